Background: an optimization exercise with open tools, aiming at small area. Do not read the settings as production practice.
The RTL was checked by simulation tests, not by an equivalence proof against the original design.
Runs are listed by start time; runs that overlapped did not see each other's results, and the first one shown may already differ from the original design.
Some runs may be left out. An edit can pass the tests and still lose a function that they never use.
No driver is modelled on the clock port, so clocking that relies on it looks cheaper here than on a real chip.
Power figures rest on the tool's default switching activity, not on a simulated workload.

[flow/design.v]
`timescale 1ns / 1ps
module master #
(
	parameter	READ_ADDR		= 123,
	parameter	READ_ADDR_FAST	= 456,
	parameter	WRITE_ADDR		= 789,
	parameter	READ_ADDR_MPU	= 114
)
(
	input	CLK,				 
	input	RESET,				 
	input	MISO,				 
	output	reg MOSI,			 
	output	reg FLASH_CS,		 
	output	reg SENSOR_CS		 
);
localparam	READ_DATA_INSTR		= 8'h3;		 
localparam	WRITE_ENABLE_INSTR	= 8'h6;		 
localparam	WRITE_DATA_INSTR	= 8'h2;		 
localparam	WRITE_DISABLE_INSTR	= 8'h4;		 
localparam	FAST_READ_INSTR		= 8'h0;		 
localparam	IDLE				= 8'h00;		
localparam	FLASH_ISNTR_READ	= 8'h01;
localparam	FLASH_ADDR_READ		= 8'h02;
localparam	FLASH_READ_STATE	= 8'h03;
localparam	LED_GLOW_1			= 8'h04;
localparam	FLASH_WRITE_ENABLE	= 8'h05;
localparam	FLASH_INSTR_WRITE	= 8'h06;
localparam	FLASH_ADDR_WRITE	= 8'h07;
localparam	FLASH_WRITE_STATE	= 8'h08;
localparam	FLASH_WRITE_DISABLE	= 8'h09;
localparam	FLASH_INSTR_FAST	= 8'h0a;
localparam	FLASH_ADDR_FAST		= 8'h0b;
localparam	FLASH_FAST_DUMMY	= 8'h0c;
localparam	FLASH_FAST_READ		= 8'h0d;
localparam	LED_GLOW_2			= 8'h0e;
localparam	SENSOR_ISNTR_READ	= 8'h0f;
localparam	SENSOR_ADDR_READ	= 8'h10;
localparam	SENSOR_READ_STATE	= 8'h11;
localparam	LED_GLOW_3			= 8'h12;
localparam	TERMINATE			= 8'h13;
reg		[23:0]	flash_addr;			 
reg		[7:0]	flash_instr;		 
reg		[63:0]	flash_data;			 
reg		[31:0]	iter;				 
reg		[7:0]	STATE;				 
reg		[7:0]	NEXT_STATE;			 
reg		ERROR;						 
reg		[7:0]	sclc_cnt;
reg		SCLK;
always @(posedge CLK) begin
	if (RESET) begin
		sclc_cnt <= 0;
		SCLK <= 0;
	end else if (sclc_cnt == 49) begin
		SCLK <= ~SCLK;
		sclc_cnt <= 0;
	end else begin
		sclc_cnt <= sclc_cnt + 1;
	end
end
wire	sclk_rise = (sclc_cnt == 49) && !SCLK;
always @(posedge CLK)
	if (RESET) begin
		STATE		<= IDLE;
		NEXT_STATE	<= FLASH_ISNTR_READ;
		flash_instr	<= READ_DATA_INSTR;
		FLASH_CS	<= 1'd1;
		SENSOR_CS	<= 1'd1;
		MOSI		<= 1'd0;
		ERROR		<= 1'd0;
	end
	else if (sclk_rise) begin
	case (STATE)
		IDLE: begin
			STATE			<= NEXT_STATE;
			iter			<= 31'd0;
			FLASH_CS		<= 1'd0;
		end
		FLASH_ISNTR_READ: begin
			MOSI			<= flash_instr[iter];
			iter			<= iter + 31'd1;
			if (iter == 31'd7) begin
				STATE		<= FLASH_ADDR_READ;
				flash_addr	<= READ_ADDR;
				iter		<= 31'd0;
			end
		end
		FLASH_ADDR_READ: begin
			MOSI			<= flash_addr[23 - iter];
			iter			<= iter + 31'd1;
			if (iter == 31'd23) begin
				STATE		<= FLASH_READ_STATE;
				iter		<= 31'd0;
			end
		end
		FLASH_READ_STATE: begin
			MOSI			<= 1'd0;
			flash_data[iter]<= MISO;
			iter			<= iter + 31'd1;
			if (iter == 31'd63) begin
				STATE		<= LED_GLOW_1;
				FLASH_CS	<= 1'd1;
				iter		<= 31'd0;
			end
		end
		LED_GLOW_1: begin
			MOSI			<= flash_data[31'd63 - iter];
			iter			<= iter + 31'd1;
			if (iter == 31'd63) begin
				NEXT_STATE	<= FLASH_WRITE_ENABLE;
				STATE		<= IDLE;
				FLASH_CS	<= 1'd1;
				flash_instr	<= WRITE_ENABLE_INSTR;
			end
		end
		FLASH_WRITE_ENABLE: begin
			MOSI			<= flash_instr[iter];
			iter			<= iter + 31'd1;
			if (iter == 31'd7) begin
				NEXT_STATE	<= FLASH_INSTR_WRITE;
				STATE		<= IDLE;
				FLASH_CS	<= 1'd1;
				flash_instr	<= WRITE_ENABLE_INSTR;
			end
		end
		FLASH_INSTR_WRITE: begin
			MOSI			<= flash_instr[iter];
			iter			<= iter + 31'd1;
			if (iter == 31'd7) begin
				STATE		<= FLASH_ADDR_WRITE;
				flash_addr	<= WRITE_ADDR;
				iter		<= 31'd0;
			end
		end
		FLASH_ADDR_WRITE: begin
			MOSI			<= flash_addr[23 - iter];
			iter			<= iter + 31'd1;
			if (iter == 31'd23) begin
				STATE		<= FLASH_WRITE_STATE;
				FLASH_CS	<= 1'd1;
				iter		<= 31'd0;
			end
		end
		FLASH_WRITE_STATE: begin
			MOSI			<= flash_data[iter];
			iter			<= iter + 31'd1;
			if (iter == 31'd63) begin
				NEXT_STATE	<= FLASH_WRITE_DISABLE;
				STATE		<= IDLE;
				FLASH_CS	<= 1'd1;
				flash_instr	<= WRITE_DISABLE_INSTR;
			end
		end
		FLASH_WRITE_DISABLE: begin
			MOSI			<= flash_instr[iter];
			iter			<= iter + 31'd1;
			if (iter == 31'd7) begin
				NEXT_STATE	<= FLASH_INSTR_FAST;
				STATE		<= IDLE;
				FLASH_CS	<= 1'd1;
				flash_instr	<= FAST_READ_INSTR;
			end
		end
		FLASH_INSTR_FAST: begin
			MOSI			<= flash_instr[iter];
			iter			<= iter + 31'd1;
			if (iter == 31'd7) begin
				STATE		<= FLASH_ADDR_FAST;
				flash_addr	<= READ_ADDR_FAST;
				iter		<= 31'd0;
			end
		end
		FLASH_ADDR_FAST: begin
			MOSI			<= flash_addr[23 - iter];
			iter			<= iter + 31'd1;
			if (iter == 31'd23) begin
				STATE		<= FLASH_FAST_DUMMY;
				FLASH_CS	<= 1'd1;
				iter		<= 31'd0;
			end
		end
		FLASH_FAST_DUMMY: begin
			iter			<= iter + 31'd1;
			if (iter == 31'd7) begin
				STATE		<= FLASH_FAST_READ;
				iter		<= 31'd0;
			end
		end
		FLASH_FAST_READ: begin
			MOSI			<= 1'd0;
			flash_data[iter]<= MISO;
			iter			<= iter + 31'd1;
			if (iter == 31'd63) begin
				STATE		<= LED_GLOW_2;
				FLASH_CS	<= 1'd1;
				iter		<= 31'd0;
			end
		end
		LED_GLOW_2: begin
			MOSI			<= flash_data[31'd63 - iter];
			iter			<= iter + 31'd1;
			if (iter == 31'd63) begin
				STATE		<= SENSOR_ISNTR_READ;
				SENSOR_CS	<= 1'd0;
				iter		<= 31'd0;
			end
		end
		SENSOR_ISNTR_READ: begin
			MOSI			<= flash_instr[iter];
			iter			<= iter + 31'd1;
			if (iter == 31'd7) begin
				STATE		<= SENSOR_ADDR_READ;
				flash_addr	<= READ_ADDR;
				iter		<= 31'd0;
			end
		end
		SENSOR_ADDR_READ: begin
			MOSI			<= flash_addr[23 - iter];
			iter			<= iter + 31'd1;
			if (iter == 31'd23) begin
				STATE		<= SENSOR_READ_STATE;
				iter		<= 31'd0;
			end
		end
		SENSOR_READ_STATE: begin
			MOSI			<= 1'd0;
			flash_data[iter]<= MISO;
			iter			<= iter + 31'd1;
			if (iter == 31'd63) begin
				STATE		<= LED_GLOW_3;
				SENSOR_CS	<= 1'd1;
				iter		<= 31'd0;
			end
		end
		LED_GLOW_3: begin
			MOSI			<= flash_data[31'd63 - iter];
			iter			<= iter + 31'd1;
			if (iter == 31'd63) begin
				STATE		<= TERMINATE;
			end
		end
		TERMINATE: begin
			STATE		<= TERMINATE;
		end
		default: begin
			ERROR		<= 1'd1;
			STATE		<= TERMINATE;
		end
	endcase
end
endmodule
[flow/run.sh]
#!/bin/bash
# synth_recipe.tcl (not shown) runs the flow's synth.tcl, then flattens the netlist and writes it again
# the make line also repeats each setting of config.mk as NAME=value (left out here)
make -C /OpenROAD-flow-scripts/flow DESIGN_CONFIG=/design/flow/config.mk WORK_HOME=/design/flow/orfs CLKGATE_MAP_FILE= SYNTH_SCRIPT=/design/flow/synth_recipe.tcl finish
[flow/config.mk]
export PLATFORM = sky130hd
export DESIGN_NAME = master
export DESIGN_NICKNAME = master
export VERILOG_FILES = /design/flow/design.v
export SDC_FILE = /design/flow/constraint.sdc
export NUM_CORES = 4
export LEC_CHECK = 0
export CAP_MARGIN = 20
export CORE_MARGIN = 2
export CORE_UTILIZATION = 40
export PLACE_DENSITY = 0.6
export SLEW_MARGIN = 20
[flow/constraint.sdc]
create_clock -name core_clock -period 5.0 [get_ports {CLK}]
set_input_delay 1.0000 -clock core_clock [delete_from_list [all_inputs] [get_ports {CLK}]]
set_output_delay 1.0000 -clock core_clock [all_outputs]
set_load 0.01 [all_outputs]
==> results.cfg, run 1 <==
[route]
drtIter0Drc = 903
drt_wl_total_mm = 25.6
drc_errors = 0
vias_per_cell = 6.41
drt.antenna.violating_nets = 0
drt_pass1_iterations = 5
wl_per_cell_um = 20.9
dr_total_vias = 7857

[clock_network]
cts_buffer_depth = 2
cts_max_level = 4
cts.clk_slew.worst_paths_ps = 60
cts_resized = 0
cts_tree = done
numCtsBuffers = 17
worst_skew_pair.late_latency_ps = 420
cts-root-buf = clkbuf_16
cts_sinks = 126
postCtsHoldBufs = 0
post-cts-setup-buffers = 0

[synthesis]
yosysWarningCount = 1
ys_seq_area_frac = 0.384
synth_cells = 966
synth-edff-count = 102
synthArstFlopShare = 0
avgSynthCellArea_sq_um = 9.56
synth_cell_types = 78
synth_fp_nets = 979
synthFlopType = edfxtp_1
synth_area_sq_um = 9240
ys_ff_latch = 126

[min_path]
worst_hold_path_type = reg -> reg
holdPathEnd = flash_instr[0]$_SDFFE_PP1P_
hold_path.startpoint = flash_instr[0]$_SDFFE_PP1P_
whs_path_depth = 2

[worst_setup_path]
arrival_ps = 4650
worstReg2RegStart = iter[6]$_DFFE_PP_
cp-end-kind = flop
path_max_fanout = 63
rr_worst_depth = 12
critPathKind = reg -> reg
startpoint_type = flop
r2r-end = flash_data[4]$_DFFE_PP_
cp_data_required_time_ps = 5170
timing.reg2reg.setup_slack_ps = 520

[floorplan]
die_area_sq_um = 24300
die_w_um = 156
initial_utilization = 0.408
rows = 55
io_pins = 6
core_region_area_sq_um = 22600
die_h_um = 156

[placement]
io_buffers = 5
gp_congestion = 0.921
dpl.hpwl_mm = 16.8

[cells_and_area]
final_common_cell = edfxtp_1
syn_to_final_growth_pct = 9.39
layout.nets = 940
drive_above_1_share = 0.133
n_fill_cell = 2168
final_cell_mix = edfxtp_1, nor2_1, nand2_1, nor4_1, mux2_1
diodes = 0

[sta]
period_share = 0.897
tns_ps = 0
period_needed_ps = 4480
tightest_slew_ps = 1090
rsz0062_at_grt = false
setup_viol = 0
slew_headroom = 0.272
skew_ps = 9.58
slew_violations = 0
fmax_mhz = 223
hold_viol_final = 0

[global_route]
grt_pass1_wl_mm = 41.6
grt_usage = 0.215
grt_overflow_total = 0
grt_max_degree = 65
antenna_found_initial = 0
first_global_vias = 7616

[status]
status = finished clean

[flow_run]
maxCapViolCount = 0
synthesized netlist by cell type, drive strengths merged, types with 28 or more instances:
master,number,area [sq um]
edfxtp,102,3060
nor2,84,315
nand2,77,289
nor4,77,513
clkbuf,66,248
mux2,64,721
nand3,34,170
nor3,33,175
xor2,32,280
o32ai,31,272
a21oi,28,140
metal layers:
metal | up-vias | part of all wire | track usage
met5 | - | 0 | 0
met4 | 0 | 0.028 | 0.0821
met3 | 64 | 0.068 | 0.0425
met2 | 341 | 0.45 | 0.335
met1 | 3796 | 0.45 | 0.297
li1 | 3656 | - | -
how the worst max path moves through the flow:
stage,cells past startpoint,from,slack (ps),end
after floorplan,6,sclc_cnt[0]$_SDFF_PP0_,520,iter[0]$_DFFE_PP_
after global placement,11,iter[1]$_DFFE_PP_,520,flash_data[5]$_DFFE_PP_
after detailed placement,12,iter[1]$_DFFE_PP_,360,flash_data[4]$_DFFE_PP_
after CTS,12,iter[1]$_DFFE_PP_,300,flash_data[4]$_DFFE_PP_
after global routing,12,iter[6]$_DFFE_PP_,70,flash_data[18]$_DFFE_PP_
final,12,iter[6]$_DFFE_PP_,520,flash_data[4]$_DFFE_PP_
stage by stage:
stage	utilization	instance area [sq um]	std cells	hold WS, ps	setup WS, ps
after floorplan	-	9250	966	422	515
after global placement	0.420	9510	1193	437	525
after detailed placement	0.420	9510	1193	447	363
after CTS	0.446	10100	1225	456	299
after global routing	0.446	10100	1225	475	70.8
final	0.446	10100	1225	448	517
flip-flops by register name, summed over array words and instances (netlist names):
signal and cells:
STATE 5, SENSOR_CS 1, flash_data 64, flash_addr 6
iter 32, FLASH_CS 1, sclc_cnt 8, NEXT_STATE 4
MOSI 1, flash_instr 3, SCLK 1
critical path: stages, from the launching register on:
cell and delay [ps]:
edfxtp_1 530, inv_1 280, ha_1 250, nor4b_1 460
nand2_1 290, nor4b_1 310, o211ai_1 110, a2111oi_0 520
buf_4 200, o221ai_4 80, buf_4 350, nor4_1 420
mux2_2 380
cells by family after synthesis:
family | share of synthesized area
fa+ha+maj | 0.0146
flops | 0.384
compound gates | 0.130
buf+inv | 0.0527
mux | 0.127
xor+xnor | 0.0550
simple gates | 0.237
final cells by class:
type	instances	area [sq um]	share of cell area
sequential	126	3540	0.351
clock buffer	28	538	0.0533
inverter	20	75.1	0.00743
clock inverter	4	50.0	0.00495
timing repair buffer	34	275	0.0272
tap	285	357	0.0353
multi-input combinational	728	5260	0.521
Power of run 1 is not shown: the default activity estimate is doubtful for this run.
==> run 2: changes to the inputs <==
==> flow/design.v (replaced) <==
`timescale 1ns / 1ps
module master #
(
	parameter	READ_ADDR		= 123,
	parameter	READ_ADDR_FAST	= 456,
	parameter	WRITE_ADDR		= 789,
	parameter	READ_ADDR_MPU	= 114
)
(
	input	CLK,
	input	RESET,
	input	MISO,
	output	reg MOSI,
	output	FLASH_CS,
	output	SENSOR_CS
);
localparam	READ_DATA_INSTR		= 8'h3;
localparam	WRITE_ENABLE_INSTR	= 8'h6;
localparam	WRITE_DISABLE_INSTR	= 8'h4;
localparam	FAST_READ_INSTR		= 8'h0;
function [23:0] rev24(input [23:0] x);
	integer k;
	for (k = 0; k < 24; k = k + 1) rev24[k] = x[23 - k];
endfunction
localparam [63:0] V1 = {31'd0, rev24(READ_ADDR), READ_DATA_INSTR, 1'b0};
localparam [63:0] V2 = {22'd0, rev24(WRITE_ADDR), WRITE_ENABLE_INSTR, 1'b0,
						WRITE_ENABLE_INSTR, 1'b0};
localparam [63:0] V3 = {14'd0, 8'd0, rev24(READ_ADDR_FAST), FAST_READ_INSTR, 1'b0,
						WRITE_DISABLE_INSTR, 1'b0};
localparam [63:0] V4 = {32'd0, rev24(READ_ADDR), FAST_READ_INSTR};
localparam [3:0] C1 = 4'd0, R = 4'd1, L1 = 4'd2, C2 = 4'd3, W = 4'd4, C3 = 4'd5,
				 FR = 4'd6, L2 = 4'd7, C4 = 4'd8, SR = 4'd9, L3 = 4'd10, TERM = 4'd11;
reg		[6:0]	c;			 
reg		[3:0]	st;
reg		[5:0]	it;
reg		[66:0]	r;			 
reg				stage;
wire	rise = (c == 7'd99);
always @(posedge CLK)
	if (RESET)		c <= 7'd50;
	else if (rise)	c <= 7'd0;
	else			c <= c + 7'd1;
reg last;
always @* begin
	case (st)
		C1:			last = (it == 6'd32);
		C2:			last = (it == 6'd41);
		C3:			last = (it == 6'd49);
		C4:			last = (it == 6'd31);
		default:	last = (it == 6'd63);
	endcase
end
always @(posedge CLK)
	if (RESET) begin
		st <= C1;
		it <= 6'd0;
	end else if (rise && st != TERM) begin
		it <= last ? 6'd0 : it + 6'd1;
		if (last) st <= st + 4'd1;
	end
wire	sampling = (st == R) || (st == FR) || (st == SR);
wire	led = (st == L1) || (st == L2) || (st == L3);
always @(posedge CLK)
	r <= {r[65:0], (rise && sampling) ? MISO : r[66]};
always @(posedge CLK)
	if (led && c == {1'b0, it}) stage <= r[0];
always @(posedge CLK)
	if (RESET) MOSI <= 1'b0;
	else if (rise) case (st)
		C1:			MOSI <= V1[it];
		C2:			if (it != 6'd0) MOSI <= V2[it];
		C3:			if (it != 6'd0) MOSI <= V3[it];
		C4:			MOSI <= V4[it];
		W:			MOSI <= r[48];
		L1, L2, L3:	MOSI <= stage;
		TERM:		;
		default:	MOSI <= 1'b0;
	endcase
assign FLASH_CS = !((st == C1 && it != 6'd0) || st == R ||
				((st == C2 || st == C3) && it != 6'd0 && it != 6'd9 && it < 6'd42));
assign SENSOR_CS = !(st == C4 || st == SR);
endmodule
--- a/flow/config.mk
+++ b/flow/config.mk
@@ -5,6 +5,7 @@
 export SDC_FILE = /design/flow/constraint.sdc
 export NUM_CORES = 4
 export LEC_CHECK = 0
+export ABC_AREA = 1
 export CAP_MARGIN = 20
 export CORE_MARGIN = 2
 export CORE_UTILIZATION = 40
==> results.cfg, run 2 <==
[global_route]
grt_pass1_wl_mm = 8.41
antenna_found_initial = 0
grt_max_degree = 15
grt_overflow_total = 0
grt_usage = 0.146
first_global_vias = 1813

[worst_setup_path]
crit_path_top_delay_cell = clkdlybuf4s50_1
path_max_fanout = 6
critPathKind = reg -> out
cp_cell_sequence = inv_1, ha_1, nand3_4, nand2_4, nand2_1, o21ai_0, a22oi_1, clkdlybuf4s50_1
arrival_ps = 2190
cp.buffers_inverters = 2
slowest_delay_ps = 570
cp_data_required_time_ps = 4000
crit_family = buffers and inverters
startpoint_type = flop
cp-end-kind = output port

[power_and_ir_drop]
p_leak_nw = 1.27
ir_drop_mv = 0.207
pwr_density_cell_nw_per_um2 = 360
p_total_mw = 1.13

[clock_network]
cts_max_level = 3
cts-root-buf = clkbuf_8
cts_sinks = 86
cts.clk_slew.worst_paths_ps = 80
cts_resized = 0
worst_skew_pair.late_latency_ps = 340
cts_buffer_depth = 2
post-cts-setup-buffers = 0
numCtsBuffers = 9
cts_tree = done
postCtsHoldBufs = 0

[cells_and_area]
layout.nets = 311
final_cell_mix = dfxtp_1, nand2_1, nor2_1, inv_1
final_common_cell = dfxtp_1
largestRegisters = r: 67 flops, c: 7 flops, it: 6 flops
regMostFlops = r
drive_above_1_share = 0.128
n_fill_cell = 677
syn_to_final_growth_pct = 11.1
diodes = 0
largest_reg_flops = 67

[status]
status = finished clean

[sta]
skew_ps = 8.77
tightest_slew_ps = 413
slew_headroom = 0.724
setup_viol = 0
slew_violations = 0
period_needed_ps = 3190
period_share = 0.639
rsz0062_at_grt = false
tns_ps = 0
hold_viol_final = 0
fmax_mhz = 313

[placement]
io_buffers = 5
gp_congestion = 0.948
dpl.hpwl_mm = 3.33

[synthesis]
synthFlopType = dfxtp_1
synth_cell_types = 39
synth-edff-count = 1
synth_cells = 289
yosysWarningCount = 1
ys_ff_latch = 86
synth_commonest_cells = dfxtp_1, nand2_1, nor2_1
synth_fp_nets = 300
avgSynthCellArea_sq_um = 9.73
synth_top_area_share = 0.605
netlist_top_cells_area = dfxtp_1, nand2_1, ha_1, nor2_1, inv_1
yosysTopAreaCell = dfxtp_1
yosysMostFrequentCell = dfxtp_1
ys_seq_area_frac = 0.616
synth_area_sq_um = 2810
synthArstFlopShare = 0

[route]
dr_total_vias = 1866
wl_per_cell_um = 11.8
drt.antenna.violating_nets = 0
vias_per_cell = 4.67
drt_pass1_iterations = 4
drt_wl_total_mm = 4.72
drtIter0Drc = 88
drc_errors = 0

[floorplan]
die_h_um = 87.8
io_pins = 6
core_region_area_sq_um = 6790
die_w_um = 87.8
initial_utilization = 0.414
rows = 30
die_area_sq_um = 7710

[min_path]
worst_hold_path_type = reg -> reg

[flow_run]
maxCapViolCount = 0
run 2: metal layers:
metal  part of all wire  vias to the layer above  global-route usage
met4              0.022                        0              0.0671
met1               0.50                      856               0.194
met3              0.043                       12              0.0490
met5                  0                        -                   0
li1                   -                      952                   -
met2               0.44                       46               0.215
run 2: cells by family after synthesis:
kind of cell	share of synthesized area
AOI/OAI and AO/OA	0.0850
DFF	0.616
buffers and inverters	0.0552
xor gates and xnor gates	0.0218
and+or+nand+nor	0.186
adders and majority gates	0.0356
run 2: power by group:
group	switching, mW	internal (mW)
clock	0.228	0.194
combinational	0.00712	0.00586
sequential	0.00333	0.688
run 2: per-stage QoR:
stage                     setup slack (ps)  instances  utilization  hold slack [ps]  instance area [sq um]
after global placement                2230        385        0.434              311                   2950
after floorplan                       2780        289            -              310                   2810
after detailed placement              2180        385        0.434              312                   2950
after CTS                             1790        400        0.460              325                   3120
final                                 1810        400        0.460              323                   3120
after global routing                  1630        400        0.460              328                   3120
run 2: area by class of cell:
| class | count | area [sq um] | area share |
|---|---|---|---|
| Sequential cell | 86 | 1730 | 0.554 |
| Multi-Input combinational cell | 165 | 925 | 0.296 |
| Clock buffer | 11 | 141 | 0.0453 |
| Inverter | 33 | 124 | 0.0396 |
| Tap cell | 96 | 120 | 0.0384 |
| Timing Repair Buffer | 5 | 50.0 | 0.0160 |
| Clock inverter | 4 | 32.5 | 0.0104 |
run 2: path summary, 6_finish.rpt:
check / start / end / slack (ps) / depth (start not counted)
setup / recovery: st[1]$_SDFFE_PP0P_ / FLASH_CS / 1810 / 8
hold / removal: r[38]$_DFF_P_ / r[39]$_DFF_P_ / 320 / 0
setup reg to reg: st[0]$_SDFFE_PP0P_ / st[2]$_SDFFE_PP0P_ / 3120 / 13
hold reg to reg: r[38]$_DFF_P_ / r[39]$_DFF_P_ / 320 / 0
run 2: worst reg2reg max path: cells and delay by family (launching register included):
kind	cells	cell delay, ps
xor gates and xnor gates	1	170
AOI/OAI and AO/OA	1	80
buffers and inverters	3	250
DFF	1	390
and+or+nand+nor	7	640
adders and majority gates	1	240
==> run 3: changes to the inputs <==
==> flow/design.v (replaced) <==
`timescale 1ns / 1ps
module master #
(
	parameter	READ_ADDR		= 123,
	parameter	READ_ADDR_FAST	= 456,
	parameter	WRITE_ADDR		= 789,
	parameter	READ_ADDR_MPU	= 114
)
(
	input	CLK,
	input	RESET,
	input	MISO,
	output	reg MOSI,
	output	FLASH_CS,
	output	SENSOR_CS
);
localparam	READ_DATA_INSTR		= 8'h3;
localparam	WRITE_ENABLE_INSTR	= 8'h6;
localparam	WRITE_DISABLE_INSTR	= 8'h4;
localparam	FAST_READ_INSTR		= 8'h0;
function [23:0] rev24(input [23:0] x);
	integer k;
	for (k = 0; k < 24; k = k + 1) rev24[k] = x[23 - k];
endfunction
localparam [63:0] V1 = {rev24(READ_ADDR), READ_DATA_INSTR, 1'b0, 31'd0};
localparam [63:0] V2 = {rev24(WRITE_ADDR), WRITE_ENABLE_INSTR, 1'b0,
						WRITE_ENABLE_INSTR, 1'b0, 22'd0};
localparam [63:0] V3 = {8'd0, rev24(READ_ADDR_FAST), FAST_READ_INSTR, 1'b0,
						WRITE_DISABLE_INSTR, 1'b0, 14'd0};
localparam [63:0] V4 = {rev24(READ_ADDR), FAST_READ_INSTR, 32'd0};
localparam [3:0] C1 = 4'd0, R = 4'd1, L1 = 4'd2, C2 = 4'd3, W = 4'd4, C3 = 4'd5,
				 FR = 4'd6, L2 = 4'd7, C4 = 4'd8, SR = 4'd9, L3 = 4'd10, TERM = 4'd11;
reg		[6:0]	c;			 
reg		[3:0]	st;
reg		[5:0]	it;
reg		[66:0]	r;			 
reg				stage;
wire	rise = c[6] & c[5] & c[1] & c[0];		 
always @(posedge CLK)
	if (RESET)		c <= 7'd50;
	else if (rise)	c <= 7'd0;
	else			c <= c + 7'd1;
wire	carry = &it;
wire	term = st[3] & st[1] & st[0];			 
always @(posedge CLK)
	if (RESET) begin
		st <= C1;
		it <= 6'd31;
	end else if (rise && !term) begin
		st <= st + {3'd0, carry};
		it <= (it + 6'd1) | ({6{carry && st == L1}} & 6'd22)
						  | ({6{carry && st == W}}  & 6'd14)
						  | ({6{carry && st == L2}} & 6'd32);
	end
wire	sampling = (st == R) || (st == FR) || (st == SR);
wire	led = (st == L1) || (st == L2) || (st == L3);
always @(posedge CLK)
	r <= {r[65:0], (rise && sampling) ? MISO : r[66]};
always @(posedge CLK)
	if (led && c == {1'b0, it}) stage <= r[0];
always @(posedge CLK)
	if (RESET) MOSI <= 1'b0;
	else if (rise) case (st)
		C1:			MOSI <= V1[it];
		C2:			if (it != 6'd22) MOSI <= V2[it];
		C3:			if (it != 6'd14) MOSI <= V3[it];
		C4:			MOSI <= V4[it];
		W:			MOSI <= r[48];
		L1, L2, L3:	MOSI <= stage;
		TERM:		;
		default:	MOSI <= 1'b0;
	endcase
assign FLASH_CS = !((st == C1 && it[5]) || st == R ||
				(st == C2 && it != 6'd22 && it != 6'd31) ||
				(st == C3 && ((it >= 6'd15 && it <= 6'd22) || (it >= 6'd24 && it <= 6'd55))));
assign SENSOR_CS = !(st == C4 || st == SR);
endmodule
==> flow/flow/run.sh (new file) <==
#!/bin/bash
# Own layout flow: the standard ORFS flow with
#  - synthesis: the standard flow's script, but the final ABC mapping uses an area-oriented
#    script (flow/area.abc) and the adders are left to ABC (no extract_fa);
#    the front-end (synth -nofsm -noshare, flatten, renames) is unchanged,
#    so the registers are those of the standard synthesis;
#  - CTS without dummy loads and with small clock buffers;
#  - port buffers of the smallest buffer cell.
set -euo pipefail
W=$PWD
F=$W/flow
# synthesis script = synth_recipe.tcl with hooks inserted after its first line
{ head -n 1 synth_recipe.tcl; cat "$F/synth_hooks.tcl"; tail -n +2 synth_recipe.tcl; } > my_synth.tcl
sed "s#SYNTH_SCRIPT=[^ ]*synth_recipe.tcl#SYNTH_SCRIPT=$W/my_synth.tcl#" standard.sh > my_standard.sh
grep -q "SYNTH_SCRIPT=$W/my_synth.tcl" my_standard.sh
export MY_ABC_SCRIPT=$F/area.abc
export CTS_ARGS="-sink_clustering_enable -repair_clock_nets -dont_use_dummy_load -buf_list sky130_fd_sc_hd__clkbuf_8"
export BUFFER_PORTS_ARGS="-buffer_cell sky130_fd_sc_hd__buf_1"
bash my_standard.sh > flow_make.log 2>&1
==> flow/flow/area.abc (new file) <==
strash
&get -n
&deepsyn -T 60
&put
dch -f
map -a
topo
==> flow/flow/synth_hooks.tcl (new file) <==
# area-oriented ABC mapping script in place of ORFS's
proc abc {args} {
  set i [lsearch -exact $args -script]
  if {$i >= 0} { lset args [expr {$i + 1}] $::env(MY_ABC_SCRIPT) }
  set j [lsearch -exact $args -D]
  if {$j >= 0} { set args [lreplace $args $j [expr {$j + 1}]] }
  yosys abc {*}$args
}
# leave adders to ABC instead of mapping them to half/full adder cells
proc extract_fa {args} {}
==> flow/standard.sh (new file) <==
#!/bin/bash
# synth_recipe.tcl (not shown) runs the flow's synth.tcl, then flattens the netlist and writes it again
# the make line also repeats each setting of config.mk as NAME=value (left out here)
make -C /OpenROAD-flow-scripts/flow DESIGN_CONFIG=/design/flow/config.mk WORK_HOME=/design/flow/orfs CLKGATE_MAP_FILE= SYNTH_SCRIPT=/design/flow/synth_recipe.tcl "${@:-finish}"
removed: flow/run.sh
==> results.cfg, run 3 <==
[worst_setup_path]
cp-end-kind = flop
cp.buffers_inverters = 7
cp_data_required_time_ps = 5250
critPathKind = reg -> reg
startpoint_type = flop
crit_family = simple AND/OR/NAND/NOR gates
path_max_fanout = 4
crit_path_top_delay_cell = nor3_1
cp_cell_sequence = clkinv_1, nor2_1, clkinv_1, nor3_1, clkinv_1, a31oi_1, clkinv_1, nor2_1, clkinv_1, nor2_1, clkinv_1, nor2_1, nand2_1, nor2_1, clkinv_1, a21oi_1
slowest_delay_ps = 440
cpMostUsedCell = clkinv_1
arrival_ps = 3400

[placement]
io_buffers = 5
dpl.hpwl_mm = 2.77
gp_congestion = 0.906

[synthesis]
synth_commonest_cells = dfxtp_1, nor2_1, clkinv_1
yosysTopAreaCell = dfxtp_1
synth_fp_nets = 235
synthFlopType = dfxtp_1
synth-edff-count = 1
synth_cell_types = 25
yosysWarningCount = 1
synth_top_area_share = 0.702
ys_seq_area_frac = 0.714
avgSynthCellArea_sq_um = 10.5
synthArstFlopShare = 0
synth_area_sq_um = 2420
yosysMostFrequentCell = dfxtp_1
netlist_top_cells_area = dfxtp_1, nor2_1, clkinv_1, o21ai_0, nand2_1
synth_cells = 232
ys_ff_latch = 86

[cells_and_area]
n_fill_cell = 577
final_cell_mix = dfxtp_1, nor2_1, clkinv_1, o21ai_0, nand2_1
multi_input_area_sq_um = 573
final_common_cell = dfxtp_1
layout.nets = 251
syn_to_final_growth_pct = 9.75
drive_above_1_share = 0.0528
regMostFlops = r
final_util = 0.452
largestRegisters = r: 67 flops, c: 7 flops, it: 6 flops
diodes = 0
largest_reg_flops = 67
seqCellArea_sq_um = 1730

[sta]
tightest_slew_ps = 541
hold_viol_final = 0
slew_violations = 0
fmax_mhz = 318
period_needed_ps = 3150
slew_headroom = 0.636
period_share = 0.630
skew_ps = 19.1
rsz0062_at_grt = false
tns_ps = 0
setup_viol = 0

[power_and_ir_drop]
p_leak_nw = 1.03
p_seq_frac = 0.650
p_sw_frac = 0.196
p_sw_mw = 0.209
ir_drop_mv = 0.354
pwr_density_cell_nw_per_um2 = 399
p_comb_frac = 0.011
clockPowerShare = 0.338
internal-power_mw = 0.854

[clock_network]
cts_tree = done
cts_resized = 0
cts_sinks = 86
cts_buffer_depth = 2
cts.clk_slew.worst_paths_ps = 90
cts_max_level = 3
numCtsBuffers = 9
cts-root-buf = clkbuf_8
worst_skew_pair.late_latency_ps = 330
postCtsHoldBufs = 0
post-cts-setup-buffers = 0

[global_route]
grt_overflow_total = 0
grt_pass1_wl_mm = 6.66
grt_max_degree = 17
first_global_vias = 1379
grt_usage = 0.139
antenna_found_initial = 0

[route]
drc_errors = 0
drt.antenna.violating_nets = 0
vias_per_cell = 4.76
drtIter0Drc = 128
wl_per_cell_um = 12.5
dr_total_vias = 1528
drt_wl_total_mm = 4.02
drt_pass1_iterations = 4

[status]
status = finished clean

[floorplan]
rows = 28
initial_utilization = 0.412
die_h_um = 81.9
die_w_um = 81.9
core_region_area_sq_um = 5890
die_area_sq_um = 6700
io_pins = 6

[min_path]
worst_hold_path_type = reg -> reg

[flow_run]
maxCapViolCount = 0
[run 3: cells by family (layout without fill, tap and decap cells)]
family	after synthesis	after routing	synth area share
compound gates	45	45	0.113
simple gates	68	68	0.119
mux	1	1	0.00464
flops	86	86	0.714
buf+inv	32	46	0.0495
[run 3: area by class of cell]
cell class,count,area share
inverter,32,0.0451
timing repair buffer,5,0.00705
tap,75,0.0353
sequential,86,0.651
clock buffer,9,0.0465
multi-input combinational,114,0.215
[run 3: power by group through the flow]
stage	clock network [mW]	logic [mW]	registers, mW
6_report	0.360	0.0119	0.691
5_1_grt	0.400	0.0138	0.691
4_1_cts	0.370	0.0120	0.691
3_5_place_dp	0	0.0120	0.707
3_3_place_gp	0	0.0121	0.707
2_1_floorplan	0	0.00858	0.706
[run 3: layer usage]
metal  up-vias  part of all wire  track usage
met4         0             0.018       0.0683
met3         9             0.063       0.0527
li1        801                 -            -
met2        42              0.41        0.182
met5         -                 0            0
met1       676              0.51        0.197
[run 3: final timing paths]
path,to,cells after the start,slack (ps),startpoint
hold reg to reg,r[26]$_DFF_P_,0,310,r[25]$_DFF_P_
setup / recovery,it[5]$_SDFFE_PP0P_,16,1850,c[0]$_SDFF_PP0_
setup reg to reg,it[5]$_SDFFE_PP0P_,16,1850,c[0]$_SDFF_PP0_
hold / removal,r[26]$_DFF_P_,0,310,r[25]$_DFF_P_
[run 3: per-stage QoR]
stage | power, mW | area, sq um | setup WS [ps] | cells | hold slack, ps
global placement | 0.719 | 2540 | 1740 | 312 | 312
detailed placement | 0.719 | 2540 | 1820 | 312 | 312
global route | 1.10 | 2660 | 1410 | 321 | 318
floorplan | 0.714 | 2420 | 2550 | 232 | 310
finish | 1.06 | 2660 | 1850 | 321 | 305
CTS | 1.07 | 2660 | 1780 | 321 | 309
==> run 4: changes to the inputs <==
==> flow/design.v (replaced) <==
`timescale 1ns / 1ps
module master #
(
	parameter	READ_ADDR		= 123,
	parameter	READ_ADDR_FAST	= 456,
	parameter	WRITE_ADDR		= 789,
	parameter	READ_ADDR_MPU	= 114
)
(
	input	CLK,
	input	RESET,
	input	MISO,
	output	reg MOSI,
	output	FLASH_CS,
	output	SENSOR_CS
);
localparam	READ_DATA_INSTR		= 8'h3;
localparam	WRITE_ENABLE_INSTR	= 8'h6;
localparam	WRITE_DISABLE_INSTR	= 8'h4;
localparam	FAST_READ_INSTR		= 8'h0;
function [23:0] rev24(input [23:0] x);
	integer k;
	for (k = 0; k < 24; k = k + 1) rev24[k] = x[23 - k];
endfunction
localparam [63:0] V1 = {31'd0, rev24(READ_ADDR), READ_DATA_INSTR, 1'b0};
localparam [63:0] V2 = {22'd0, rev24(WRITE_ADDR), WRITE_ENABLE_INSTR, 1'b0,
						WRITE_ENABLE_INSTR, 1'b0};
localparam [63:0] V3 = {14'd0, 8'd0, rev24(READ_ADDR_FAST), FAST_READ_INSTR, 1'b0,
						WRITE_DISABLE_INSTR, 1'b0};
localparam [63:0] V4 = {32'd0, rev24(READ_ADDR), FAST_READ_INSTR};
localparam [3:0] C1 = 4'd0, R = 4'd1, L1 = 4'd2, C2 = 4'd3, W = 4'd4, C3 = 4'd5,
				 FR = 4'd6, L2 = 4'd7, C4 = 4'd8, SR = 4'd9, L3 = 4'd10, TERM = 4'd11;
reg		[6:0]	c;			 
reg		[3:0]	st;
reg		[5:0]	it;
reg		[66:0]	r;			 
reg				stage;
wire	rise = c[6] & c[5] & c[1] & c[0];		 
always @(posedge CLK)
	if (RESET)		c <= 7'd50;
	else if (rise)	c <= 7'd0;
	else			c <= c + 7'd1;
reg last;
always @* begin
	case (st)
		C1:			last = it[5];						 
		C2:			last = it[5] & it[3] & it[0];		 
		C3:			last = it[5] & it[4] & it[0];		 
		C4:			last = &it[4:0];					 
		default:	last = &it;							 
	endcase
end
wire	term = st[3] & st[1] & st[0];			 
always @(posedge CLK)
	if (RESET) begin
		st <= C1;
		it <= 6'd0;
	end else if (rise && !term) begin
		it <= last ? 6'd0 : it + 6'd1;
		if (last) st <= st + 4'd1;
	end
wire	sampling = (st == R) || (st == FR) || (st == SR);
wire	led = (st == L1) || (st == L2) || (st == L3);
always @(posedge CLK)
	r <= {r[65:0], (rise && sampling) ? MISO : r[66]};
always @(posedge CLK)
	if ((led && c == {1'b0, it}) || (st == W && c == 7'd51)) stage <= r[0];
always @(posedge CLK)
	if (RESET) MOSI <= 1'b0;
	else if (rise) case (st)
		C1:			MOSI <= V1[it];
		C2:			MOSI <= (it == 6'd0) ? stage : V2[it];
		C3:			MOSI <= (it == 6'd0) ? stage : V3[it];
		C4:			MOSI <= V4[it];
		W, L1, L2, L3, TERM:	MOSI <= stage;
		default:	MOSI <= 1'b0;
	endcase
assign FLASH_CS = !((st == C1 && it != 6'd0) || st == R ||
				((st == C2 || st == C3) && it != 6'd0 && it != 6'd9 && it < 6'd42));
assign SENSOR_CS = !(st == C4 || st == SR);
endmodule
--- a/flow/flow/run.sh
+++ b/flow/flow/run.sh
@@ -4,7 +4,9 @@
 #    script (flow/area.abc) and the adders are left to ABC (no extract_fa);
 #    the front-end (synth -nofsm -noshare, flatten, renames) is unchanged,
 #    so the registers are those of the standard synthesis;
-#  - CTS without dummy loads and with small clock buffers;
+#  - CTS without dummy loads; afterwards each clock buffer is downsized to the
+#    smallest clkbuf that keeps every flip-flop clock pin's slew under 110 ps
+#    (flow/post_cts.tcl);
 #  - port buffers of the smallest buffer cell.
 set -euo pipefail
 W=$PWD
@@ -15,5 +17,7 @@
 grep -q "SYNTH_SCRIPT=$W/my_synth.tcl" my_standard.sh
 export MY_ABC_SCRIPT=$F/area.abc
 export CTS_ARGS="-sink_clustering_enable -repair_clock_nets -dont_use_dummy_load -buf_list sky130_fd_sc_hd__clkbuf_8"
+export POST_CTS_TCL=$F/post_cts.tcl
+export MY_CLK_SLEW_PS=110
 export BUFFER_PORTS_ARGS="-buffer_cell sky130_fd_sc_hd__buf_1"
 bash my_standard.sh > flow_make.log 2>&1
==> flow/flow/post_cts.tcl (new file) <==
# Downsize each clock-tree buffer to the smallest clkbuf whose flip-flop clock
# pins keep a slew under the limit below (placement parasitics, with margin
# for the extracted ones). Smaller cells keep their origin, so placement stays
# legal.
set my_clk_slew_limit [expr {$::env(MY_CLK_SLEW_PS) / 1000.0}]  ;# in ns, as STA reports slews
proc my_sink_slew {inst} {
  set w 0
  foreach opin [get_pins -of_objects $inst -filter "direction == output"] {
    foreach pin [get_pins -of_objects [get_nets -of_objects $opin] -filter "direction == input"] {
      foreach a {max min} { foreach e {rise fall} {
        set s [get_property $pin slew_${a}_$e]
        if {[string is double -strict $s] && $s > $w} { set w $s }
      }}
    }
  }
  return $w
}
proc my_all_sink_slew {} {
  set w 0
  foreach pin [get_pins -hierarchical */CLK] {
    foreach a {max min} { foreach e {rise fall} {
      set s [get_property $pin slew_${a}_$e]
      if {[string is double -strict $s] && $s > $w} { set w $s }
    }}
  }
  return $w
}
estimate_parasitics -placement
puts "my_post_cts: worst clock pin slew before [my_all_sink_slew]"
# leaves first (those driving flip-flops), then the buffers above them
set leaves {}
set others {}
foreach inst [get_cells -filter "ref_name =~ sky130_fd_sc_hd__clkbuf_*"] {
  set drives_ff 0
  foreach opin [get_pins -of_objects $inst -filter "direction == output"] {
    foreach pin [get_pins -of_objects [get_nets -of_objects $opin] -filter "direction == input"] {
      if {[get_property $pin name] == "CLK"} { set drives_ff 1 }
    }
  }
  if {$drives_ff} { lappend leaves $inst } else { lappend others $inst }
}
foreach inst [concat $leaves $others] {
  set name [get_full_name $inst]
  set orig [get_property $inst ref_name]
  foreach cand {sky130_fd_sc_hd__clkbuf_1 sky130_fd_sc_hd__clkbuf_2 sky130_fd_sc_hd__clkbuf_4} {
    if {$cand == $orig} { break }
    replace_cell $inst $cand
    estimate_parasitics -placement
    if {[my_all_sink_slew] <= $my_clk_slew_limit} {
      puts "my_post_cts: $name $orig -> $cand"
      break
    }
    replace_cell $inst $orig
    estimate_parasitics -placement
  }
}
puts "my_post_cts: worst clock pin slew after [my_all_sink_slew]"
==> results.cfg, run 4 <==
[route]
vias_per_cell = 4.83
drt_pass1_iterations = 4
drt_wl_total_mm = 3.83
dr_total_vias = 1513
drc_errors = 0
drtIter0Drc = 87
wl_per_cell_um = 12.2
drt.antenna.violating_nets = 0

[sta]
tns_ps = 0
skew_ps = 26.5
hold_viol_final = 0
fmax_mhz = 297
period_needed_ps = 3370
slew_violations = 0
hold_slack_ps = 306
setup_viol = 0
period_share = 0.673
tightest_slew_ps = 554
rsz0062_at_grt = false
slew_headroom = 0.630

[cells_and_area]
fin_cells = 313
drive_above_1_share = 0.0420
n_fill_cell = 578
multi_input_area_sq_um = 546
largestRegisters = r: 67 flops, c: 7 flops, it: 6 flops
diodes = 0
final_cell_mix = dfxtp_1, nor2_1, clkinv_1, nand2_1, nor3_1
seqCellArea_sq_um = 1730
final_common_cell = dfxtp_1
syn_to_final_growth_pct = 8.47
final_cell_area_sq_um = 2580
largest_reg_flops = 67
regMostFlops = r
layout.nets = 243

[worst_setup_path]
slowest_delay_ps = 510
startpoint_type = flop
arrival_ps = 2370
critPathKind = reg -> out
cp-end-kind = output port
cp_data_required_time_ps = 4000
path_max_fanout = 7
crit_path_top_delay_cell = dfxtp_1
cp_cell_sequence = clkinv_1, a21oi_1, nand3_1, a31oi_1, a22oi_1, buf_1

[floorplan]
core_region_area_sq_um = 5820
initial_utilization = 0.409
die_area_sq_um = 6580
io_pins = 6
rows = 28
die_h_um = 81.1
die_w_um = 81.1

[placement]
dp.cells = 304
io_buffers = 5
place_area_sq_um = 2490
gp_congestion = 0.939
dpl.hpwl_mm = 2.54

[global_route]
grt_max_degree = 16
grt_usage = 0.140
first_global_vias = 1415
antenna_found_initial = 0
grt_overflow_total = 0
grt_pass1_wl_mm = 6.63

[clock_network]
worst_skew_pair.late_latency_ps = 730
cts_sinks = 86
cts.clk_slew.worst_paths_ps = 100
cts_tree = done

[min_path]
worst_hold_path_type = reg -> reg

[synthesis]
avgSynthCellArea_sq_um = 10.6
synth_top_area_share = 0.715
synth_fp_nets = 227
synth-edff-count = 1
ys_ff_latch = 86
ys_seq_area_frac = 0.728
synthArstFlopShare = 0
synth_cells = 224
synthFlopType = dfxtp_1
yosysWarningCount = 1
yosysTopAreaCell = dfxtp_1
synth_area_sq_um = 2380
yosysMostFrequentCell = dfxtp_1
netlist_top_cells_area = dfxtp_1, nor2_1, clkinv_1, nand2_1, nor3_1
synth_commonest_cells = dfxtp_1, nor2_1, clkinv_1
synth_cell_types = 23

[status]
status = finished clean

[flow_run]
maxCapViolCount = 0

[power_and_ir_drop]
ir_drop_mv = 0.239
p_total_mw = 0.998
pwr_density_cell_nw_per_um2 = 387
p_leak_nw = 0.953
-- run 4: cell type report --
type,instances,area share
clock buffers,9,0.0344
well taps,75,0.0364
repair buffers,5,0.00727
flip-flops and latches,86,0.671
inverters,27,0.0393
multi-input cells,111,0.211
-- run 4: final timing paths --
check | start | to | slack [ps] | cells past startpoint
setup / recovery | st[0]$_SDFFE_PP0P_ | FLASH_CS | 1630 | 6
hold / removal | r[19]$_DFF_P_ | r[20]$_DFF_P_ | 310 | 0
setup reg to reg | c[0]$_SDFF_PP0_ | st[3]$_SDFFE_PP0P_ | 1950 | 20
hold reg to reg | r[19]$_DFF_P_ | r[20]$_DFF_P_ | 310 | 0
-- run 4: metal layers --
metal	track usage	routed length (um)
met1	0.188	1880
met3	0.0700	317
met2	0.190	1600
met5	0	0
met4	0.0576	37
-- run 4: report_power, final --
group          total [mW]  internal [mW]  switching (mW)
Sequential          0.690          0.688         0.00191
Clock               0.297          0.110           0.187
Combinational      0.0116        0.00388         0.00772
-- run 4: cells by family (layout without fill, tap and decap cells) --
group / count (synthesis) / after routing / share of synthesized area
flip-flops: 86 / 86 / 0.728
buffers and inverters: 27 / 41 / 0.0426
AND/OR/NAND/NOR: 75 / 75 / 0.131
AO/OA/AOI/OAI: 35 / 35 / 0.0936
multiplexers: 1 / 1 / 0.00473
-- run 4: through the flow --
stage	util	setup WS, ps
6_report	0.444	1630
5_1_grt	0.444	1390
3_5_place_dp	0.428	2010
3_3_place_gp	0.428	2170
2_1_floorplan	-	2420
-- run 4: critical path, delay by kind of cell, from the launching register on --
| kind | cells | cell delay [ps] |
|---|---|---|
| compound gates | 3 | 580 |
| flops | 1 | 510 |
| buf+inv | 2 | 380 |
| simple gates | 1 | 170 |
==> run 5: changes to the inputs <==
--- a/flow/design.v
+++ b/flow/design.v
@@ -55,9 +55,9 @@
 	if (RESET) begin
 		st <= C1;
 		it <= 6'd0;
-	end else if (rise && !term) begin
+	end else if (rise) begin
 		it <= last ? 6'd0 : it + 6'd1;
-		if (last) st <= st + 4'd1;
+		if (last && !term) st <= st + 4'd1;
 	end
 wire	sampling = (st == R) || (st == FR) || (st == SR);
 wire	led = (st == L1) || (st == L2) || (st == L3);
--- a/flow/flow/run.sh
+++ b/flow/flow/run.sh
@@ -1,7 +1,8 @@
 #!/bin/bash
 # Own layout flow: the standard ORFS flow with
 #  - synthesis: the standard flow's script, but the final ABC mapping uses an area-oriented
-#    script (flow/area.abc) and the adders are left to ABC (no extract_fa);
+#    script (flow/area.abc, run with several seeds, smallest result kept) and
+#    the adders are left to ABC (no extract_fa);
 #    the front-end (synth -nofsm -noshare, flatten, renames) is unchanged,
 #    so the registers are those of the standard synthesis;
 #  - CTS without dummy loads; afterwards each clock buffer is downsized to the
@@ -15,7 +16,11 @@
 { head -n 1 synth_recipe.tcl; cat "$F/synth_hooks.tcl"; tail -n +2 synth_recipe.tcl; } > my_synth.tcl
 sed "s#SYNTH_SCRIPT=[^ ]*synth_recipe.tcl#SYNTH_SCRIPT=$W/my_synth.tcl#" standard.sh > my_standard.sh
 grep -q "SYNTH_SCRIPT=$W/my_synth.tcl" my_standard.sh
-export MY_ABC_SCRIPT=$F/area.abc
+export MY_ABC_DIR=$W/abc_scripts
+mkdir -p "$MY_ABC_DIR"
+for S in ${MY_ABC_SEEDS:-1 2 3 4 5 6 7 8}; do
+  sed "s/SEED/$S/" "$F/area.abc" > "$MY_ABC_DIR/seed_$S.abc"
+done
 export CTS_ARGS="-sink_clustering_enable -repair_clock_nets -dont_use_dummy_load -buf_list sky130_fd_sc_hd__clkbuf_8"
 export POST_CTS_TCL=$F/post_cts.tcl
 export MY_CLK_SLEW_PS=110
==> flow/flow/area.abc (replaced) <==
strash
&get -n
&deepsyn -T 30 -S SEED
&put
dch -f
map -a
topo
==> flow/flow/synth_hooks.tcl (replaced) <==
# Final ABC mapping: instead of ORFS's script, run an area-oriented script
# (&deepsyn, then area mapping) with several random seeds and keep the
# smallest mapped netlist. Flip-flops are mapped before ABC and untouched.
proc abc {args} {
  set li [lsearch -exact $args -liberty]
  set lib [lindex $args [expr {$li + 1}]]
  foreach opt {-script -D} {
    set i [lsearch -exact $args $opt]
    if {$i >= 0} { set args [lreplace $args $i [expr {$i + 1}]] }
  }
  yosys design -save my_pre_abc
  set best_area 1e18
  set n 0
  foreach script [lsort [glob $::env(MY_ABC_DIR)/*.abc]] {
    yosys design -load my_pre_abc
    yosys abc -script $script {*}$args
    set tmp $::env(MY_ABC_DIR)/stat_$n.txt
    yosys tee -q -o $tmp stat -liberty $lib
    set fh [open $tmp r]
    set txt [read $fh]
    close $fh
    if {[regexp {Chip area for module [^:]*: ([0-9.]+)} $txt -> area]} {
      puts "my_abc: $script area $area"
      if {$area < $best_area} {
        set best_area $area
        yosys design -save my_best_abc
      }
    }
    incr n
  }
  puts "my_abc: best area $best_area"
  yosys design -load my_best_abc
}
# leave adders to ABC instead of mapping them to half/full adder cells
proc extract_fa {args} {}
==> results.cfg, run 5 <==
[worst_setup_path]
cp-end-kind = output port
startpoint_type = flop
path_max_fanout = 6
cp_data_required_time_ps = 4000
arrival_ps = 2020
critPathKind = reg -> out

[route]
dr_total_vias = 1466
drt_pass1_iterations = 5
drt_wl_total_mm = 3.65
drtIter0Drc = 175
drc_errors = 0
wl_per_cell_um = 12.2
vias_per_cell = 4.92
drt.antenna.violating_nets = 0

[clock_network]
worst_skew_pair.late_latency_ps = 470
cts_sinks = 86
cts.clk_slew.worst_paths_ps = 100
cts_tree = done

[cells_and_area]
final_cell_mix = dfxtp_1, nor2_1, clkinv_1, nand2_1, o21ai_0
syn_to_final_growth_pct = 8.17
largestRegisters = r: 67 flops, c: 7 flops, it: 6 flops
layout.nets = 231
regMostFlops = r
drive_above_1_share = 0.0442
final_common_cell = dfxtp_1
n_fill_cell = 548
final_cell_area_sq_um = 2550
largest_reg_flops = 67
fin_cells = 298
diodes = 0
final_util = 0.455

[sta]
period_share = 0.605
period_needed_ps = 3020
setup_viol = 0
slew_headroom = 0.707
tns_ps = 0
hold_viol_final = 0
fmax_mhz = 331
skew_ps = 30.8
rsz0062_at_grt = false
fin_ws_ps = 1980
tightest_slew_ps = 438
slew_violations = 0
hold_slack_ps = 322

[synthesis]
netlist_top_cells_area = dfxtp_1, nor2_1, clkinv_1, o21ai_0, nand2_1
ys_ff_latch = 86
synthFlopType = dfxtp_1
synth_area_sq_um = 2360
synth_commonest_cells = dfxtp_1, nor2_1, clkinv_1
synth-edff-count = 1
yosysMostFrequentCell = dfxtp_1
synthArstFlopShare = 0
yosysWarningCount = 1
synth_fp_nets = 215
synth_cells = 212
avgSynthCellArea_sq_um = 11.1
synth_cell_types = 26
yosysTopAreaCell = dfxtp_1
ys_seq_area_frac = 0.735
synth_top_area_share = 0.722

[global_route]
antenna_found_initial = 0
first_global_vias = 1337
grt_pass1_wl_mm = 6.30
grt_usage = 0.129
grt_max_degree = 16
grt_overflow_total = 0

[floorplan]
die_area_sq_um = 6520
initial_utilization = 0.420
die_h_um = 80.8
core_region_area_sq_um = 5610
rows = 27
die_w_um = 80.8
io_pins = 6

[power_and_ir_drop]
p_total_mw = 0.994
p_leak_nw = 0.937
ir_drop_mv = 0.294
pwr_density_cell_nw_per_um2 = 390

[flow_run]
maxCapViolCount = 0

[placement]
dp.cells = 289
io_buffers = 5
gp_congestion = 0.927
pre_cts_slack_ps = 2020
place_area_sq_um = 2470
dpl.hpwl_mm = 2.37

[min_path]
worst_hold_path_type = reg -> reg

[status]
status = finished clean
[run 5: per-layer routing]
layer | GRT usage | share of wire | wire (um)
met4 | 0.0390 | 0.015 | 54
met2 | 0.184 | 0.41 | 1510
met3 | 0.0544 | 0.080 | 291
met5 | 0 | 0 | 0
met1 | 0.177 | 0.49 | 1800
[run 5: worst paths after layout]
path | startpoint | end | slack (ps) | cells past startpoint
hold reg to reg | r[10]$_DFF_P_ | r[11]$_DFF_P_ | 320 | 0
setup reg to reg | c[0]$_SDFF_PP0_ | st[2]$_SDFFE_PP0P_ | 2010 | 16
setup / recovery | st[1]$_SDFFE_PP0P_ | FLASH_CS | 1980 | 6
hold / removal | r[10]$_DFF_P_ | r[11]$_DFF_P_ | 320 | 0
[run 5: cells by family (layout without fill, tap and decap cells)]
group	after synthesis	after routing	share of synthesized area
flip-flops	86	86	0.735
AND/OR/NAND/NOR	60	60	0.107
AO/OA/AOI/OAI	40	40	0.115
buffers and inverters	25	39	0.0398
XOR/XNOR	1	1	0.00372
[run 5: report_power, final]
group	internal, mW	total (mW)	switching (mW)
combinational	0.00417	0.0122	0.00802
clock	0.104	0.291	0.187
sequential	0.688	0.690	0.00212
total	0.796	0.994	0.198
[run 5: cell type report]
cell class | instances | area [sq um] | share of cell area
Timing Repair Buffer | 5 | 18.8 | 0.00736
Sequential cell | 86 | 1730 | 0.679
Inverter | 25 | 93.8 | 0.0368
Tap cell | 72 | 90.1 | 0.0353
Multi-Input combinational cell | 101 | 532 | 0.209
Clock buffer | 9 | 83.8 | 0.0329
[run 5: worst max-delay path, cell delays in order (launching register included)]
cell and delay, ps:
dfxtp_1 460, clkinv_1 250, nor2_1 180, clkinv_1 110
o211ai_1 140, a2bb2oi_1 240, buf_1 180
==> run 6: changes to the inputs <==
--- a/flow/design.v
+++ b/flow/design.v
@@ -22,7 +22,7 @@
 	integer k;
 	for (k = 0; k < 24; k = k + 1) rev24[k] = x[23 - k];
 endfunction
-localparam [63:0] V1 = {31'd0, rev24(READ_ADDR), READ_DATA_INSTR, 1'b0};
+localparam [63:0] V1 = {22'd0, rev24(READ_ADDR), READ_DATA_INSTR, 1'b0, 9'd0};
 localparam [63:0] V2 = {22'd0, rev24(WRITE_ADDR), WRITE_ENABLE_INSTR, 1'b0,
 						WRITE_ENABLE_INSTR, 1'b0};
 localparam [63:0] V3 = {14'd0, 8'd0, rev24(READ_ADDR_FAST), FAST_READ_INSTR, 1'b0,
@@ -43,8 +43,7 @@
 reg last;
 always @* begin
 	case (st)
-		C1:			last = it[5];						 
-		C2:			last = it[5] & it[3] & it[0];		 
+		C1, C2:		last = it[5] & it[3] & it[0];		 
 		C3:			last = it[5] & it[4] & it[0];		 
 		C4:			last = &it[4:0];					 
 		default:	last = &it;							 
@@ -54,7 +53,7 @@
 always @(posedge CLK)
 	if (RESET) begin
 		st <= C1;
-		it <= 6'd0;
+		it <= 6'd9;
 	end else if (rise) begin
 		it <= last ? 6'd0 : it + 6'd1;
 		if (last && !term) st <= st + 4'd1;
@@ -75,7 +74,7 @@
 		W, L1, L2, L3, TERM:	MOSI <= stage;
 		default:	MOSI <= 1'b0;
 	endcase
-assign FLASH_CS = !((st == C1 && it != 6'd0) || st == R ||
-				((st == C2 || st == C3) && it != 6'd0 && it != 6'd9 && it < 6'd42));
+assign FLASH_CS = !(st == R ||
+				((st == C1 || st == C2 || st == C3) && it != 6'd0 && it != 6'd9 && it < 6'd42));
 assign SENSOR_CS = !(st == C4 || st == SR);
 endmodule
--- a/flow/flow/run.sh
+++ b/flow/flow/run.sh
@@ -6,7 +6,7 @@
 #    the front-end (synth -nofsm -noshare, flatten, renames) is unchanged,
 #    so the registers are those of the standard synthesis;
 #  - CTS without dummy loads; afterwards each clock buffer is downsized to the
-#    smallest clkbuf that keeps every flip-flop clock pin's slew under 110 ps
+#    smallest clkbuf that keeps every flip-flop clock pin's slew under 120 ps
 #    (flow/post_cts.tcl);
 #  - port buffers of the smallest buffer cell.
 set -euo pipefail
@@ -23,6 +23,6 @@
 done
 export CTS_ARGS="-sink_clustering_enable -repair_clock_nets -dont_use_dummy_load -buf_list sky130_fd_sc_hd__clkbuf_8"
 export POST_CTS_TCL=$F/post_cts.tcl
-export MY_CLK_SLEW_PS=110
+export MY_CLK_SLEW_PS=120
 export BUFFER_PORTS_ARGS="-buffer_cell sky130_fd_sc_hd__buf_1"
 bash my_standard.sh > flow_make.log 2>&1
==> results.cfg, run 6 <==
[worst_setup_path]
critPathKind = reg -> out
arrival_ps = 2220
slowest_delay_ps = 420
crit_family = compound AO/OA/AOI/OAI gates
cp_cell_sequence = clkinv_1, o21ai_0, a41oi_1, a32oi_1, buf_1
cp_data_required_time_ps = 4000
cp.buffers_inverters = 2
startpoint_type = flop
crit_path_top_delay_cell = dfxtp_1
path_max_fanout = 7
cp-end-kind = output port

[sta]
fin_ws_ps = 1780
period_share = 0.644
tightest_slew_ps = 510
slew_violations = 0
period_needed_ps = 3220
hold_slack_ps = 286
rsz0062_at_grt = false
setup_viol = 0
skew_ps = 65.7
slew_headroom = 0.651
tns_ps = 0
hold_viol_final = 0
fmax_mhz = 311

[synthesis]
yosysMostFrequentCell = dfxtp_1
synthFlopType = dfxtp_1
avgSynthCellArea_sq_um = 11.0
ys_seq_area_frac = 0.739
synth_area_sq_um = 2340
yosysTopAreaCell = dfxtp_1
synth-edff-count = 1
netlist_top_cells_area = dfxtp_1, nor2_1, o21ai_0, clkinv_1, nand2_1
synth_cell_types = 24
synth_cells = 214
yosysWarningCount = 1
synth_fp_nets = 217
ys_ff_latch = 86
synthArstFlopShare = 0
synth_commonest_cells = dfxtp_1, nor2_1, clkinv_1
synth_top_area_share = 0.726

[floorplan]
rows = 27
die_h_um = 80.5
io_pins = 6
core_region_area_sq_um = 5570
die_w_um = 80.5
initial_utilization = 0.420
die_area_sq_um = 6490

[power_and_ir_drop]
clockPowerShare = 0.287
p_sw_frac = 0.198
p_total_mw = 0.984
ir_drop_mv = 0.293
p_seq_frac = 0.703
internal-power_mw = 0.789
p_sw_mw = 0.195
p_leak_nw = 0.957
p_comb_frac = 0.010
pwr_density_cell_nw_per_um2 = 389

[cells_and_area]
multi_input_area_sq_um = 533
drive_above_1_share = 0.0395
diodes = 0
largestRegisters = r: 67 flops, c: 7 flops, it: 6 flops
regMostFlops = r
layout.nets = 233
fin_cells = 300
largest_reg_flops = 67
final_common_cell = dfxtp_1
n_fill_cell = 529
final_cell_mix = dfxtp_1, nor2_1, clkinv_1, o21ai_0, nand2_1
syn_to_final_growth_pct = 8.06
seqCellArea_sq_um = 1730

[route]
drtIter0Drc = 75
drt.antenna.violating_nets = 0
vias_per_cell = 4.73
wl_per_cell_um = 11.9
drt_wl_total_mm = 3.58
dr_total_vias = 1418
drc_errors = 0
drt_pass1_iterations = 4

[min_path]
worst_hold_path_type = reg -> reg

[placement]
io_buffers = 5
pre_cts_slack_ps = 2580
dp.cells = 291
gp_congestion = 0.845
dpl.hpwl_mm = 2.44

[global_route]
first_global_vias = 1332
grt_overflow_total = 0
grt_usage = 0.135
antenna_found_initial = 0
grt_max_degree = 15
grt_pass1_wl_mm = 6.35

[flow_run]
maxCapViolCount = 0

[clock_network]
cts.clk_slew.worst_paths_ps = 110
worst_skew_pair.late_latency_ps = 710
cts_sinks = 86
cts_tree = done

[status]
status = finished clean
[run 6: metal layers]
layer  GRT usage  share of wire  vias up
met5           0              0        -
met3      0.0607          0.062        7
met4      0.0763          0.020        0
met1       0.172           0.48      634
met2       0.189           0.43       33
li1            -              -      744
[run 6: per-stage QoR]
stage	area, sq um	utilization
2_1_floorplan	2340	-
3_3_place_gp	2450	0.440
3_5_place_dp	2450	0.440
5_1_grt	2530	0.454
6_report	2530	0.454
[run 6: path summary, 6_finish.rpt]
check                          start            endpoint  slack, ps  cells after the start
hold reg to reg        r[18]$_DFF_P_       r[19]$_DFF_P_        290                      0
hold / removal         r[18]$_DFF_P_       r[19]$_DFF_P_        290                      0
setup reg to reg     c[1]$_SDFF_PP1_  st[3]$_SDFFE_PP0P_       2560                     14
setup / recovery  st[2]$_SDFFE_PP0P_            FLASH_CS       1780                      5
[run 6: final cells by class]
cell class	count	share of cell area
Tap cell	72	0.0356
Multi-Input combinational cell	107	0.210
Sequential cell	86	0.684
Clock buffer	9	0.0316
Inverter	21	0.0311
Timing Repair Buffer	5	0.00741
[run 6: power groups by stage]
stage | combinational (mW) | clock, mW | sequential (mW)
floorplan | 0.00692 | 0 | 0.707
global placement | 0.00988 | 0 | 0.707
detailed placement | 0.00990 | 0 | 0.707
global route | 0.0118 | 0.325 | 0.692
finish | 0.00989 | 0.283 | 0.691
[run 6: cell families (layout without fill, tap and decap cells)]
family,Yosys count,after routing,share of synthesized area
AO/OA/AOI/OAI,41,41,0.108
buffers and inverters,21,35,0.0336
flip-flops,86,86,0.739
multiplexers,1,1,0.00480
AND/OR/NAND/NOR,65,65,0.115
==> run 7: changes to the inputs <==
--- a/flow/design.v
+++ b/flow/design.v
@@ -27,7 +27,7 @@
 						WRITE_ENABLE_INSTR, 1'b0};
 localparam [63:0] V3 = {14'd0, 8'd0, rev24(READ_ADDR_FAST), FAST_READ_INSTR, 1'b0,
 						WRITE_DISABLE_INSTR, 1'b0};
-localparam [63:0] V4 = {32'd0, rev24(READ_ADDR), FAST_READ_INSTR};
+localparam [63:0] V4 = {22'd0, rev24(READ_ADDR), FAST_READ_INSTR, 10'd0};
 localparam [3:0] C1 = 4'd0, R = 4'd1, L1 = 4'd2, C2 = 4'd3, W = 4'd4, C3 = 4'd5,
 				 FR = 4'd6, L2 = 4'd7, C4 = 4'd8, SR = 4'd9, L3 = 4'd10, TERM = 4'd11;
 reg		[6:0]	c;			 
@@ -43,9 +43,8 @@
 reg last;
 always @* begin
 	case (st)
-		C1, C2:		last = it[5] & it[3] & it[0];		 
+		C1, C2, C4:	last = it[5] & it[3] & it[0];		 
 		C3:			last = it[5] & it[4] & it[0];		 
-		C4:			last = &it[4:0];					 
 		default:	last = &it;							 
 	endcase
 end
@@ -55,7 +54,7 @@
 		st <= C1;
 		it <= 6'd9;
 	end else if (rise) begin
-		it <= last ? 6'd0 : it + 6'd1;
+		it <= last ? ((st == L2) ? 6'd10 : 6'd0) : it + 6'd1;
 		if (last && !term) st <= st + 4'd1;
 	end
 wire	sampling = (st == R) || (st == FR) || (st == SR);
--- a/flow/flow/run.sh
+++ b/flow/flow/run.sh
@@ -1,8 +1,8 @@
 #!/bin/bash
 # Own layout flow: the standard ORFS flow with
-#  - synthesis: the standard flow's script, but the final ABC mapping uses an area-oriented
-#    script (flow/area.abc, run with several seeds, smallest result kept) and
-#    the adders are left to ABC (no extract_fa);
+#  - synthesis: the standard flow's script, but the final ABC mapping uses area-oriented
+#    scripts (flow/area.abc, flow/area_nf.abc, each run with several seeds,
+#    smallest result kept) and the adders are left to ABC (no extract_fa);
 #    the front-end (synth -nofsm -noshare, flatten, renames) is unchanged,
 #    so the registers are those of the standard synthesis;
 #  - CTS without dummy loads; afterwards each clock buffer is downsized to the
@@ -19,7 +19,8 @@
 export MY_ABC_DIR=$W/abc_scripts
 mkdir -p "$MY_ABC_DIR"
 for S in ${MY_ABC_SEEDS:-1 2 3 4 5 6 7 8}; do
-  sed "s/SEED/$S/" "$F/area.abc" > "$MY_ABC_DIR/seed_$S.abc"
+  sed "s/SEED/$S/" "$F/area.abc" > "$MY_ABC_DIR/map_seed_$S.abc"
+  sed "s/SEED/$S/" "$F/area_nf.abc" > "$MY_ABC_DIR/nf_seed_$S.abc"
 done
 export CTS_ARGS="-sink_clustering_enable -repair_clock_nets -dont_use_dummy_load -buf_list sky130_fd_sc_hd__clkbuf_8"
 export POST_CTS_TCL=$F/post_cts.tcl
==> flow/flow/area_nf.abc (new file) <==
strash
&get -n
&deepsyn -T 30 -S SEED
&dch -f
&nf -a -R 1000
&put
topo
==> results.cfg, run 7 <==
[status]
status = finished clean

[cells_and_area]
fin_cells = 283
largest_reg_flops = 67
diodes = 0
regMostFlops = r
largestRegisters = r: 67 flops, c: 7 flops, it: 6 flops
final_cell_mix = dfxtp_1, nor2_1, a21oi_1, nand2_1, o21ai_0
layout.nets = 216
syn_to_final_growth_pct = 7.99
final_common_cell = dfxtp_1
drive_above_1_share = 0.0427

[global_route]
first_global_vias = 1250
antenna_found_initial = 0
grt_overflow_total = 0
grt_usage = 0.127
grt_max_degree = 15
grt_pass1_wl_mm = 5.88

[sta]
period_needed_ps = 2980
rsz0062_at_grt = false
skew_ps = 38.9
hold_slack_ps = 289
hold_viol_final = 0
fmax_mhz = 336
slew_headroom = 0.693
slew_violations = 0
tightest_slew_ps = 460
fin_ws_ps = 2020
tns_ps = 0
setup_viol = 0
period_share = 0.595

[worst_setup_path]
arrival_ps = 1980
worstReg2RegStart = st[2]$_SDFFE_PP0P_
crit_family = compound AO/OA/AOI/OAI gates
timing.reg2reg.setup_slack_ps = 2590
r2r-end = st[2]$_SDFFE_PP0P_
slowest_delay_ps = 430
rr_worst_depth = 9
cp.depth = 6
startpoint_type = flop
crit_path_top_delay_cell = dfxtp_1
path_max_fanout = 7
cp_cell_sequence = clkinv_1, a21oi_1, nand2_1, o22a_1, o21ai_0, buf_1
cp.buffers_inverters = 2
cp_data_required_time_ps = 4000
cp-end-kind = output port
critPathKind = reg -> out

[placement]
gp_congestion = 0.921
io_buffers = 5
dpl.hpwl_mm = 2.18
dp.cells = 274
pre_cts_slack_ps = 2560

[route]
drtIter0Drc = 71
drt_pass1_iterations = 4
dr_total_vias = 1360
vias_per_cell = 4.81
drt.antenna.violating_nets = 0
drc_errors = 0
wl_per_cell_um = 12.2
drt_wl_total_mm = 3.44

[clock_network]
cts.clk_slew.worst_paths_ps = 110
cts_tree = done
cts_sinks = 86
worst_skew_pair.late_latency_ps = 490

[power_and_ir_drop]
p_leak_nw = 0.951
pwr_density_cell_nw_per_um2 = 392
ir_drop_mv = 0.249

[synthesis]
synth_area_sq_um = 2330
yosysTopAreaCell = dfxtp_1
synthArstFlopShare = 0
yosysWarningCount = 1
synth_commonest_cells = dfxtp_1, nor2_1, a21oi_1
avgSynthCellArea_sq_um = 11.8
ys_ff_latch = 86
synth-edff-count = 1
synthFlopType = dfxtp_1
yosysMostFrequentCell = dfxtp_1
synth_top_area_share = 0.730
synth_cells = 197
netlist_top_cells_area = dfxtp_1, a21oi_1, nor2_1, o21ai_0, nand2_1
ys_seq_area_frac = 0.742
synth_fp_nets = 200
synth_cell_types = 32

[min_path]
holdPathEnd = r[10]$_DFF_P_
worst_hold_path_type = reg -> reg
whs_path_depth = 0
hold_path.startpoint = r[9]$_DFF_P_

[floorplan]
io_pins = 6
rows = 27
die_area_sq_um = 6460
die_h_um = 80.4
core_region_area_sq_um = 5570
initial_utilization = 0.418
die_w_um = 80.4

[flow_run]
maxCapViolCount = 0
[run 7: cell count changes after synthesis, moves of 2 or more]
cell,before,now
nor2b_1,0,3
xnor2_1,0,2
and2_0,0,4
o21ai_0,16,12
nor2_1,35,18
or2_0,0,2
o31ai_1,3,1
a21oi_1,9,14
a211oi_1,3,1
nand2_1,16,13
and3_1,0,7
clkinv_1,21,6
[run 7: how the worst max path moves through the flow]
stage                             startpoint        to
after global placement    it[0]$_SDFFE_PP1P_  FLASH_CS
after floorplan           it[0]$_SDFFE_PP1P_  FLASH_CS
after detailed placement  it[0]$_SDFFE_PP1P_  FLASH_CS
final                     it[0]$_SDFFE_PP1P_  FLASH_CS
after global routing      it[0]$_SDFFE_PP1P_  FLASH_CS
[run 7: power breakdown]
part           switching (mW)  internal (mW)
registers             0.00380          0.689
logic                 0.00634        0.00481
clock network           0.187         0.0953
total                   0.197          0.789
[run 7: metal layers]
layer  vias up  routed length [um]  track usage
met5         -                   0            0
met4         0                  45       0.0593
met3         6                 247       0.0798
met2        34                1380        0.162
met1       614                1770        0.166
li1        706                   -            -
[run 7: worst reg2reg max path, delay by kind of cell (launching register included)]
| kind | cells | cell delay (ps) |
|---|---|---|
| simple gates | 4 | 850 |
| compound gates | 5 | 1060 |
| flops | 1 | 410 |
[run 7: layout make-up]
type,count,area (sq um)
sequential,86,1730
timing repair buffer,5,18.8
tap,72,90.1
fill,537,3060
inverter,6,22.5
multi-input combinational,105,578
clock buffer,9,77.6
[run 7: stage by stage]
stage / cell area (sq um) / utilization / power [mW]
after floorplan: 2330 / - / 0.716
after global placement: 2440 / 0.438 / 0.720
after detailed placement: 2440 / 0.438 / 0.720
after global routing: 2520 / 0.452 / 1.04
final: 2520 / 0.452 / 0.986
[run 7: kinds of logic after synthesis]
kind of cell / synth area share
DFF: 0.742
AOI/OAI and AO/OA: 0.112
muxes: 0.00483
and+or+nand+nor: 0.120
buffers and inverters: 0.00966
xor gates and xnor gates: 0.0113
==> run 8: changes to the inputs <==
--- a/flow/flow/post_cts.tcl
+++ b/flow/flow/post_cts.tcl
@@ -1,4 +1,7 @@
-# Downsize each clock-tree buffer to the smallest clkbuf whose flip-flop clock
+# Clock tree trimming after CTS (ORFS POST_CTS_TCL hook):
+# 1. re-cluster the flip-flops evenly under the H-tree's leaf buffers (each
+#    leaf moved to the centre of its cluster), then
+# 2. downsize each clock-tree buffer to the smallest clkbuf whose flip-flop clock
 # pins keep a slew under the limit below (placement parasitics, with margin
 # for the extracted ones). Smaller cells keep their origin, so placement stays
 # legal.
@@ -25,8 +28,85 @@
   }
   return $w
 }
+proc my_drives_ff {inst} {
+  set net [[$inst findITerm X] getNet]
+  foreach it [$net getITerms] { if {[[$it getMTerm] getName] == "CLK"} { return 1 } }
+  return 0
+}
+# Balanced re-clustering of the flip-flop clock pins under the existing leaf
+# buffers: capacity-limited k-means on pin positions, each leaf buffer moved
+# to its cluster's centre.
+proc my_recluster {} {
+  set block [ord::get_db_block]
+  set leaves {}
+  foreach inst [$block getInsts] {
+    if {[string match sky130_fd_sc_hd__clkbuf_* [[$inst getMaster] getName]] && [my_drives_ff $inst]} {
+      lappend leaves $inst
+    }
+  }
+  set k [llength $leaves]
+  set sinks {}
+  foreach inst $leaves {
+    foreach it [[[$inst findITerm X] getNet] getITerms] {
+      if {[$it getInst] != $inst} { lappend sinks $it }
+    }
+  }
+  set pts {}
+  foreach it $sinks {
+    set b [[$it getInst] getBBox]
+    lappend pts [list [expr {([$b xMin] + [$b xMax]) / 2}] [expr {([$b yMin] + [$b yMax]) / 2}]]
+  }
+  set n [llength $pts]
+  set cap [expr {($n + $k - 1) / $k}]
+  set cen {}
+  foreach inst $leaves { lappend cen [$inst getLocation] }
+  for {set iter 0} {$iter < 40} {incr iter} {
+    set pairs {}
+    for {set p 0} {$p < $n} {incr p} {
+      lassign [lindex $pts $p] x y
+      for {set g 0} {$g < $k} {incr g} {
+        lassign [lindex $cen $g] cx cy
+        lappend pairs [list [expr {abs($x - $cx) + abs($y - $cy)}] $p $g]
+      }
+    }
+    set pairs [lsort -real -index 0 $pairs]
+    set asg [lrepeat $n -1]
+    set cnt [lrepeat $k 0]
+    foreach pr $pairs {
+      lassign $pr d p g
+      if {[lindex $asg $p] >= 0 || [lindex $cnt $g] >= $cap} { continue }
+      lset asg $p $g
+      lset cnt $g [expr {[lindex $cnt $g] + 1}]
+    }
+    set newcen {}
+    for {set g 0} {$g < $k} {incr g} {
+      set sx 0; set sy 0; set m 0
+      foreach pt $pts a $asg {
+        if {$a == $g} { lassign $pt x y; set sx [expr {$sx + $x}]; set sy [expr {$sy + $y}]; incr m }
+      }
+      if {$m > 0} { lappend newcen [list [expr {$sx / $m}] [expr {$sy / $m}]] } else { lappend newcen [lindex $cen $g] }
+    }
+    set cen $newcen
+  }
+  foreach it $sinks a $asg {
+    set net [[[lindex $leaves $a] findITerm X] getNet]
+    if {[$it getNet] != $net} { $it disconnect; $it connect $net }
+  }
+  for {set g 0} {$g < $k} {incr g} {
+    set inst [lindex $leaves $g]
+    lassign [lindex $cen $g] cx cy
+    set w [[$inst getMaster] getWidth]
+    $inst setLocation [expr {int($cx - $w / 2)}] [expr {int($cy)}]
+    replace_cell [get_cells [$inst getName]] sky130_fd_sc_hd__clkbuf_8
+  }
+  detailed_placement
+  estimate_parasitics -placement
+}
+
 estimate_parasitics -placement
 puts "my_post_cts: worst clock pin slew before [my_all_sink_slew]"
+my_recluster
+puts "my_post_cts: worst clock pin slew after re-clustering [my_all_sink_slew]"
 # leaves first (those driving flip-flops), then the buffers above them
 set leaves {}
 set others {}
@@ -54,4 +134,6 @@
     estimate_parasitics -placement
   }
 }
+detailed_placement
+estimate_parasitics -placement
 puts "my_post_cts: worst clock pin slew after [my_all_sink_slew]"
==> results.cfg, run 8 <==
[global_route]
antenna_found_initial = 0
grt_usage = 0.129
grt_overflow_total = 0
grt_max_degree = 13
first_global_vias = 1243
grt_pass1_wl_mm = 5.96

[floorplan]
die_w_um = 80.4
core_region_area_sq_um = 5570
die_h_um = 80.4
die_area_sq_um = 6460
initial_utilization = 0.418
rows = 27
io_pins = 6

[cells_and_area]
layout.nets = 216
largest_reg_flops = 67
seqCellArea_sq_um = 1730
n_fill_cell = 538
syn_to_final_growth_pct = 7.67
regMostFlops = r
final_cell_mix = dfxtp_1, nor2_1, a21oi_1, nand2_1, o21ai_0
largestRegisters = r: 67 flops, c: 7 flops, it: 6 flops
drive_above_1_share = 0.0379
final_common_cell = dfxtp_1
final_util = 0.451
diodes = 0
multi_input_area_sq_um = 578
fin_cells = 283

[sta]
fmax_mhz = 316
slew_violations = 0
setup_viol = 0
rsz0062_at_grt = false
period_needed_ps = 3170
skew_ps = 32.3
period_share = 0.633
tns_ps = 0
tightest_slew_ps = 497
hold_viol_final = 0
slew_headroom = 0.669

[worst_setup_path]
crit_path_top_delay_cell = dfxtp_1
worstReg2RegStart = st[2]$_SDFFE_PP0P_
cp_cell_sequence = clkinv_1, a21oi_1, nand2_1, o22a_1, o21ai_0, buf_1
timing.reg2reg.setup_slack_ps = 2590
rr_worst_depth = 9
arrival_ps = 2170
cp_data_required_time_ps = 4000
startpoint_type = flop
path_max_fanout = 7
critPathKind = reg -> out
cp-end-kind = output port
slowest_delay_ps = 440
crit_path_start = it[0]$_SDFFE_PP1P_

[synthesis]
synthArstFlopShare = 0
synth-simple-area-share = 0.120
synth-xor-area-share = 0.0113
yosysWarningCount = 1
synth-edff-count = 1
ys_ff_latch = 86
synth_area_sq_um = 2330
synthAdderAreaFrac = 0
synth_commonest_cells = dfxtp_1, nor2_1, a21oi_1
synth_top_family_by_area = simple AND/OR/NAND/NOR gates
yosysTopAreaCell = dfxtp_1
synth_fp_nets = 200
avgSynthCellArea_sq_um = 11.8
synthFlopType = dfxtp_1
synth_compound_area_frac = 0.112
synth_top_area_share = 0.730
synth_cell_types = 32
yosysMostFrequentCell = dfxtp_1
netlist_top_cells_area = dfxtp_1, a21oi_1, nor2_1, o21ai_0, nand2_1
synth_mux_area_frac = 0.00483
ys_seq_area_frac = 0.742
synth_cells = 197

[clock_network]
cts.clk_slew.worst_paths_ps = 110
cts_tree = done
cts_sinks = 86
worst_skew_pair.late_latency_ps = 690

[route]
drt_wl_total_mm = 3.46
drc_errors = 0
drtIter0Drc = 51
wl_per_cell_um = 12.2
dr_total_vias = 1351
vias_per_cell = 4.77
drt.antenna.violating_nets = 0
drt_pass1_iterations = 4

[flow_run]
maxCapViolCount = 0

[placement]
dp.cells = 274
dpl.hpwl_mm = 2.18
gp_congestion = 0.921
io_buffers = 5

[power_and_ir_drop]
p_total_mw = 0.978
p_leak_nw = 0.946
pwr_density_cell_nw_per_um2 = 389
ir_drop_mv = 0.236

[min_path]
whs_path_depth = 0
hold_path.startpoint = r[37]$_DFF_P_
worst_hold_path_type = reg -> reg

[status]
status = finished clean
==> run 8: path summary, 6_finish.rpt <==
kind / end
worst min-delay path: r[38]$_DFF_P_
worst max-delay path: FLASH_CS
worst min register to register: r[38]$_DFF_P_
worst max register to register: st[2]$_SDFFE_PP0P_
==> run 8: power breakdown <==
group	total [mW]	internal, mW	leakage (nW)	switching [mW]
combinational	0.0111	0.00481	0.210	0.00627
sequential	0.693	0.689	0.695	0.00373
clock	0.274	0.0846	0.0406	0.189
total	0.978	0.778	0.946	0.199
==> run 8: cell families after synthesis <==
family / count (synthesis)
mux: 1
simple gates: 59
flops: 86
buf+inv: 6
xor+xnor: 3
compound gates: 42
==> run 8: per-stage QoR <==
step | worst slack (ps) | cell area (sq um) | hold slack [ps]
after global routing | 1560 | 2510 | 302
after global placement | 2490 | 2440 | 312
after floorplan | 2790 | 2330 | 310
after detailed placement | 2560 | 2440 | 312
final | 1830 | 2510 | 304
==> run 8: routing by layer <==
metal | vias to the layer above | track usage | routed length (um)
met2 | 41 | 0.170 | 1420
met4 | 0 | 0.0847 | 38
met3 | 6 | 0.0562 | 230
li1 | 708 | - | -
met5 | - | 0 | 0
met1 | 596 | 0.167 | 1770
==> run 8: layout make-up <==
| cell class | count | area share |
|---|---|---|
| timing repair buffer | 5 | 0.00747 |
| sequential | 86 | 0.690 |
| inverter | 6 | 0.00897 |
| clock buffer | 9 | 0.0279 |
| multi-input combinational | 105 | 0.230 |
| tap | 72 | 0.0359 |
==> run 8: worst max-delay path, delay by kind of cell (launching register included) <==
family                 cells  cell delay [ps]
buffers and inverters      2              360
and+or+nand+nor            1               90
AOI/OAI and AO/OA          3              590
DFF                        1              440
==> run 9: changes to the inputs <==
--- a/flow/flow/run.sh
+++ b/flow/flow/run.sh
@@ -18,7 +18,7 @@
 grep -q "SYNTH_SCRIPT=$W/my_synth.tcl" my_standard.sh
 export MY_ABC_DIR=$W/abc_scripts
 mkdir -p "$MY_ABC_DIR"
-for S in ${MY_ABC_SEEDS:-1 2 3 4 5 6 7 8}; do
+for S in ${MY_ABC_SEEDS:-1 2 3 4 5 6 7 8 9 10 11 12 13 14}; do
   sed "s/SEED/$S/" "$F/area.abc" > "$MY_ABC_DIR/map_seed_$S.abc"
   sed "s/SEED/$S/" "$F/area_nf.abc" > "$MY_ABC_DIR/nf_seed_$S.abc"
 done
==> results.cfg, run 9 <==
[status]
status = finished clean

[sta]
tightest_slew_ps = 564
period_needed_ps = 3220
skew_ps = 30.9
period_share = 0.643
hold_viol_final = 0
setup_viol = 0
hold_slack_ps = 335
slew_violations = 0
fmax_mhz = 311
slew_headroom = 0.623
rsz0062_at_grt = false
tns_ps = 0

[route]
drt.antenna.violating_nets = 0
drt_pass1_iterations = 4
vias_per_cell = 4.95
dr_total_vias = 1395
drtIter0Drc = 94
wl_per_cell_um = 12.2
drc_errors = 0
drt_wl_total_mm = 3.44

[cells_and_area]
largestRegisters = r: 67 flops, c: 7 flops, it: 6 flops
seqCellArea_sq_um = 1730
multi_input_area_sq_um = 568
diodes = 0
n_fill_cell = 533
final_common_cell = dfxtp_1
largest_reg_flops = 67
syn_to_final_growth_pct = 7.68
layout.nets = 215
final_cell_mix = dfxtp_1, a21oi_1, nand2_1, nor2_1, o21ai_0
regMostFlops = r
drive_above_1_share = 0.0381

[worst_setup_path]
cp-end-kind = output port
cpMostUsedCell = nand2_1
crit_family = simple AND/OR/NAND/NOR gates
crit_path_start = it[1]$_SDFFE_PP0P_
cp.buffers_inverters = 1
cp_cell_sequence = nor4_1, a21oi_1, o21ai_0, nand2_1, nand2_1, buf_1
slowest_delay_ps = 460
crit_path_top_delay_cell = dfxtp_1
startpoint_type = flop
path_max_fanout = 12
arrival_ps = 2220
cp_data_required_time_ps = 4000
critPathKind = reg -> out
worstReg2RegStart = c[0]$_SDFF_PP0_

[synthesis]
synthFlopType = dfxtp_1
ys_ff_latch = 86
yosysWarningCount = 1
synth_commonest_cells = dfxtp_1, a21oi_1, nand2_1
synth_cells = 196
synth-edff-count = 1
synth_top_area_share = 0.730
synth_area_sq_um = 2330
synth_cell_types = 32
yosysTopAreaCell = dfxtp_1
ys_seq_area_frac = 0.743
avgSynthCellArea_sq_um = 11.9
synthArstFlopShare = 0
yosysMostFrequentCell = dfxtp_1
netlist_top_cells_area = dfxtp_1, a21oi_1, nand2_1, o21ai_0, nor2_1
synth_fp_nets = 199

[floorplan]
die_w_um = 80.3
io_pins = 6
rows = 27
initial_utilization = 0.418
core_region_area_sq_um = 5570
die_h_um = 80.3
die_area_sq_um = 6450

[power_and_ir_drop]
p_leak_nw = 0.915
p_total_mw = 0.968
ir_drop_mv = 0.207
pwr_density_cell_nw_per_um2 = 386

[placement]
gp_congestion = 0.878
io_buffers = 5
dpl.hpwl_mm = 2.18

[clock_network]
worst_skew_pair.late_latency_ps = 660
cts_tree = done
cts_sinks = 86
cts.clk_slew.worst_paths_ps = 110

[global_route]
busiest_layer = met2
grt_pass1_wl_mm = 6.02
grt_overflow_total = 0
grt_util_met2 = 0.171
grt_usage = 0.125
first_global_vias = 1351
antenna_found_initial = 0
grtUsageMet3 = 0.0539
grt_max_degree = 13
met1_usage = 0.163

[flow_run]
maxCapViolCount = 0

[min_path]
hold_path.startpoint = r[37]$_DFF_P_
worst_hold_path_type = reg -> reg
## run 9: cell count changes after synthesis, sizes merged, moves of 3 or more
cell	delta
nor2	-5
nand2	+3
and3	-3
a21oi	+4
nor3	-4
## run 9: path summary, 6_finish.rpt
check                       end  slack, ps  cells past startpoint
min reg2reg       r[38]$_DFF_P_        330                      0
min               r[38]$_DFF_P_        330                      0
max                    FLASH_CS       1780                      6
max reg2reg  st[2]$_SDFFE_PP0P_       2320                     10
## run 9: kinds of logic (layout without fill, tap and decap cells)
group | after synthesis | count (layout) | share of synthesized area
AOI/OAI and AO/OA | 47 | 47 | 0.124
DFF | 86 | 86 | 0.743
muxes | 1 | 1 | 0.00483
buffers and inverters | 8 | 22 | 0.0129
xor gates and xnor gates | 5 | 5 | 0.0188
and+or+nand+nor | 49 | 49 | 0.0967
## run 9: routing by layer
layer | part of all wire | vias to the layer above
met2 | 0.40 | 41
met1 | 0.51 | 630
met4 | 0.030 | 0
li1 | - | 711
met5 | 0 | -
met3 | 0.055 | 13
## run 9: layout make-up
type / instances / share of cell area
clock buffers: 9 / 0.0279
inverters: 8 / 0.0120
multi-input cells: 102 / 0.226
flip-flops and latches: 86 / 0.690
well taps: 72 / 0.0359
repair buffers: 5 / 0.00748
## run 9: stage by stage
step	util	setup slack (ps)	std cells	area [sq um]
6_report	0.450	1780	282	2510
3_3_place_gp	0.437	2490	273	2440
3_5_place_dp	0.437	2340	273	2440
2_1_floorplan	-	2740	196	2330
5_1_grt	0.450	1450	282	2510
## run 9: report_power, final
group	switching (mW)	internal [mW]	total, mW
clock	0.179	0.0845	0.263
combinational	0.00671	0.00492	0.0116
sequential	0.00416	0.689	0.693
total	0.190	0.778	0.968

what the ideal ports hide:
The results above use ideal ports. As a check the final layouts listed here were re-extracted and re-timed, cells and wires unchanged. Step 1, drivers: a clkbuf_16 drives CLK and a buf_2 each remaining input, both assumed. Step 2 also shifts input and output timing later by t, the mid clock arrival at the registers, as if the neighbouring blocks saw the same clock. Three values: ideal ports, drivers, drivers and shift; two values: the first two.
run	t (ns)	slack for setup (ns)	worst setup path at the end	worst slew at a driven data input, ns	pins driven straight from the clock port
run 1	0.462	0.517 / 0.517 / 0.517	register to register	0.04	1
run 2	0.367	1.805 / 1.777 / 2.144	register to output	0.03	1
run 3	0.353	1.851 / 1.851 / 1.851	register to register	0.04	1
run 4	0.738	1.635 / 1.611 / 1.947	register to register	0.03	1
run 5	0.481	1.976 / 1.956 / 2.005	register to register	0.03	1
run 6	0.707	1.780 / 1.754 / 2.461	register to output	0.03	1
run 7	0.495	2.024 / 2.001 / 2.497	register to output	0.03	1
run 8	0.700	1.834 / 1.809 / 2.509	register to output	0.03	1
run 9	0.670	1.785 / 1.762 / 2.320	register to register	0.03	1
After both steps every run listed still meets setup and hold.
